This is an optimization exercise on Yosys and OpenROAD, whose aim is small area, a short achievable clock period and few clock cycles, not a production implementation.
RTL that was checked went through simulation tests only; none was proved equivalent to the original.
The runs stand in the order in which they began. Some may have run side by side, so a run need not build on the results above it, and the first need not be the original design.
Some runs may be left out. An edit can pass the tests and still lose a function that they never use.
Function not checked in run 3: the RTL went through the layout flow alone.
Power figures rest on the tool's default switching activity, not on a simulated workload.

### flow/design.v
module lab9(input clk,
            input reset,
            input give_valid,
            input [13:0]Intake,
            output reg [13:0]UpPrime,
            output reg [13:0]LowPrime,
            output reg out_valid);
reg [13:0]upper_temp_value;
reg [2:0]find_upper;
reg [2:0]combine_upper;
reg [13:0]ix;
reg [13:0]lower_temp_value;
reg [2:0]find_lower;
reg [2:0]combine_lower;
reg [13:0]iy;
reg [3:0]work_state;
wire[7:0]lower_root;
wire[7:0]upper_root;
always@(posedge clk or posedge reset)
begin
    if(reset)
    begin
        upper_temp_value <= 0;
		  find_upper <= 0;
		  combine_upper <= 1;
		  ix <= 2;
		  lower_temp_value <= 0;
		  find_lower <= 0;
		  combine_lower <= 1;
		  iy <= 2;
		  work_state <= 1;
		  out_valid <= 0;
		  UpPrime <= 0;
		  LowPrime <= 0;
    end
    else if(work_state == 0)
    begin
		  upper_temp_value <= 0;
		  find_upper <= 0;
		  combine_upper <= 1;
		  ix <= 2;
		  lower_temp_value <= 0;
		  find_lower <= 0;
		  combine_lower <= 1;
		  iy <= 2;
		  work_state <= 1;
		  out_valid <= 0;
		  UpPrime <= 0;
		  LowPrime <= 0;
    end
	 else if(work_state == 1)
	 begin
			if(give_valid)
			begin
				upper_temp_value <= Intake;
				lower_temp_value <= Intake;
				work_state <= 2;
			end
	 end
	 else if(work_state == 2)
	 begin
			if(find_upper == 1 && find_lower == 1)
				work_state <= 3;
			else
			begin
				if(find_upper != 1)
				begin
					if(combine_upper == 1)
					begin
						upper_temp_value <= upper_temp_value + 1;
						combine_upper <= 0;
					end
					else
					begin
						if(ix > upper_root)
							find_upper <= 1;
						else
						begin
							if(upper_temp_value % ix == 0)
							begin
								combine_upper <= 1;
								ix <= 2;
							end
							else
							begin
								ix <= ix + 1;
							end
						end
					end
				end
				if(find_lower != 1)
				begin
					if(combine_lower == 1)
					begin
						lower_temp_value <= lower_temp_value - 1;
						combine_lower <= 0;
					end
					else
					begin
						if(iy > lower_root)
							find_lower <= 1;
						else
						begin
							if(lower_temp_value % iy == 0)
							begin
								combine_lower <= 1;
								iy <= 2;
							end
							else
							begin
								iy <= iy + 1;
							end
						end
					end	
				end
			end
	 end
	 else if(work_state == 3)
	 begin
			work_state <= 0;
			out_valid <= 1;
			UpPrime <= upper_temp_value;
			LowPrime <= lower_temp_value;
	 end
end
sqrt x0(.in(upper_temp_value), .out(upper_root) );
sqrt x1(.in(lower_temp_value), .out(lower_root) );
endmodule
module sqrt(
input [13:0]in,
output reg [7:0]out);
always@(*)
begin
	if ( in >= 9409 ) out <=  97 ;
    else if ( in >= 7921 ) out <=  89 ;
    else if ( in >= 6889 ) out <=  83 ;
    else if ( in >= 6241 ) out <=  79 ;
    else if ( in >= 5329 ) out <=  73 ;
    else if ( in >= 5041 ) out <=  71 ;
    else if ( in >= 4489 ) out <=  67 ;
    else if ( in >= 3721 ) out <=  61 ;
    else if ( in >= 3481 ) out <=  59 ;
    else if ( in >= 2809 ) out <=  53 ;
    else if ( in >= 2209 ) out <=  47 ;
    else if ( in >= 1849 ) out <=  43 ;
    else if ( in >= 1681 ) out <=  41 ;
    else if ( in >= 1369 ) out <=  37 ;
    else if ( in >= 961 ) out <=  31 ;
    else if ( in >= 841 ) out <=  29 ;
    else if ( in >= 529 ) out <=  23 ;
    else if ( in >= 361 ) out <=  19 ;
    else if ( in >= 289 ) out <=  17 ;
    else if ( in >= 169 ) out <=  13 ;
    else if ( in >= 121 ) out <=  11 ;
    else if ( in >= 49 ) out <=  7 ;
    else if ( in >= 25 ) out <=  5 ;
    else if ( in >= 9 ) out <=  3 ;
    else if ( in >= 4 ) out <=  2 ;
    else out <=  1 ;
end
endmodule 
### flow/run.sh
#!/bin/bash
# synth_recipe.tcl (not shown) runs the flow's synth.tcl, then flattens the netlist and writes it again
# the make line also repeats each setting of config.mk as NAME=value (left out here)
make -C /OpenROAD-flow-scripts/flow DESIGN_CONFIG=/design/flow/config.mk WORK_HOME=/design/flow/orfs CLKGATE_MAP_FILE= SYNTH_SCRIPT=/design/flow/synth_recipe.tcl finish
### flow/config.mk
export PLATFORM = sky130hd
export DESIGN_NAME = lab9
export DESIGN_NICKNAME = lab9
export VERILOG_FILES = /design/flow/design.v
export SDC_FILE = /design/flow/constraint.sdc
export NUM_CORES = 4
export LEC_CHECK = 0
export CAP_MARGIN = 20
export CORE_MARGIN = 2
export CORE_UTILIZATION = 40
export SLEW_MARGIN = 20
### flow/constraint.sdc
create_clock -name core_clock -period 85.0 [get_ports {clk}]
set_input_delay 17.0000 -clock core_clock [delete_from_list [all_inputs] [get_ports {clk}]]
set_output_delay 17.0000 -clock core_clock [all_outputs]
set_load 0.01 [all_outputs]
==> results of run 1 <==
[cells in the final DEF, fill, tap and decap left out, drive strengths merged, types with 24 or more instances in the layout]
cell type	count
ha	744
nor2	704
nand2	663
buf	570
a21oi	540
nor3	501
o21ai	419
o21a	388
o31ai	212
xnor2	206
a21o	206
nand3	190
inv	156
or2	155
xor2	147
mux2	136
nand4	102
or3	95
and2	92
nand2b	87
dfrtp	86
nor2b	77
a31oi	76
o211ai	75
a211oi	70
and3	69
nor4	68
mux2i	60
clkdlybuf4s50	45
conb	34
a211o	34
o31a	32
a22o	31
a31o	29
o21bai	29
a21boi	28
or4	26
o211a	24
[logic make-up (layout without fill, tap and decap cells)]
| kind of cell | after synthesis | count (layout) | share of synthesized area, % |
|---|---|---|---|
| XOR/XNOR | 353 | 353 | 6.22 |
| AND/OR/NAND/NOR | 2932 | 2936 | 29.1 |
| multiplexers | 196 | 196 | 4.29 |
| other | 1 | 34 | 0.00746 |
| buffers and inverters | 402 | 793 | 3.13 |
| AO/OA/AOI/OAI | 2485 | 2487 | 34.1 |
| flip-flops | 91 | 91 | 4.54 |
| adder cells (fa/ha/maj) | 750 | 750 | 18.7 |
[state kept, by name, summed over array words and instances (netlist names), 2 cells and up]
signal / count
upper_temp_value: 14
LowPrime: 14
ix: 14
UpPrime: 14
iy: 14
work_state: 2
lower_temp_value: 14
[layout make-up]
cell class | count | area (sq um)
Inverter | 161 | 614
Tap cell | 1650 | 2060
Sequential cell | 91 | 2290
Timing Repair Buffer | 616 | 4880
Clock buffer | 11 | 253
Multi-Input combinational cell | 6756 | 49100
Clock inverter | 5 | 82.6
Fill cell | 12500 | 65800
[through the flow]
step	cells	util (%)	setup TNS, ns
floorplan	7243	-	0
global placement	9082	44.1	-0.0103
detailed placement	9082	44.1	-22.00
CTS	9102	44.6	0
global route	9290	47.4	-10.46
finish	9290	47.4	0
[worst paths after layout]
kind                                          endpoint  slack, ns  cells past startpoint
worst max-delay path                 ix[5]$_DFFE_PP0P_       3.92                    410
worst min-delay path            UpPrime[0]$_DFFE_PP0P_       0.49                      2
worst max register to register       ix[5]$_DFFE_PP0P_       3.92                    410
worst min register to register  UpPrime[0]$_DFFE_PP0P_       0.49                      2
max in group asynchronous            ix[4]$_DFFE_PP0P_      66.79                      3
min in group asynchronous           ix[13]$_DFFE_PP0P_      17.06                      2
[routing by layer]
metal  global-route usage, %  vias up  share of wire [%]
met5                       0        -             0.0069
met4                    4.35        2                1.7
li1                        -    28400                  -
met3                    3.04      229                6.3
met2                    40.3     1651                 44
met1                    35.9    27000                 48
[critical path, delay by kind of cell (launching register included)]
kind	cells	cell delay [ns]
AO/OA/AOI/OAI	236	45.09
adder cells (fa/ha/maj)	31	9.14
buffers and inverters	19	2.90
flip-flops	1	0.44
multiplexers	12	3.68
AND/OR/NAND/NOR	112	19.58
[timing repair]
item,in CTS,in global routing
gates resized for setup,46,456
setup buffers,4,179
endpoints found under the setup margin,18,18
gates cloned,0,9
pin swaps,1,167
==> impl_metrics.json, run 1 <==
{
  "status": "complete, no violations",
  "reg2reg_from": "ix[13]$_DFFE_PP0P_",
  "viasPerCell": 6.17,
  "yosysMostFrequentCell": "ha_1",
  "place.gp.congestion": 0.927,
  "place_area_sq_um": 55200,
  "dieArea_sq_um": 129000,
  "end_kind": "register",
  "n_antenna_cell": 0,
  "worstPathArrival_ns": 81.34,
  "critical_path_class": "register to register",
  "synthFlopType": "dfrtp_1",
  "area_growth_syn_to_layout_pct": 18.0,
  "yosys_register_bits": 91,
  "grt_max_degree": 58,
  "syn_area_per_cell_sq_um": 6.97,
  "finClkSkew_ns": 0.00802,
  "cts_buffers": 9,
  "fmax_mhz": 12.3,
  "async_flop_share_pct": 100,
  "layout-drive-gt1-share_pct": 18.3,
  "finalWorstSetupSlack_ns": 3.92,
  "placementRows": 130,
  "drt_wl_total_mm": 174,
  "critPathLaunch": "ix[13]$_DFFE_PP0P_",
  "tightestPinTransition_ns": 1.19,
  "ys_warn_count": 2,
  "max_slew_margin_pct": 20.4,
  "antenna_found_initial": 4,
  "drv_slew": 0,
  "grt_overflow": 0,
  "num_vias": 57300,
  "setup_viol": 0,
  "die_h_um": 358,
  "clk_latency_ns": 0.37,
  "cpPeakStageDelay_ns": 0.75,
  "synth_top_area_share_pct": 18.5,
  "hold_path.class": "register to register",
  "drcViolationCount": 0,
  "cts_root_buf": "clkbuf_16",
  "dp_hpwl_mm": 134,
  "nets": 8398,
  "min_from": "UpPrime[0]$_DFFE_PP0P_",
  "synth_edf_count": 0,
  "dr.pass1.iters": 8,
  "grt_pass1_wl_mm": 269,
  "htree_levels": 3,
  "first_global_vias": 52000,
  "netlist_area_sq_um": 50300,
  "pre_cts_slack_ns": -2.10,
  "clk_pin_slew_ns": 0.07,
  "core_sq_um": 125000,
  "track_usage_pct": 25.0,
  "clockBufferDepth": 2,
  "die_w_um": 358,
  "worst_path_max_delay_cell": "o31ai_1",
  "cp_common_cell": "o21a_1",
  "startpoint_type": "register",
  "drv_cap": 0,
  "hold_ws_ns": 0.490,
  "synth_cells": 7210,
  "detail-route-antenna-nets": 0,
  "ys_seq_area_share_pct": 4.54,
  "cts_num_sinks": 91,
  "cp.required_ns": 85.26,
  "io_pins": 46,
  "holdBufCountCts": 0,
  "synth_cell_types": 138,
  "hold_viol": 0,
  "initial_core_util_pct": 40.2,
  "wl_per_cell_um": 18.8,
  "yosys-top-cells-area": "ha_1, o21a_1, a21oi_1, nor2_1, nor3_1",
  "cts_tree": "done",
  "synth_common_cells": "ha_1, nor2_1, nand2_1",
  "cp_max_fo": 21,
  "first_iter_violations": 4647,
  "synth_area_leader_cell": "ha_1",
  "port-buffer-count": 45,
  "fin_crit_ns": 81.08,
  "fin_area_sq_um": 59300,
  "post-route-period-util_pct": 95.4
}
Testbench counts, summed over its fixed seeds: cycles 1,027,620.
Power of run 1 is not shown: default switching activity piles up to over one toggle a cycle in this logic, so the estimate is an artifact.
==> run 2, diff against run 1 <==
==> flow/design.v (replaced) <==
module lab9(input clk,
            input reset,
            input give_valid,
            input [13:0] Intake,
            output [13:0] UpPrime,
            output [13:0] LowPrime,
            output reg out_valid);
reg [12:0] up_q;      
reg [13:0] low_q;
reg pend_up, pend_low;
wire busy = pend_up | pend_low;
assign UpPrime  = {up_q, 1'b1};
assign LowPrime = low_q;
wire [8:0] blk = !busy ? Intake[13:5] : pend_up ? up_q[12:4] : low_q[13:5];
wire [4:0] off = Intake[4:0];
reg [15:0] word;
always @* begin
  case (blk)
      9'd0: word = 16'hcb6f;
      9'd1: word = 16'h64b4;
      9'd2: word = 16'h129a;
      9'd3: word = 16'h816d;
      9'd4: word = 16'h4c32;
      9'd5: word = 16'h864a;
      9'd6: word = 16'h820d;
      9'd7: word = 16'h2196;
      9'd8: word = 16'h34c9;
      9'd9: word = 16'h5a04;
      9'd10: word = 16'h6120;
      9'd11: word = 16'ha489;
      9'd12: word = 16'h1144;
      9'd13: word = 16'h2986;
      9'd14: word = 16'h82d1;
      9'd15: word = 16'h4a28;
      9'd16: word = 16'h4030;
      9'd17: word = 16'h3242;
      9'd18: word = 16'h9921;
      9'd19: word = 16'h0834;
      9'd20: word = 16'h064b;
      9'd21: word = 16'h4225;
      9'd22: word = 16'h4884;
      9'd23: word = 16'h148a;
      9'd24: word = 16'h4205;
      9'd25: word = 16'h6c30;
      9'd26: word = 16'hb408;
      9'd27: word = 16'h0b40;
      9'd28: word = 16'h08a0;
      9'd29: word = 16'h1251;
      9'd30: word = 16'h8928;
      9'd31: word = 16'h6504;
      9'd32: word = 16'h3098;
      9'd33: word = 16'h804c;
      9'd34: word = 16'h4496;
      9'd35: word = 16'h8012;
      9'd36: word = 16'h4221;
      9'd37: word = 16'h4112;
      9'd38: word = 16'h04c9;
      9'd39: word = 16'hc021;
      9'd40: word = 16'h2d32;
      9'd41: word = 16'h0098;
      9'd42: word = 16'h4900;
      9'd43: word = 16'h0804;
      9'd44: word = 16'h9681;
      9'd45: word = 16'h8268;
      9'd46: word = 16'h25b0;
      9'd47: word = 16'h2208;
      9'd48: word = 16'h8948;
      9'd49: word = 16'h40a2;
      9'd50: word = 16'h2659;
      9'd51: word = 16'h9004;
      9'd52: word = 16'h4006;
      9'd53: word = 16'h3043;
      9'd54: word = 16'h9244;
      9'd55: word = 16'h6900;
      9'd56: word = 16'h8210;
      9'd57: word = 16'h0808;
      9'd58: word = 16'h0da4;
      9'd59: word = 16'h1241;
      9'd60: word = 16'hc060;
      9'd61: word = 16'h2400;
      9'd62: word = 16'h22d2;
      9'd63: word = 16'h0861;
      9'd64: word = 16'h0484;
      9'd65: word = 16'h821b;
      9'd66: word = 16'hd301;
      9'd67: word = 16'h0110;
      9'd68: word = 16'ha002;
      9'd69: word = 16'hc044;
      9'd70: word = 16'h6022;
      9'd71: word = 16'h1491;
      9'd72: word = 16'h400c;
      9'd73: word = 16'h04a6;
      9'd74: word = 16'h94d2;
      9'd75: word = 16'h0920;
      9'd76: word = 16'h2094;
      9'd77: word = 16'h0052;
      9'd78: word = 16'h1008;
      9'd79: word = 16'h4ca2;
      9'd80: word = 16'h8200;
      9'd81: word = 16'h5101;
      9'd82: word = 16'h0810;
      9'd83: word = 16'ha48b;
      9'd84: word = 16'h9a25;
      9'd85: word = 16'h4430;
      9'd86: word = 16'h1081;
      9'd87: word = 16'h034c;
      9'd88: word = 16'h2502;
      9'd89: word = 16'h8052;
      9'd90: word = 16'h4908;
      9'd91: word = 16'h2084;
      9'd92: word = 16'h3250;
      9'd93: word = 16'h1800;
      9'd94: word = 16'h40a2;
      9'd95: word = 16'h2411;
      9'd96: word = 16'h0128;
      9'd97: word = 16'h0184;
      9'd98: word = 16'ha001;
      9'd99: word = 16'h0a41;
      9'd100: word = 16'h4512;
      9'd101: word = 16'h3600;
      9'd102: word = 16'h0008;
      9'd103: word = 16'h2926;
      9'd104: word = 16'h8283;
      9'd105: word = 16'hc061;
      9'd106: word = 16'h0480;
      9'd107: word = 16'h1010;
      9'd108: word = 16'h006d;
      9'd109: word = 16'h4822;
      9'd110: word = 16'h2658;
      9'd111: word = 16'hc20c;
      9'd112: word = 16'h4810;
      9'd113: word = 16'h2489;
      9'd114: word = 16'h5820;
      9'd115: word = 16'h4520;
      9'd116: word = 16'h2488;
      9'd117: word = 16'h1900;
      9'd118: word = 16'h2502;
      9'd119: word = 16'h10c0;
      9'd120: word = 16'h0868;
      9'd121: word = 16'h0114;
      9'd122: word = 16'h32ca;
      9'd123: word = 16'h8028;
      9'd124: word = 16'h0400;
      9'd125: word = 16'h264b;
      9'd126: word = 16'h1300;
      9'd127: word = 16'h6090;
      9'd128: word = 16'h8082;
      9'd129: word = 16'hd025;
      9'd130: word = 16'h0100;
      9'd131: word = 16'h3210;
      9'd132: word = 16'h430c;
      9'd133: word = 16'h2186;
      9'd134: word = 16'h0011;
      9'd135: word = 16'h4308;
      9'd136: word = 16'h0424;
      9'd137: word = 16'h1048;
      9'd138: word = 16'h900c;
      9'd139: word = 16'h0092;
      9'd140: word = 16'h2043;
      9'd141: word = 16'h002d;
      9'd142: word = 16'h0906;
      9'd143: word = 16'h2488;
      9'd144: word = 16'hc040;
      9'd145: word = 16'h0932;
      9'd146: word = 16'h8209;
      9'd147: word = 16'h5300;
      9'd148: word = 16'h0880;
      9'd149: word = 16'h9680;
      9'd150: word = 16'h8141;
      9'd151: word = 16'h4000;
      9'd152: word = 16'h1048;
      9'd153: word = 16'h0848;
      9'd154: word = 16'h4896;
      9'd155: word = 16'h2058;
      9'd156: word = 16'hc329;
      9'd157: word = 16'h2080;
      9'd158: word = 16'h9402;
      9'd159: word = 16'h9260;
      9'd160: word = 16'h2000;
      9'd161: word = 16'h2281;
      9'd162: word = 16'h1044;
      9'd163: word = 16'h05a0;
      9'd164: word = 16'h9040;
      9'd165: word = 16'h4901;
      9'd166: word = 16'h0420;
      9'd167: word = 16'h000a;
      9'd168: word = 16'h8924;
      9'd169: word = 16'h4834;
      9'd170: word = 16'h8013;
      9'd171: word = 16'hc02c;
      9'd172: word = 16'h2982;
      9'd173: word = 16'h2400;
      9'd174: word = 16'h0845;
      9'd175: word = 16'h0800;
      9'd176: word = 16'h3698;
      9'd177: word = 16'h5204;
      9'd178: word = 16'h0484;
      9'd179: word = 16'h04d0;
      9'd180: word = 16'h8a00;
      9'd181: word = 16'h4490;
      9'd182: word = 16'h3282;
      9'd183: word = 16'h1865;
      9'd184: word = 16'h0090;
      9'd185: word = 16'h020a;
      9'd186: word = 16'h4001;
      9'd187: word = 16'h2802;
      9'd188: word = 16'ha440;
      9'd189: word = 16'h9204;
      9'd190: word = 16'h0430;
      9'd191: word = 16'h8611;
      9'd192: word = 16'h4208;
      9'd193: word = 16'h2c00;
      9'd194: word = 16'h0452;
      9'd195: word = 16'hc908;
      9'd196: word = 16'h6084;
      9'd197: word = 16'h1248;
      9'd198: word = 16'h9909;
      9'd199: word = 16'h4424;
      9'd200: word = 16'h2400;
      9'd201: word = 16'h0300;
      9'd202: word = 16'h2114;
      9'd203: word = 16'h1000;
      9'd204: word = 16'h1a01;
      9'd205: word = 16'h0532;
      9'd206: word = 16'h2088;
      9'd207: word = 16'h4040;
      9'd208: word = 16'h0906;
      9'd209: word = 16'h84c3;
      9'd210: word = 16'h0140;
      9'd211: word = 16'h6030;
      9'd212: word = 16'h0218;
      9'd213: word = 16'h1168;
      9'd214: word = 16'h0c90;
      9'd215: word = 16'ha202;
      9'd216: word = 16'h0004;
      9'd217: word = 16'h2986;
      9'd218: word = 16'h1489;
      9'd219: word = 16'h8224;
      9'd220: word = 16'h4102;
      9'd221: word = 16'h8008;
      9'd222: word = 16'h1904;
      9'd223: word = 16'h0880;
      9'd224: word = 16'h1210;
      9'd225: word = 16'h4268;
      9'd226: word = 16'h04a4;
      9'd227: word = 16'h0200;
      9'd228: word = 16'h1061;
      9'd229: word = 16'h0c06;
      9'd230: word = 16'h0010;
      9'd231: word = 16'h1201;
      9'd232: word = 16'h2010;
      9'd233: word = 16'h9403;
      9'd234: word = 16'h4221;
      9'd235: word = 16'h6512;
      9'd236: word = 16'h9418;
      9'd237: word = 16'h0a0c;
      9'd238: word = 16'h2804;
      9'd239: word = 16'h1401;
      9'd240: word = 16'h0a29;
      9'd241: word = 16'h40a4;
      9'd242: word = 16'h00d0;
      9'd243: word = 16'h0140;
      9'd244: word = 16'h0490;
      9'd245: word = 16'h2041;
      9'd246: word = 16'h402d;
      9'd247: word = 16'h4882;
      9'd248: word = 16'h20c1;
      9'd249: word = 16'h1000;
      9'd250: word = 16'h0130;
      9'd251: word = 16'h2408;
      9'd252: word = 16'h5904;
      9'd253: word = 16'h2484;
      9'd254: word = 16'h0200;
      9'd255: word = 16'h8229;
      9'd256: word = 16'h6100;
      9'd257: word = 16'h0258;
      9'd258: word = 16'h8148;
      9'd259: word = 16'h4816;
      9'd260: word = 16'h0010;
      9'd261: word = 16'h1121;
      9'd262: word = 16'h0006;
      9'd263: word = 16'ha0ca;
      9'd264: word = 16'h0240;
      9'd265: word = 16'h0400;
      9'd266: word = 16'hb091;
      9'd267: word = 16'h4200;
      9'd268: word = 16'h0c04;
      9'd269: word = 16'h0681;
      9'd270: word = 16'h4809;
      9'd271: word = 16'h2514;
      9'd272: word = 16'h2092;
      9'd273: word = 16'h1125;
      9'd274: word = 16'h00a0;
      9'd275: word = 16'h860a;
      9'd276: word = 16'hc10c;
      9'd277: word = 16'h4802;
      9'd278: word = 16'h2000;
      9'd279: word = 16'h0845;
      9'd280: word = 16'h0032;
      9'd281: word = 16'h0698;
      9'd282: word = 16'h1304;
      9'd283: word = 16'h0022;
      9'd284: word = 16'h0482;
      9'd285: word = 16'h8148;
      9'd286: word = 16'h4414;
      9'd287: word = 16'h1282;
      9'd288: word = 16'h1824;
      9'd289: word = 16'h4010;
      9'd290: word = 16'h8043;
      9'd291: word = 16'hd028;
      9'd292: word = 16'h2004;
      9'd293: word = 16'h2481;
      9'd294: word = 16'hd864;
      9'd295: word = 16'h2c00;
      9'd296: word = 16'h1209;
      9'd297: word = 16'h4108;
      9'd298: word = 16'h00a2;
      9'd299: word = 16'h0200;
      9'd300: word = 16'hca41;
      9'd301: word = 16'h4120;
      9'd302: word = 16'h10c0;
      9'd303: word = 16'h1801;
      9'd304: word = 16'h04a4;
      9'd305: word = 16'ha418;
      9'd306: word = 16'h1220;
      9'd307: word = 16'h2094;
      9'd308: word = 16'ha083;
      9'd309: word = 16'h0240;
      9'd310: word = 16'h4432;
      9'd311: word = 16'h0480;
      default: word = 16'h0000;
  endcase
end
reg [15:0] mu, ml;
integer i;
always @* begin
  for (i = 0; i < 16; i = i + 1) begin
    mu[i] = busy | (2*i+1 > off);
    ml[i] = busy | (2*i+1 < off);
  end
end
wire [15:0] cu = word & mu;
wire [15:0] cl = word & ml;
reg [3:0] iu, il;
always @* begin
  iu = 4'd0;
  for (i = 15; i >= 0; i = i - 1) if (cu[i]) iu = i;
  il = 4'd0;
  for (i = 0; i < 16; i = i + 1) if (cl[i]) il = i;
end
wire fu = |cu;
wire fl = |cl;
wire n_is3 = Intake[13:2] == 12'd0;    
always @(posedge clk or posedge reset) begin
  if (reset) begin
    pend_up <= 1'b0;
    pend_low <= 1'b0;
    out_valid <= 1'b0;
  end else if (!busy) begin
    pend_up <= give_valid & ~fu;
    pend_low <= give_valid & ~fl;
    out_valid <= give_valid & fu & fl;
  end else if (pend_up) begin
    pend_up <= ~fu;
    out_valid <= fu & ~pend_low;
  end else begin
    pend_low <= ~fl;
    out_valid <= fl;
  end
end
always @(posedge clk) begin
  if (!busy) begin
    up_q <= fu ? {blk, iu} : {blk + 9'd1, 4'd0};
    low_q <= fl ? (n_is3 ? 14'd2 : {blk, il, 1'b1}) : {blk - 9'd1, 5'd0};
  end else if (pend_up) begin
    if (!fu) up_q <= {blk + 9'd1, 4'd0};
    else up_q <= {blk, iu};
  end else begin
    if (!fl) low_q <= {blk - 9'd1, 5'd0};
    else low_q <= {blk, il, 1'b1};
  end
end
endmodule
==> impl_metrics.json, run 2 <==
{
  "status": "did not finish",
  "haltStage": "synthesis (1_2_yosys)",
  "stop_error": "ERROR: TCL interpreter returned an error: Source files actually used in the design:",
  "ys_warn_count": 1
}
Testbench counts for the RTL of run 2, summed over its fixed seeds: cycles 19,418.
==> run 3, diff against run 2 <==
==> flow/design.v (replaced) <==
module lab9(input clk,
            input reset,
            input give_valid,
            input [13:0] Intake,
            output [13:0] UpPrime,
            output [13:0] LowPrime,
            output reg out_valid);
reg [12:0] up_q;      
reg [13:0] low_q;
reg pend_up, pend_low;
wire busy = pend_up | pend_low;
assign UpPrime  = {up_q, 1'b1};
assign LowPrime = low_q;
wire [7:0] blk = !busy ? Intake[13:6] : pend_up ? up_q[12:5] : low_q[13:6];
wire [5:0] off = Intake[5:0];
wire [31:0] word;
wire [15:0] row = 16'b1 << blk[7:4];
wire [15:0] t0_0 = 16'h1699;
wire [15:0] t0_1 = 16'h24c;
wire [15:0] t0_2 = 16'hc02;
wire [15:0] t0_3 = 16'h52;
wire [15:0] t0_4 = 16'h4a48;
wire [15:0] t0_5 = 16'h20a0;
wire [15:0] t0_6 = 16'h2048;
wire [15:0] t0_7 = 16'h1924;
wire [15:0] t0_8 = 16'ha0;
wire [15:0] t0_9 = 16'h452;
assign word[0] = (row[0] & t0_0[blk[3:0]]) | (row[1] & t0_1[blk[3:0]]) | (row[2] & t0_2[blk[3:0]]) | (row[3] & t0_3[blk[3:0]]) | (row[4] & t0_4[blk[3:0]]) | (row[5] & t0_5[blk[3:0]]) | (row[6] & t0_6[blk[3:0]]) | (row[7] & t0_7[blk[3:0]]) | (row[8] & t0_8[blk[3:0]]) | (row[9] & t0_9[blk[3:0]]);
wire [15:0] t1_0 = 16'h407;
wire [15:0] t1_1 = 16'h8412;
wire [15:0] t1_2 = 16'h902c;
wire [15:0] t1_3 = 16'h2814;
wire [15:0] t1_4 = 16'ha0c1;
wire [15:0] t1_5 = 16'h860;
wire [15:0] t1_6 = 16'h4102;
wire [15:0] t1_8 = 16'h5108;
wire [15:0] t1_9 = 16'hc22;
assign word[1] = (row[0] & t1_0[blk[3:0]]) | (row[1] & t1_1[blk[3:0]]) | (row[2] & t1_2[blk[3:0]]) | (row[3] & t1_3[blk[3:0]]) | (row[4] & t1_4[blk[3:0]]) | (row[5] & t1_5[blk[3:0]]) | (row[6] & t1_6[blk[3:0]]) | (row[8] & t1_8[blk[3:0]]) | (row[9] & t1_9[blk[3:0]]);
wire [15:0] t2_0 = 16'h1849;
wire [15:0] t2_1 = 16'h2c02;
wire [15:0] t2_2 = 16'h451;
wire [15:0] t2_3 = 16'h40;
wire [15:0] t2_4 = 16'h20b4;
wire [15:0] t2_5 = 16'h292;
wire [15:0] t2_6 = 16'h9124;
wire [15:0] t2_7 = 16'h4882;
wire [15:0] t2_8 = 16'ha448;
wire [15:0] t2_9 = 16'h10d;
assign word[2] = (row[0] & t2_0[blk[3:0]]) | (row[1] & t2_1[blk[3:0]]) | (row[2] & t2_2[blk[3:0]]) | (row[3] & t2_3[blk[3:0]]) | (row[4] & t2_4[blk[3:0]]) | (row[5] & t2_5[blk[3:0]]) | (row[6] & t2_6[blk[3:0]]) | (row[7] & t2_7[blk[3:0]]) | (row[8] & t2_8[blk[3:0]]) | (row[9] & t2_9[blk[3:0]]);
wire [15:0] t3_0 = 16'ha41b;
wire [15:0] t3_1 = 16'h309;
wire [15:0] t3_2 = 16'h2090;
wire [15:0] t3_3 = 16'h34c9;
wire [15:0] t3_4 = 16'h5224;
wire [15:0] t3_5 = 16'h100;
wire [15:0] t3_6 = 16'h2489;
wire [15:0] t3_7 = 16'h940;
wire [15:0] t3_8 = 16'h482;
wire [15:0] t3_9 = 16'h10;
assign word[3] = (row[0] & t3_0[blk[3:0]]) | (row[1] & t3_1[blk[3:0]]) | (row[2] & t3_2[blk[3:0]]) | (row[3] & t3_3[blk[3:0]]) | (row[4] & t3_4[blk[3:0]]) | (row[5] & t3_5[blk[3:0]]) | (row[6] & t3_6[blk[3:0]]) | (row[7] & t3_7[blk[3:0]]) | (row[8] & t3_8[blk[3:0]]) | (row[9] & t3_9[blk[3:0]]);
wire [15:0] t4_0 = 16'h186;
wire [15:0] t4_1 = 16'h9293;
wire [15:0] t4_2 = 16'h4260;
wire [15:0] t4_3 = 16'h184;
wire [15:0] t4_4 = 16'h2008;
wire [15:0] t4_5 = 16'h9120;
wire [15:0] t4_6 = 16'hc22;
wire [15:0] t4_7 = 16'h2659;
wire [15:0] t4_8 = 16'h9124;
wire [15:0] t4_9 = 16'h800;
assign word[4] = (row[0] & t4_0[blk[3:0]]) | (row[1] & t4_1[blk[3:0]]) | (row[2] & t4_2[blk[3:0]]) | (row[3] & t4_3[blk[3:0]]) | (row[4] & t4_4[blk[3:0]]) | (row[5] & t4_5[blk[3:0]]) | (row[6] & t4_6[blk[3:0]]) | (row[7] & t4_7[blk[3:0]]) | (row[8] & t4_8[blk[3:0]]) | (row[9] & t4_9[blk[3:0]]);
wire [15:0] t5_0 = 16'hc325;
wire [15:0] t5_1 = 16'h6094;
wire [15:0] t5_2 = 16'h8408;
wire [15:0] t5_3 = 16'h1241;
wire [15:0] t5_4 = 16'h4010;
wire [15:0] t5_5 = 16'h8018;
wire [15:0] t5_7 = 16'h2926;
wire [15:0] t5_8 = 16'h1200;
wire [15:0] t5_9 = 16'hb29;
assign word[5] = (row[0] & t5_0[blk[3:0]]) | (row[1] & t5_1[blk[3:0]]) | (row[2] & t5_2[blk[3:0]]) | (row[3] & t5_3[blk[3:0]]) | (row[4] & t5_4[blk[3:0]]) | (row[5] & t5_5[blk[3:0]]) | (row[7] & t5_7[blk[3:0]]) | (row[8] & t5_8[blk[3:0]]) | (row[9] & t5_9[blk[3:0]]);
wire [15:0] t6_0 = 16'h4d1;
wire [15:0] t6_1 = 16'hcb08;
wire [15:0] t6_2 = 16'h4020;
wire [15:0] t6_3 = 16'h30c0;
wire [15:0] t6_4 = 16'h1940;
wire [15:0] t6_5 = 16'h4086;
wire [15:0] t6_6 = 16'h202;
wire [15:0] t6_7 = 16'h1204;
wire [15:0] t6_8 = 16'h12;
wire [15:0] t6_9 = 16'hca;
assign word[6] = (row[0] & t6_0[blk[3:0]]) | (row[1] & t6_1[blk[3:0]]) | (row[2] & t6_2[blk[3:0]]) | (row[3] & t6_3[blk[3:0]]) | (row[4] & t6_4[blk[3:0]]) | (row[5] & t6_5[blk[3:0]]) | (row[6] & t6_6[blk[3:0]]) | (row[7] & t6_7[blk[3:0]]) | (row[8] & t6_8[blk[3:0]]) | (row[9] & t6_9[blk[3:0]]);
wire [15:0] t7_0 = 16'h4892;
wire [15:0] t7_1 = 16'ha0cb;
wire [15:0] t7_2 = 16'h8861;
wire [15:0] t7_3 = 16'h2430;
wire [15:0] t7_4 = 16'h2401;
wire [15:0] t7_5 = 16'h1b40;
wire [15:0] t7_6 = 16'h2884;
wire [15:0] t7_7 = 16'h1602;
wire [15:0] t7_8 = 16'h4320;
wire [15:0] t7_9 = 16'h5a0;
assign word[7] = (row[0] & t7_0[blk[3:0]]) | (row[1] & t7_1[blk[3:0]]) | (row[2] & t7_2[blk[3:0]]) | (row[3] & t7_3[blk[3:0]]) | (row[4] & t7_4[blk[3:0]]) | (row[5] & t7_5[blk[3:0]]) | (row[6] & t7_6[blk[3:0]]) | (row[7] & t7_7[blk[3:0]]) | (row[8] & t7_8[blk[3:0]]) | (row[9] & t7_9[blk[3:0]]);
wire [15:0] t8_0 = 16'h8261;
wire [15:0] t8_1 = 16'h21b0;
wire [15:0] t8_2 = 16'h3002;
wire [15:0] t8_3 = 16'h8805;
wire [15:0] t8_4 = 16'h4886;
wire [15:0] t8_5 = 16'h50;
wire [15:0] t8_6 = 16'hc328;
wire [15:0] t8_7 = 16'h6000;
wire [15:0] t8_8 = 16'h2403;
assign word[8] = (row[0] & t8_0[blk[3:0]]) | (row[1] & t8_1[blk[3:0]]) | (row[2] & t8_2[blk[3:0]]) | (row[3] & t8_3[blk[3:0]]) | (row[4] & t8_4[blk[3:0]]) | (row[5] & t8_5[blk[3:0]]) | (row[6] & t8_6[blk[3:0]]) | (row[7] & t8_7[blk[3:0]]) | (row[8] & t8_8[blk[3:0]]);
wire [15:0] t9_0 = 16'h148b;
wire [15:0] t9_1 = 16'h9a44;
wire [15:0] t9_2 = 16'h4502;
wire [15:0] t9_3 = 16'ha090;
wire [15:0] t9_4 = 16'h4204;
wire [15:0] t9_5 = 16'hd00;
wire [15:0] t9_6 = 16'h441;
wire [15:0] t9_7 = 16'h8121;
wire [15:0] t9_8 = 16'h2010;
wire [15:0] t9_9 = 16'h250;
assign word[9] = (row[0] & t9_0[blk[3:0]]) | (row[1] & t9_1[blk[3:0]]) | (row[2] & t9_2[blk[3:0]]) | (row[3] & t9_3[blk[3:0]]) | (row[4] & t9_4[blk[3:0]]) | (row[5] & t9_5[blk[3:0]]) | (row[6] & t9_6[blk[3:0]]) | (row[7] & t9_7[blk[3:0]]) | (row[8] & t9_8[blk[3:0]]) | (row[9] & t9_9[blk[3:0]]);
wire [15:0] t10_0 = 16'h2414;
wire [15:0] t10_1 = 16'h22da;
wire [15:0] t10_2 = 16'h1021;
wire [15:0] t10_3 = 16'h4ca4;
wire [15:0] t10_4 = 16'h8010;
wire [15:0] t10_5 = 16'hc308;
wire [15:0] t10_6 = 16'h2812;
wire [15:0] t10_7 = 16'h442;
wire [15:0] t10_8 = 16'hc040;
wire [15:0] t10_9 = 16'h900;
assign word[10] = (row[0] & t10_0[blk[3:0]]) | (row[1] & t10_1[blk[3:0]]) | (row[2] & t10_2[blk[3:0]]) | (row[3] & t10_3[blk[3:0]]) | (row[4] & t10_4[blk[3:0]]) | (row[5] & t10_5[blk[3:0]]) | (row[6] & t10_6[blk[3:0]]) | (row[7] & t10_7[blk[3:0]]) | (row[8] & t10_8[blk[3:0]]) | (row[9] & t10_9[blk[3:0]]);
wire [15:0] t11_0 = 16'hca05;
wire [15:0] t11_1 = 16'h2130;
wire [15:0] t11_2 = 16'h2600;
wire [15:0] t11_3 = 16'h1300;
wire [15:0] t11_4 = 16'h2480;
wire [15:0] t11_5 = 16'h4d0;
wire [15:0] t11_6 = 16'h8948;
wire [15:0] t11_7 = 16'h4180;
wire [15:0] t11_8 = 16'hc0;
wire [15:0] t11_9 = 16'h49;
assign word[11] = (row[0] & t11_0[blk[3:0]]) | (row[1] & t11_1[blk[3:0]]) | (row[2] & t11_2[blk[3:0]]) | (row[3] & t11_3[blk[3:0]]) | (row[4] & t11_4[blk[3:0]]) | (row[5] & t11_5[blk[3:0]]) | (row[6] & t11_6[blk[3:0]]) | (row[7] & t11_7[blk[3:0]]) | (row[8] & t11_8[blk[3:0]]) | (row[9] & t11_9[blk[3:0]]);
wire [15:0] t12_0 = 16'h2252;
wire [15:0] t12_1 = 16'h841;
wire [15:0] t12_2 = 16'h4ca2;
wire [15:0] t12_3 = 16'ha200;
wire [15:0] t12_4 = 16'h9020;
wire [15:0] t12_5 = 16'h906;
wire [15:0] t12_6 = 16'ha048;
wire [15:0] t12_7 = 16'h4045;
wire [15:0] t12_8 = 16'h2020;
wire [15:0] t12_9 = 16'h299;
assign word[12] = (row[0] & t12_0[blk[3:0]]) | (row[1] & t12_1[blk[3:0]]) | (row[2] & t12_2[blk[3:0]]) | (row[3] & t12_3[blk[3:0]]) | (row[4] & t12_4[blk[3:0]]) | (row[5] & t12_5[blk[3:0]]) | (row[6] & t12_6[blk[3:0]]) | (row[7] & t12_7[blk[3:0]]) | (row[8] & t12_8[blk[3:0]]) | (row[9] & t12_9[blk[3:0]]);
wire [15:0] t13_0 = 16'h2030;
wire [15:0] t13_1 = 16'h8291;
wire [15:0] t13_2 = 16'h504c;
wire [15:0] t13_3 = 16'h2c82;
wire [15:0] t13_4 = 16'h40;
wire [15:0] t13_5 = 16'h4941;
wire [15:0] t13_6 = 16'hb4;
wire [15:0] t13_7 = 16'h1090;
wire [15:0] t13_8 = 16'h921;
wire [15:0] t13_9 = 16'h404;
assign word[13] = (row[0] & t13_0[blk[3:0]]) | (row[1] & t13_1[blk[3:0]]) | (row[2] & t13_2[blk[3:0]]) | (row[3] & t13_3[blk[3:0]]) | (row[4] & t13_4[blk[3:0]]) | (row[5] & t13_5[blk[3:0]]) | (row[6] & t13_6[blk[3:0]]) | (row[7] & t13_7[blk[3:0]]) | (row[8] & t13_8[blk[3:0]]) | (row[9] & t13_9[blk[3:0]]);
wire [15:0] t14_0 = 16'h1925;
wire [15:0] t14_1 = 16'h4426;
wire [15:0] t14_2 = 16'ha01a;
wire [15:0] t14_3 = 16'h304;
wire [15:0] t14_4 = 16'h6104;
wire [15:0] t14_5 = 16'h2000;
wire [15:0] t14_6 = 16'h4005;
wire [15:0] t14_7 = 16'h4820;
wire [15:0] t14_8 = 16'h8481;
wire [15:0] t14_9 = 16'h848;
assign word[14] = (row[0] & t14_0[blk[3:0]]) | (row[1] & t14_1[blk[3:0]]) | (row[2] & t14_2[blk[3:0]]) | (row[3] & t14_3[blk[3:0]]) | (row[4] & t14_4[blk[3:0]]) | (row[5] & t14_5[blk[3:0]]) | (row[6] & t14_6[blk[3:0]]) | (row[7] & t14_7[blk[3:0]]) | (row[8] & t14_8[blk[3:0]]) | (row[9] & t14_9[blk[3:0]]);
wire [15:0] t15_0 = 16'ha289;
wire [15:0] t15_1 = 16'h5940;
wire [15:0] t15_2 = 16'h526;
wire [15:0] t15_3 = 16'h12;
wire [15:0] t15_4 = 16'hcb21;
wire [15:0] t15_5 = 16'h4434;
wire [15:0] t15_6 = 16'h8;
wire [15:0] t15_7 = 16'h40;
wire [15:0] t15_8 = 16'h422;
wire [15:0] t15_9 = 16'h44a;
assign word[15] = (row[0] & t15_0[blk[3:0]]) | (row[1] & t15_1[blk[3:0]]) | (row[2] & t15_2[blk[3:0]]) | (row[3] & t15_3[blk[3:0]]) | (row[4] & t15_4[blk[3:0]]) | (row[5] & t15_5[blk[3:0]]) | (row[6] & t15_6[blk[3:0]]) | (row[7] & t15_7[blk[3:0]]) | (row[8] & t15_8[blk[3:0]]) | (row[9] & t15_9[blk[3:0]]);
wire [15:0] t16_0 = 16'h4422;
wire [15:0] t16_1 = 16'ha408;
wire [15:0] t16_2 = 16'h8309;
wire [15:0] t16_3 = 16'h4112;
wire [15:0] t16_4 = 16'h41;
wire [15:0] t16_5 = 16'h8805;
wire [15:0] t16_6 = 16'h100;
wire [15:0] t16_7 = 16'h8498;
wire [15:0] t16_8 = 16'h944;
wire [15:0] t16_9 = 16'h84;
assign word[16] = (row[0] & t16_0[blk[3:0]]) | (row[1] & t16_1[blk[3:0]]) | (row[2] & t16_2[blk[3:0]]) | (row[3] & t16_3[blk[3:0]]) | (row[4] & t16_4[blk[3:0]]) | (row[5] & t16_5[blk[3:0]]) | (row[6] & t16_6[blk[3:0]]) | (row[7] & t16_7[blk[3:0]]) | (row[8] & t16_8[blk[3:0]]) | (row[9] & t16_9[blk[3:0]]);
wire [15:0] t17_0 = 16'h94c;
wire [15:0] t17_1 = 16'h506;
wire [15:0] t17_2 = 16'h12d1;
wire [15:0] t17_3 = 16'h4048;
wire [15:0] t17_4 = 16'h124;
wire [15:0] t17_5 = 16'h3008;
wire [15:0] t17_6 = 16'h1940;
wire [15:0] t17_7 = 16'h834;
wire [15:0] t17_8 = 16'ha60a;
assign word[17] = (row[0] & t17_0[blk[3:0]]) | (row[1] & t17_1[blk[3:0]]) | (row[2] & t17_2[blk[3:0]]) | (row[3] & t17_3[blk[3:0]]) | (row[4] & t17_4[blk[3:0]]) | (row[5] & t17_5[blk[3:0]]) | (row[6] & t17_6[blk[3:0]]) | (row[7] & t17_7[blk[3:0]]) | (row[8] & t17_8[blk[3:0]]);
wire [15:0] t18_0 = 16'h865b;
wire [15:0] t18_1 = 16'h221;
wire [15:0] t18_2 = 16'h2814;
wire [15:0] t18_3 = 16'h1089;
wire [15:0] t18_4 = 16'h45;
wire [15:0] t18_5 = 16'h4930;
wire [15:0] t18_6 = 16'h3008;
wire [15:0] t18_7 = 16'h4144;
wire [15:0] t18_8 = 16'h982;
wire [15:0] t18_9 = 16'h200;
assign word[18] = (row[0] & t18_0[blk[3:0]]) | (row[1] & t18_1[blk[3:0]]) | (row[2] & t18_2[blk[3:0]]) | (row[3] & t18_3[blk[3:0]]) | (row[4] & t18_4[blk[3:0]]) | (row[5] & t18_5[blk[3:0]]) | (row[6] & t18_6[blk[3:0]]) | (row[7] & t18_7[blk[3:0]]) | (row[8] & t18_8[blk[3:0]]) | (row[9] & t18_9[blk[3:0]]);
wire [15:0] t19_0 = 16'h8a6;
wire [15:0] t19_1 = 16'h10d1;
wire [15:0] t19_2 = 16'ha01;
wire [15:0] t19_3 = 16'h6180;
wire [15:0] t19_4 = 16'h30d8;
wire [15:0] t19_5 = 16'h1028;
wire [15:0] t19_6 = 16'h4406;
wire [15:0] t19_7 = 16'ha041;
wire [15:0] t19_8 = 16'h5209;
wire [15:0] t19_9 = 16'h112;
assign word[19] = (row[0] & t19_0[blk[3:0]]) | (row[1] & t19_1[blk[3:0]]) | (row[2] & t19_2[blk[3:0]]) | (row[3] & t19_3[blk[3:0]]) | (row[4] & t19_4[blk[3:0]]) | (row[5] & t19_5[blk[3:0]]) | (row[6] & t19_6[blk[3:0]]) | (row[7] & t19_7[blk[3:0]]) | (row[8] & t19_8[blk[3:0]]) | (row[9] & t19_9[blk[3:0]]);
wire [15:0] t20_0 = 16'h5209;
wire [15:0] t20_1 = 16'h16;
wire [15:0] t20_2 = 16'h944b;
wire [15:0] t20_3 = 16'h9020;
wire [15:0] t20_4 = 16'h2122;
wire [15:0] t20_5 = 16'h8610;
wire [15:0] t20_6 = 16'h240;
wire [15:0] t20_7 = 16'h20;
wire [15:0] t20_8 = 16'h1083;
wire [15:0] t20_9 = 16'h301;
assign word[20] = (row[0] & t20_0[blk[3:0]]) | (row[1] & t20_1[blk[3:0]]) | (row[2] & t20_2[blk[3:0]]) | (row[3] & t20_3[blk[3:0]]) | (row[4] & t20_4[blk[3:0]]) | (row[5] & t20_5[blk[3:0]]) | (row[6] & t20_6[blk[3:0]]) | (row[7] & t20_7[blk[3:0]]) | (row[8] & t20_8[blk[3:0]]) | (row[9] & t20_9[blk[3:0]]);
wire [15:0] t21_0 = 16'h1683;
wire [15:0] t21_1 = 16'h8148;
wire [15:0] t21_2 = 16'h4b0;
wire [15:0] t21_3 = 16'h2258;
wire [15:0] t21_4 = 16'h8141;
wire [15:0] t21_5 = 16'h832;
wire [15:0] t21_6 = 16'h2648;
wire [15:0] t21_7 = 16'h8101;
wire [15:0] t21_8 = 16'h2104;
wire [15:0] t21_9 = 16'h42;
assign word[21] = (row[0] & t21_0[blk[3:0]]) | (row[1] & t21_1[blk[3:0]]) | (row[2] & t21_2[blk[3:0]]) | (row[3] & t21_3[blk[3:0]]) | (row[4] & t21_4[blk[3:0]]) | (row[5] & t21_5[blk[3:0]]) | (row[6] & t21_6[blk[3:0]]) | (row[7] & t21_7[blk[3:0]]) | (row[8] & t21_8[blk[3:0]]) | (row[9] & t21_9[blk[3:0]]);
wire [15:0] t22_0 = 16'h6106;
wire [15:0] t22_1 = 16'ha441;
wire [15:0] t22_2 = 16'h1844;
wire [15:0] t22_3 = 16'h4812;
wire [15:0] t22_4 = 16'hb010;
wire [15:0] t22_5 = 16'ha00;
wire [15:0] t22_6 = 16'h584;
wire [15:0] t22_7 = 16'h601;
wire [15:0] t22_8 = 16'h4809;
wire [15:0] t22_9 = 16'h400;
assign word[22] = (row[0] & t22_0[blk[3:0]]) | (row[1] & t22_1[blk[3:0]]) | (row[2] & t22_2[blk[3:0]]) | (row[3] & t22_3[blk[3:0]]) | (row[4] & t22_4[blk[3:0]]) | (row[5] & t22_5[blk[3:0]]) | (row[6] & t22_6[blk[3:0]]) | (row[7] & t22_7[blk[3:0]]) | (row[8] & t22_8[blk[3:0]]) | (row[9] & t22_9[blk[3:0]]);
wire [15:0] t23_0 = 16'h869;
wire [15:0] t23_1 = 16'h110;
wire [15:0] t23_2 = 16'h2298;
wire [15:0] t23_3 = 16'h8901;
wire [15:0] t23_4 = 16'h44a4;
wire [15:0] t23_5 = 16'h603;
wire [15:0] t23_6 = 16'h9100;
wire [15:0] t23_7 = 16'h4900;
wire [15:0] t23_8 = 16'h9048;
wire [15:0] t23_9 = 16'ha04;
assign word[23] = (row[0] & t23_0[blk[3:0]]) | (row[1] & t23_1[blk[3:0]]) | (row[2] & t23_2[blk[3:0]]) | (row[3] & t23_3[blk[3:0]]) | (row[4] & t23_4[blk[3:0]]) | (row[5] & t23_5[blk[3:0]]) | (row[6] & t23_6[blk[3:0]]) | (row[7] & t23_7[blk[3:0]]) | (row[8] & t23_8[blk[3:0]]) | (row[9] & t23_9[blk[3:0]]);
wire [15:0] t24_0 = 16'ha04a;
wire [15:0] t24_1 = 16'h804;
wire [15:0] t24_2 = 16'h922;
wire [15:0] t24_3 = 16'h1609;
wire [15:0] t24_4 = 16'h30c;
wire [15:0] t24_5 = 16'h6;
wire [15:0] t24_6 = 16'h1452;
wire [15:0] t24_7 = 16'h220;
wire [15:0] t24_8 = 16'h4184;
wire [15:0] t24_9 = 16'h50;
assign word[24] = (row[0] & t24_0[blk[3:0]]) | (row[1] & t24_1[blk[3:0]]) | (row[2] & t24_2[blk[3:0]]) | (row[3] & t24_3[blk[3:0]]) | (row[4] & t24_4[blk[3:0]]) | (row[5] & t24_5[blk[3:0]]) | (row[6] & t24_6[blk[3:0]]) | (row[7] & t24_7[blk[3:0]]) | (row[8] & t24_8[blk[3:0]]) | (row[9] & t24_9[blk[3:0]]);
wire [15:0] t25_0 = 16'h6594;
wire [15:0] t25_1 = 16'h20c0;
wire [15:0] t25_2 = 16'h801;
wire [15:0] t25_3 = 16'h4086;
wire [15:0] t25_4 = 16'h860a;
wire [15:0] t25_5 = 16'hd101;
wire [15:0] t25_6 = 16'h2814;
wire [15:0] t25_7 = 16'h804b;
wire [15:0] t25_8 = 16'h9261;
wire [15:0] t25_9 = 16'h420;
assign word[25] = (row[0] & t25_0[blk[3:0]]) | (row[1] & t25_1[blk[3:0]]) | (row[2] & t25_2[blk[3:0]]) | (row[3] & t25_3[blk[3:0]]) | (row[4] & t25_4[blk[3:0]]) | (row[5] & t25_5[blk[3:0]]) | (row[6] & t25_6[blk[3:0]]) | (row[7] & t25_7[blk[3:0]]) | (row[8] & t25_8[blk[3:0]]) | (row[9] & t25_9[blk[3:0]]);
wire [15:0] t26_0 = 16'h9825;
wire [15:0] t26_1 = 16'h4000;
wire [15:0] t26_2 = 16'h8698;
wire [15:0] t26_3 = 16'h4304;
wire [15:0] t26_4 = 16'h480;
wire [15:0] t26_5 = 16'h8642;
wire [15:0] t26_6 = 16'h149;
wire [15:0] t26_7 = 16'h60b4;
wire [15:0] t26_8 = 16'h12d0;
wire [15:0] t26_9 = 16'h90c;
assign word[26] = (row[0] & t26_0[blk[3:0]]) | (row[1] & t26_1[blk[3:0]]) | (row[2] & t26_2[blk[3:0]]) | (row[3] & t26_3[blk[3:0]]) | (row[4] & t26_4[blk[3:0]]) | (row[5] & t26_5[blk[3:0]]) | (row[6] & t26_6[blk[3:0]]) | (row[7] & t26_7[blk[3:0]]) | (row[8] & t26_8[blk[3:0]]) | (row[9] & t26_9[blk[3:0]]);
wire [15:0] t27_0 = 16'h32d0;
wire [15:0] t27_1 = 16'h9820;
wire [15:0] t27_2 = 16'h40a0;
wire [15:0] t27_3 = 16'h44a;
wire [15:0] t27_4 = 16'h1100;
wire [15:0] t27_5 = 16'h2894;
wire [15:0] t27_6 = 16'h9003;
wire [15:0] t27_7 = 16'h844;
wire [15:0] t27_8 = 16'hc02;
wire [15:0] t27_9 = 16'h88;
assign word[27] = (row[0] & t27_0[blk[3:0]]) | (row[1] & t27_1[blk[3:0]]) | (row[2] & t27_2[blk[3:0]]) | (row[3] & t27_3[blk[3:0]]) | (row[4] & t27_4[blk[3:0]]) | (row[5] & t27_5[blk[3:0]]) | (row[6] & t27_6[blk[3:0]]) | (row[7] & t27_7[blk[3:0]]) | (row[8] & t27_8[blk[3:0]]) | (row[9] & t27_9[blk[3:0]]);
wire [15:0] t28_0 = 16'h4910;
wire [15:0] t28_1 = 16'h2600;
wire [15:0] t28_2 = 16'h4108;
wire [15:0] t28_3 = 16'hc24;
wire [15:0] t28_4 = 16'h8613;
wire [15:0] t28_5 = 16'h4900;
wire [15:0] t28_6 = 16'h424;
wire [15:0] t28_7 = 16'h1098;
wire [15:0] t28_8 = 16'h8104;
wire [15:0] t28_9 = 16'h82;
assign word[28] = (row[0] & t28_0[blk[3:0]]) | (row[1] & t28_1[blk[3:0]]) | (row[2] & t28_2[blk[3:0]]) | (row[3] & t28_3[blk[3:0]]) | (row[4] & t28_4[blk[3:0]]) | (row[5] & t28_5[blk[3:0]]) | (row[6] & t28_6[blk[3:0]]) | (row[7] & t28_7[blk[3:0]]) | (row[8] & t28_8[blk[3:0]]) | (row[9] & t28_9[blk[3:0]]);
wire [15:0] t29_0 = 16'h9169;
wire [15:0] t29_1 = 16'h4c80;
wire [15:0] t29_2 = 16'ha200;
wire [15:0] t29_3 = 16'hc10c;
wire [15:0] t29_4 = 16'h6086;
wire [15:0] t29_5 = 16'h2041;
wire [15:0] t29_6 = 16'h1a01;
wire [15:0] t29_7 = 16'h6420;
wire [15:0] t29_8 = 16'h88;
wire [15:0] t29_9 = 16'h30c;
assign word[29] = (row[0] & t29_0[blk[3:0]]) | (row[1] & t29_1[blk[3:0]]) | (row[2] & t29_2[blk[3:0]]) | (row[3] & t29_3[blk[3:0]]) | (row[4] & t29_4[blk[3:0]]) | (row[5] & t29_5[blk[3:0]]) | (row[6] & t29_6[blk[3:0]]) | (row[7] & t29_7[blk[3:0]]) | (row[8] & t29_8[blk[3:0]]) | (row[9] & t29_9[blk[3:0]]);
wire [15:0] t30_0 = 16'h9491;
wire [15:0] t30_1 = 16'h90c;
wire [15:0] t30_2 = 16'h584;
wire [15:0] t30_3 = 16'h82d0;
wire [15:0] t30_4 = 16'ha09;
wire [15:0] t30_5 = 16'h534;
wire [15:0] t30_6 = 16'h28a;
wire [15:0] t30_7 = 16'h921;
wire [15:0] t30_8 = 16'h422;
wire [15:0] t30_9 = 16'h53;
assign word[30] = (row[0] & t30_0[blk[3:0]]) | (row[1] & t30_1[blk[3:0]]) | (row[2] & t30_2[blk[3:0]]) | (row[3] & t30_3[blk[3:0]]) | (row[4] & t30_4[blk[3:0]]) | (row[5] & t30_5[blk[3:0]]) | (row[6] & t30_6[blk[3:0]]) | (row[7] & t30_7[blk[3:0]]) | (row[8] & t30_8[blk[3:0]]) | (row[9] & t30_9[blk[3:0]]);
wire [15:0] t31_0 = 16'h26;
wire [15:0] t31_1 = 16'h24b;
wire [15:0] t31_2 = 16'h1205;
wire [15:0] t31_3 = 16'h2090;
wire [15:0] t31_4 = 16'h8401;
wire [15:0] t31_5 = 16'hc020;
wire [15:0] t31_6 = 16'h6902;
wire [15:0] t31_7 = 16'h8010;
wire [15:0] t31_8 = 16'h4208;
wire [15:0] t31_9 = 16'h102;
assign word[31] = (row[0] & t31_0[blk[3:0]]) | (row[1] & t31_1[blk[3:0]]) | (row[2] & t31_2[blk[3:0]]) | (row[3] & t31_3[blk[3:0]]) | (row[4] & t31_4[blk[3:0]]) | (row[5] & t31_5[blk[3:0]]) | (row[6] & t31_6[blk[3:0]]) | (row[7] & t31_7[blk[3:0]]) | (row[8] & t31_8[blk[3:0]]) | (row[9] & t31_9[blk[3:0]]);
reg [31:0] mu, ml;
integer i;
always @* begin
  for (i = 0; i < 32; i = i + 1) begin
    mu[i] = busy | (2*i+1 > off);
    ml[i] = busy | (2*i+1 < off);
  end
end
wire [31:0] cu = word & mu;
wire [31:0] cl = word & ml;
reg [4:0] iu, il;
always @* begin
  iu = 5'd0;
  for (i = 31; i >= 0; i = i - 1) if (cu[i]) iu = i;
  il = 5'd0;
  for (i = 0; i < 32; i = i + 1) if (cl[i]) il = i;
end
wire fu = |cu;
wire fl = |cl;
wire n_is3 = Intake[13:2] == 12'd0;    
always @(posedge clk or posedge reset) begin
  if (reset) begin
    pend_up <= 1'b0;
    pend_low <= 1'b0;
    out_valid <= 1'b0;
  end else if (!busy) begin
    pend_up <= give_valid & ~fu;
    pend_low <= give_valid & ~fl;
    out_valid <= give_valid & fu & fl;
  end else if (pend_up) begin
    pend_up <= ~fu;
    out_valid <= fu & ~pend_low;
  end else begin
    pend_low <= ~fl;
    out_valid <= fl;
  end
end
always @(posedge clk) begin
  if (!busy) begin
    up_q <= fu ? {blk, iu} : {blk + 8'd1, 5'd0};
    low_q <= fl ? (n_is3 ? 14'd2 : {blk, il, 1'b1}) : {blk - 8'd1, 6'd0};
  end else if (pend_up) begin
    if (!fu) up_q <= {blk + 8'd1, 5'd0};
    else up_q <= {blk, iu};
  end else begin
    if (!fl) low_q <= {blk - 8'd1, 6'd0};
    else low_q <= {blk, il, 1'b1};
  end
end
endmodule
==> flow/flow/run.sh (new file) <==
#!/bin/bash
# Standard ORFS layout, except that synthesis maps logic with ABC's area-oriented
# mapper (map -a) instead of the delay-oriented one. The synthesis script is
# synth_recipe.tcl with only the abc command's -script argument replaced, so the
# registers are the standard synthesis's.
# Ports are buffered with the smallest buffer, sky130_fd_sc_hd__buf_1.
set -euo pipefail
here=$(pwd)
export MY_ABC_SCRIPT=$here/flow/abc_area.script
{
  cat <<'TCL'
proc abc {args} {
  set i [lsearch -exact $args -script]
  if {$i >= 0} { lset args [expr {$i + 1}] $::env(MY_ABC_SCRIPT) }
  yosys abc {*}$args
}
TCL
  cat synth_recipe.tcl
} > my_synth.tcl
bash standard.sh SYNTH_SCRIPT=$here/my_synth.tcl "BUFFER_PORTS_ARGS=-buffer_cell sky130_fd_sc_hd__buf_1" finish > $here/flow_make.log 2>&1
==> flow/flow/abc_area.script (new file) <==
strash
dch
map -a
==> flow/standard.sh (new file) <==
#!/bin/bash
# synth_recipe.tcl (not shown) runs the flow's synth.tcl, then flattens the netlist and writes it again
# the make line also repeats each setting of config.mk as NAME=value (left out here)
make -C /OpenROAD-flow-scripts/flow DESIGN_CONFIG=/design/flow/config.mk WORK_HOME=/design/flow/orfs CLKGATE_MAP_FILE= SYNTH_SCRIPT=/design/flow/synth_recipe.tcl "${@:-finish}"
--- a/flow/config.mk
+++ b/flow/config.mk
@@ -7,5 +7,5 @@
 export LEC_CHECK = 0
 export CAP_MARGIN = 20
 export CORE_MARGIN = 2
-export CORE_UTILIZATION = 40
+export CORE_UTILIZATION = 60
 export SLEW_MARGIN = 20
removed: flow/run.sh
==> impl_metrics.json, run 3 <==
{
  "haltStage": "global routing (5_1_grt)",
  "cts_num_sinks": 30,
  "die_h_um": 108,
  "stop_error": "[ERROR GRT-0116] Global routing finished with congestion. Check the congestion regions in the DRC Viewer.",
  "synth_cells": 1160,
  "initial_core_util_pct": 62.1,
  "port-buffer-count": 44,
  "die_w_um": 108,
  "yosysMostFrequentCell": "nor2_1",
  "synth_common_cells": "nor2_1, clkinv_1, nand2_1",
  "holdBufCountCts": 0,
  "synth_area_leader_cell": "nor2_1",
  "first_global_vias": 10300,
  "syn_area_per_cell_sq_um": 5.58,
  "netlist_area_sq_um": 6470,
  "synthFlopType": "edfxtp_1",
  "htree_levels": 2,
  "synth_top_area_share_pct": 13.1,
  "synth_cell_types": 42,
  "place.gp.congestion": 1.60,
  "grt_overflow": 5,
  "placementRows": 37,
  "dp_hpwl_mm": 25.6,
  "status": "did not finish",
  "yosys_register_bits": 30,
  "clockBufferDepth": 2,
  "synth_edf_count": 27,
  "ys_warn_count": 1,
  "cts_buffers": 5,
  "grt_max_degree": 62,
  "async_flop_share_pct": 10.0,
  "ys_seq_area_share_pct": 13.7,
  "cts_root_buf": "clkbuf_8",
  "yosys-top-cells-area": "nor2_1, edfxtp_1, clkinv_1, nand3_1, nand2_1",
  "io_pins": 46,
  "track_usage_pct": 71.4,
  "ctsResizeCount": 0,
  "grt_pass1_wl_mm": 62.2,
  "postCtsSetupBuffers": 0
}
## run 3: metal layers
layer / global-route usage [%] / overflow
met5: 28.6 / 0
met4: 62.3 / 2
met3: 59.2 / 1
met2: 85.4 / 1
met1: 74.4 / 1
## run 3: worst max path at each step
| stage | endpoint | slack (ns) | cells after the start |
|---|---|---|---|
| detailed placement | up_q[12]$_DFFE_PP_ | 61.81 | 21 |
| global placement | low_q[1]$_DFFE_PP_ | 61.66 | 31 |
| CTS | up_q[12]$_DFFE_PP_ | 62.12 | 21 |
| floorplan | low_q[1]$_DFFE_PP_ | 60.77 | 29 |
## run 3: cell families after synthesis
kind of cell	share of synthesized area, %
compound gates	30.9
xor+xnor	0.812
fa+ha+maj	2.90
buf+inv	10.9
flops	13.7
other cells	0.0580
simple gates	40.8
## run 3: per-stage QoR
step	area (sq um)	std cells	hold WS (ns)	utilization (%)	setup slack [ns]
after floorplan	6470	1160	0.507	-	60.77
after global placement	6940	1356	0.550	66.6	61.66
after detailed placement	6940	1356	0.562	66.6	61.81
after CTS	7050	1364	0.578	67.7	62.12
==> run 4, diff against run 3 <==
--- a/flow/design.v
+++ b/flow/design.v
@@ -5,13 +5,15 @@
             output [13:0] UpPrime,
             output [13:0] LowPrime,
             output reg out_valid);
-reg [12:0] up_q;      
-reg [13:0] low_q;
+reg [7:0] up_blk, low_blk;
+reg [4:0] up_idx, low_idx;
+reg low_lsb;
 reg pend_up, pend_low;
 wire busy = pend_up | pend_low;
-assign UpPrime  = {up_q, 1'b1};
-assign LowPrime = low_q;
-wire [7:0] blk = !busy ? Intake[13:6] : pend_up ? up_q[12:5] : low_q[13:6];
+assign UpPrime  = {up_blk, up_idx, 1'b1};
+assign LowPrime = {low_blk, low_idx, low_lsb};
+wire [7:0] nxt = (pend_up ? up_blk : low_blk) + (pend_up ? 8'd1 : {8{1'b1}});
+wire [7:0] blk = busy ? nxt : Intake[13:6];
 wire [5:0] off = Intake[5:0];
 wire [31:0] word;
 wire [15:0] row = 16'b1 << blk[7:4];
@@ -373,16 +375,135 @@
 end
 wire [31:0] cu = word & mu;
 wire [31:0] cl = word & ml;
-reg [4:0] iu, il;
-always @* begin
-  iu = 5'd0;
-  for (i = 31; i >= 0; i = i - 1) if (cu[i]) iu = i;
-  il = 5'd0;
-  for (i = 0; i < 32; i = i + 1) if (cl[i]) il = i;
-end
-wire fu = |cu;
-wire fl = |cl;
-wire n_is3 = Intake[13:2] == 12'd0;    
+wire eu_f0_0 = cu[0] | cu[1];
+wire eu_i0_0 = ~cu[0];
+wire eu_f0_1 = cu[2] | cu[3];
+wire eu_i0_1 = ~cu[2];
+wire eu_f0_2 = cu[4] | cu[5];
+wire eu_i0_2 = ~cu[4];
+wire eu_f0_3 = cu[6] | cu[7];
+wire eu_i0_3 = ~cu[6];
+wire eu_f0_4 = cu[8] | cu[9];
+wire eu_i0_4 = ~cu[8];
+wire eu_f0_5 = cu[10] | cu[11];
+wire eu_i0_5 = ~cu[10];
+wire eu_f0_6 = cu[12] | cu[13];
+wire eu_i0_6 = ~cu[12];
+wire eu_f0_7 = cu[14] | cu[15];
+wire eu_i0_7 = ~cu[14];
+wire eu_f0_8 = cu[16] | cu[17];
+wire eu_i0_8 = ~cu[16];
+wire eu_f0_9 = cu[18] | cu[19];
+wire eu_i0_9 = ~cu[18];
+wire eu_f0_10 = cu[20] | cu[21];
+wire eu_i0_10 = ~cu[20];
+wire eu_f0_11 = cu[22] | cu[23];
+wire eu_i0_11 = ~cu[22];
+wire eu_f0_12 = cu[24] | cu[25];
+wire eu_i0_12 = ~cu[24];
+wire eu_f0_13 = cu[26] | cu[27];
+wire eu_i0_13 = ~cu[26];
+wire eu_f0_14 = cu[28] | cu[29];
+wire eu_i0_14 = ~cu[28];
+wire eu_f0_15 = cu[30] | cu[31];
+wire eu_i0_15 = ~cu[30];
+wire eu_f1_0 = eu_f0_0 | eu_f0_1;
+wire [1:0] eu_i1_0 = ~eu_f0_0 ? {1'b1, eu_i0_1} : {1'b0, eu_i0_0};
+wire eu_f1_1 = eu_f0_2 | eu_f0_3;
+wire [1:0] eu_i1_1 = ~eu_f0_2 ? {1'b1, eu_i0_3} : {1'b0, eu_i0_2};
+wire eu_f1_2 = eu_f0_4 | eu_f0_5;
+wire [1:0] eu_i1_2 = ~eu_f0_4 ? {1'b1, eu_i0_5} : {1'b0, eu_i0_4};
+wire eu_f1_3 = eu_f0_6 | eu_f0_7;
+wire [1:0] eu_i1_3 = ~eu_f0_6 ? {1'b1, eu_i0_7} : {1'b0, eu_i0_6};
+wire eu_f1_4 = eu_f0_8 | eu_f0_9;
+wire [1:0] eu_i1_4 = ~eu_f0_8 ? {1'b1, eu_i0_9} : {1'b0, eu_i0_8};
+wire eu_f1_5 = eu_f0_10 | eu_f0_11;
+wire [1:0] eu_i1_5 = ~eu_f0_10 ? {1'b1, eu_i0_11} : {1'b0, eu_i0_10};
+wire eu_f1_6 = eu_f0_12 | eu_f0_13;
+wire [1:0] eu_i1_6 = ~eu_f0_12 ? {1'b1, eu_i0_13} : {1'b0, eu_i0_12};
+wire eu_f1_7 = eu_f0_14 | eu_f0_15;
+wire [1:0] eu_i1_7 = ~eu_f0_14 ? {1'b1, eu_i0_15} : {1'b0, eu_i0_14};
+wire eu_f2_0 = eu_f1_0 | eu_f1_1;
+wire [2:0] eu_i2_0 = ~eu_f1_0 ? {1'b1, eu_i1_1} : {1'b0, eu_i1_0};
+wire eu_f2_1 = eu_f1_2 | eu_f1_3;
+wire [2:0] eu_i2_1 = ~eu_f1_2 ? {1'b1, eu_i1_3} : {1'b0, eu_i1_2};
+wire eu_f2_2 = eu_f1_4 | eu_f1_5;
+wire [2:0] eu_i2_2 = ~eu_f1_4 ? {1'b1, eu_i1_5} : {1'b0, eu_i1_4};
+wire eu_f2_3 = eu_f1_6 | eu_f1_7;
+wire [2:0] eu_i2_3 = ~eu_f1_6 ? {1'b1, eu_i1_7} : {1'b0, eu_i1_6};
+wire eu_f3_0 = eu_f2_0 | eu_f2_1;
+wire [3:0] eu_i3_0 = ~eu_f2_0 ? {1'b1, eu_i2_1} : {1'b0, eu_i2_0};
+wire eu_f3_1 = eu_f2_2 | eu_f2_3;
+wire [3:0] eu_i3_1 = ~eu_f2_2 ? {1'b1, eu_i2_3} : {1'b0, eu_i2_2};
+wire eu_f4_0 = eu_f3_0 | eu_f3_1;
+wire [4:0] eu_i4_0 = ~eu_f3_0 ? {1'b1, eu_i3_1} : {1'b0, eu_i3_0};
+wire el_f0_0 = cl[0] | cl[1];
+wire el_i0_0 = cl[1];
+wire el_f0_1 = cl[2] | cl[3];
+wire el_i0_1 = cl[3];
+wire el_f0_2 = cl[4] | cl[5];
+wire el_i0_2 = cl[5];
+wire el_f0_3 = cl[6] | cl[7];
+wire el_i0_3 = cl[7];
+wire el_f0_4 = cl[8] | cl[9];
+wire el_i0_4 = cl[9];
+wire el_f0_5 = cl[10] | cl[11];
+wire el_i0_5 = cl[11];
+wire el_f0_6 = cl[12] | cl[13];
+wire el_i0_6 = cl[13];
+wire el_f0_7 = cl[14] | cl[15];
+wire el_i0_7 = cl[15];
+wire el_f0_8 = cl[16] | cl[17];
+wire el_i0_8 = cl[17];
+wire el_f0_9 = cl[18] | cl[19];
+wire el_i0_9 = cl[19];
+wire el_f0_10 = cl[20] | cl[21];
+wire el_i0_10 = cl[21];
+wire el_f0_11 = cl[22] | cl[23];
+wire el_i0_11 = cl[23];
+wire el_f0_12 = cl[24] | cl[25];
+wire el_i0_12 = cl[25];
+wire el_f0_13 = cl[26] | cl[27];
+wire el_i0_13 = cl[27];
+wire el_f0_14 = cl[28] | cl[29];
+wire el_i0_14 = cl[29];
+wire el_f0_15 = cl[30] | cl[31];
+wire el_i0_15 = cl[31];
+wire el_f1_0 = el_f0_0 | el_f0_1;
+wire [1:0] el_i1_0 = el_f0_1 ? {1'b1, el_i0_1} : {1'b0, el_i0_0};
+wire el_f1_1 = el_f0_2 | el_f0_3;
+wire [1:0] el_i1_1 = el_f0_3 ? {1'b1, el_i0_3} : {1'b0, el_i0_2};
+wire el_f1_2 = el_f0_4 | el_f0_5;
+wire [1:0] el_i1_2 = el_f0_5 ? {1'b1, el_i0_5} : {1'b0, el_i0_4};
+wire el_f1_3 = el_f0_6 | el_f0_7;
+wire [1:0] el_i1_3 = el_f0_7 ? {1'b1, el_i0_7} : {1'b0, el_i0_6};
+wire el_f1_4 = el_f0_8 | el_f0_9;
+wire [1:0] el_i1_4 = el_f0_9 ? {1'b1, el_i0_9} : {1'b0, el_i0_8};
+wire el_f1_5 = el_f0_10 | el_f0_11;
+wire [1:0] el_i1_5 = el_f0_11 ? {1'b1, el_i0_11} : {1'b0, el_i0_10};
+wire el_f1_6 = el_f0_12 | el_f0_13;
+wire [1:0] el_i1_6 = el_f0_13 ? {1'b1, el_i0_13} : {1'b0, el_i0_12};
+wire el_f1_7 = el_f0_14 | el_f0_15;
+wire [1:0] el_i1_7 = el_f0_15 ? {1'b1, el_i0_15} : {1'b0, el_i0_14};
+wire el_f2_0 = el_f1_0 | el_f1_1;
+wire [2:0] el_i2_0 = el_f1_1 ? {1'b1, el_i1_1} : {1'b0, el_i1_0};
+wire el_f2_1 = el_f1_2 | el_f1_3;
+wire [2:0] el_i2_1 = el_f1_3 ? {1'b1, el_i1_3} : {1'b0, el_i1_2};
+wire el_f2_2 = el_f1_4 | el_f1_5;
+wire [2:0] el_i2_2 = el_f1_5 ? {1'b1, el_i1_5} : {1'b0, el_i1_4};
+wire el_f2_3 = el_f1_6 | el_f1_7;
+wire [2:0] el_i2_3 = el_f1_7 ? {1'b1, el_i1_7} : {1'b0, el_i1_6};
+wire el_f3_0 = el_f2_0 | el_f2_1;
+wire [3:0] el_i3_0 = el_f2_1 ? {1'b1, el_i2_1} : {1'b0, el_i2_0};
+wire el_f3_1 = el_f2_2 | el_f2_3;
+wire [3:0] el_i3_1 = el_f2_3 ? {1'b1, el_i2_3} : {1'b0, el_i2_2};
+wire el_f4_0 = el_f3_0 | el_f3_1;
+wire [4:0] el_i4_0 = el_f3_1 ? {1'b1, el_i3_1} : {1'b0, el_i3_0};
+wire [4:0] iu = eu_i4_0;
+wire fu = eu_f4_0;
+wire [4:0] il = el_i4_0;
+wire fl = el_f4_0;
+wire n_is3 = ~busy & (Intake[13:2] == 12'd0);    
 always @(posedge clk or posedge reset) begin
   if (reset) begin
     pend_up <= 1'b0;
@@ -401,15 +522,14 @@
   end
 end
 always @(posedge clk) begin
-  if (!busy) begin
-    up_q <= fu ? {blk, iu} : {blk + 8'd1, 5'd0};
-    low_q <= fl ? (n_is3 ? 14'd2 : {blk, il, 1'b1}) : {blk - 8'd1, 6'd0};
-  end else if (pend_up) begin
-    if (!fu) up_q <= {blk + 8'd1, 5'd0};
-    else up_q <= {blk, iu};
-  end else begin
-    if (!fl) low_q <= {blk - 8'd1, 6'd0};
-    else low_q <= {blk, il, 1'b1};
+  if (!busy || pend_up) begin
+    up_blk <= blk;
+    up_idx <= iu;
+  end
+  if (!busy || !pend_up) begin
+    low_blk <= blk;
+    low_idx <= n_is3 ? 5'd1 : il;
+    low_lsb <= ~n_is3;
   end
 end
 endmodule
==> flow/run.sh (new file) <==
#!/bin/bash
# synth_recipe.tcl (not shown) runs the flow's synth.tcl, then flattens the netlist and writes it again
# the make line also repeats each setting of config.mk as NAME=value (left out here)
make -C /OpenROAD-flow-scripts/flow DESIGN_CONFIG=/design/flow/config.mk WORK_HOME=/design/flow/orfs CLKGATE_MAP_FILE= SYNTH_SCRIPT=/design/flow/synth_recipe.tcl finish
--- a/flow/config.mk
+++ b/flow/config.mk
@@ -7,5 +7,5 @@
 export LEC_CHECK = 0
 export CAP_MARGIN = 20
 export CORE_MARGIN = 2
-export CORE_UTILIZATION = 60
+export CORE_UTILIZATION = 40
 export SLEW_MARGIN = 20
removed: flow/flow/run.sh
removed: flow/flow/abc_area.script
removed: flow/standard.sh
==> impl_metrics.json, run 4 <==
{
  "status": "complete, no violations",
  "viasPerCell": 8.30,
  "synth_common_cells": "nand2_1, a21oi_1, nor2_1",
  "first_iter_violations": 3177,
  "drv_cap": 0,
  "nets": 1376,
  "layout-drive-gt1-share_pct": 8.91,
  "grt_max_degree": 66,
  "ys_warn_count": 1,
  "synth_area_leader_cell": "edfxtp_1",
  "irDropWorstVdd_mv": 0.0152,
  "cts_root_buf": "clkbuf_16",
  "tns_ns": 0,
  "dr.pass1.iters": 13,
  "core_sq_um": 21200,
  "synth_cells": 1370,
  "hold_path.class": "register to register",
  "htree_levels": 2,
  "yosys_register_bits": 30,
  "clk_pin_slew_ns": 0.05,
  "cp_max_fo": 14,
  "clockBufferDepth": 2,
  "cts_buffers": 5,
  "holdBufCountCts": 0,
  "met1_usage_pct": 64.7,
  "async_flop_share_pct": 10.0,
  "drv_slew": 0,
  "critical_path_class": "primary input to register",
  "leakagePower_nw": 3.17,
  "hold_viol": 0,
  "syn_area_per_cell_sq_um": 6.33,
  "antenna_found_initial": 8,
  "max_slew_margin_pct": 13.0,
  "crit_buf_inv": 3,
  "initial_core_util_pct": 41.0,
  "yosysMostFrequentCell": "nand2_1",
  "cts_num_sinks": 30,
  "num_vias": 13500,
  "grt.busiest_layer": "met2",
  "met3_usage_pct": 28.7,
  "dp_hpwl_mm": 44.9,
  "drt_wl_total_mm": 63.3,
  "drcViolationCount": 0,
  "mostFrequentLayoutCells": "nand2_1, nor2_1, a21oi_1, o21ai_0, nand3_1",
  "finClkSkew_ns": 0.00737,
  "synth_cell_types": 96,
  "ys_seq_area_share_pct": 10.2,
  "crit_chain": "clkdlybuf4s50_1 -> nor2b_1 -> o31a_1 -> inv_1 -> ha_1 -> inv_1 -> a21oi_1 -> nor2_1 -> nand2_1 -> o211ai_1 -> a21oi_1 -> nor4_2 -> o21ai_0 -> a21o_1 -> or2_1 -> or2_1 -> o22a_1",
  "worst_path_max_delay_cell": "nor4_2",
  "total_power_uw": 308,
  "end_kind": "register",
  "cp.required_ns": 85.03,
  "dieArea_sq_um": 22900,
  "grt_pass1_wl_mm": 88.8,
  "die_w_um": 151,
  "synth_edf_count": 27,
  "setup_viol": 0,
  "cp_top_family": "simple AND/OR/NAND/NOR gates",
  "die_h_um": 151,
  "cpPeakStageDelay_ns": 1.09,
  "wl_per_cell_um": 38.9,
  "reg_top3": "low_blk x8, up_blk x8",
  "synthFlopType": "edfxtp_1",
  "power_density_nw_per_um2": 32.6,
  "tightestPinTransition_ns": 1.31,
  "final_common_cell": "nand2_1",
  "netlist_area_sq_um": 8670,
  "ctsResizeCount": 0,
  "place.gp.congestion": 1.15,
  "port-buffer-count": 44,
  "placementRows": 53,
  "synth_top_area_share_pct": 9.36,
  "clk_latency_ns": 0.28,
  "yosys-top-cells-area": "edfxtp_1, a21oi_1, o21ai_0, nand2_1, nor2_1",
  "use_met2_pct": 73.3,
  "rsz0062_at_grt": "no",
  "fin_crit_ns": 23.31,
  "worstPathArrival_ns": 23.34,
  "grt_overflow": 0,
  "cts_tree": "done",
  "first_global_vias": 12300,
  "post-route-period-util_pct": 27.4,
  "detail-route-antenna-nets": 0,
  "track_usage_pct": 54.5,
  "fmax_mhz": 42.9,
  "io_pins": 46,
  "area_growth_syn_to_layout_pct": 9.11,
  "startpoint_type": "primary input",
  "postCtsSetupBuffers": 0
}
[run 4: changes by cell type after synthesis, moves of 21 or more]
cell,delta
clkbuf_1,+66
o22ai_1,+26
buf_2,+43
clkinv_1,-184
nand3_1,-70
o21ai_0,+38
a21oi_1,+61
nor2_1,-84
inv_1,+21
[run 4: cell families after synthesis]
logic type	Yosys count	synth area share, %
mux	10	1.20
simple gates	542	30.0
buf+inv	157	8.43
flops	30	10.2
fa+ha+maj	13	1.88
xor+xnor	6	0.606
compound gates	611	47.6
other cells	1	0.0433
[run 4: path summary, 6_finish.rpt]
kind | start | end | slack [ns] | depth (start not counted)
max in group asynchronous | reset | pend_low$_DFFE_PP0P_ | 67.98 | 2
worst max register to register | pend_low$_DFFE_PP0P_ | low_idx[1]$_SDFFCE_PP0P_ | 77.82 | 16
worst min register to register | pend_low$_DFFE_PP0P_ | pend_low$_DFFE_PP0P_ | 0.94 | 2
worst min-delay path | pend_low$_DFFE_PP0P_ | pend_low$_DFFE_PP0P_ | 0.94 | 2
min in group asynchronous | reset | pend_up$_DFF_PP0_ | 16.88 | 2
worst max-delay path | Intake[6] | low_idx[1]$_SDFFCE_PP0P_ | 61.69 | 17
[run 4: power by group]
part           internal (mW)  switching (mW)
clock network         0.0107         0.00633
registers             0.0261         0.00907
logic                 0.0759           0.180
total                  0.113           0.195
[run 4: routing by layer]
layer,part of all wire (%),vias to the layer above
li1,-,5269
met1,35,6176
met2,37,1594
met3,18,459
met4,10,8
met5,0.30,-
[run 4: worst register-to-register path, cell delays in order (launching register included)]
cell	delay, ns
dfrtp_1	0.75
nor2b_1	0.58
o21ai_1	0.22
and3_4	0.35
clkinv_2	0.10
buf_4	0.64
buf_4	0.72
nor2_1	0.43
o21bai_1	0.26
a32oi_1	0.19
o22ai_1	0.15
nor4_2	1.03
o21ai_0	0.39
a21o_1	0.30
or2_1	0.30
or2_1	0.30
o22a_1	0.23
[run 4: area by class of cell]
cell class	instances	area, sq um
Fill cell	2229	11700
Multi-Input combinational cell	1183	7110
Sequential cell	30	886
Timing Repair Buffer	102	876
Tap cell	275	344
Clock buffer	6	129
Inverter	24	92.6
Antenna cell	5	12.5
Clock inverter	2	10.0
[run 4: through the flow]
stage | util [%] | instance area [sq um] | instances | setup slack (ns) | hold slack (ns)
after floorplan | - | 8670 | 1370 | 63.78 | 0.731
after global placement | 43.9 | 9290 | 1613 | 61.80 | 0.856
after detailed placement | 44.0 | 9300 | 1614 | 61.96 | 0.890
after CTS | 44.6 | 9440 | 1622 | 62.25 | 0.896
after global routing | 44.7 | 9450 | 1625 | 61.67 | 0.941
final | 44.7 | 9460 | 1627 | 61.69 | 0.942
Testbench counts for the RTL of run 4, summed over its fixed seeds: cycles 17,618.
==> run 5, diff against run 4 <==
==> flow/flow/run.sh (new file) <==
#!/bin/bash
# Standard ORFS layout, except that synthesis maps logic with ABC's area-oriented
# mapper (amap, repeated) instead of the delay-oriented one. The synthesis script is
# synth_recipe.tcl with only the abc command's -script argument replaced, so the
# registers are the standard synthesis's.
# Ports are buffered with the smallest buffer, sky130_fd_sc_hd__buf_1.
# Timing repair aims for 63 ns of setup slack, so that the critical paths are sped up
# (the constraints themselves are unchanged).
set -euo pipefail
here=$(pwd)
export MY_ABC_SCRIPT=$here/flow/abc_area.script
{
  cat <<'TCL'
proc abc {args} {
  set i [lsearch -exact $args -script]
  if {$i >= 0} { lset args [expr {$i + 1}] $::env(MY_ABC_SCRIPT) }
  yosys abc {*}$args
}
TCL
  cat synth_recipe.tcl
} > my_synth.tcl
bash standard.sh SYNTH_SCRIPT=$here/my_synth.tcl "BUFFER_PORTS_ARGS=-buffer_cell sky130_fd_sc_hd__buf_1" SETUP_SLACK_MARGIN=63 finish > $here/flow_make.log 2>&1
==> flow/flow/abc_area.script (new file) <==
strash
dch
amap
strash
dch
amap
strash
dch
amap
strash
dch
amap
strash
dch
amap
==> flow/standard.sh (new file) <==
#!/bin/bash
# synth_recipe.tcl (not shown) runs the flow's synth.tcl, then flattens the netlist and writes it again
# the make line also repeats each setting of config.mk as NAME=value (left out here)
make -C /OpenROAD-flow-scripts/flow DESIGN_CONFIG=/design/flow/config.mk WORK_HOME=/design/flow/orfs CLKGATE_MAP_FILE= SYNTH_SCRIPT=/design/flow/synth_recipe.tcl "${@:-finish}"
--- a/flow/config.mk
+++ b/flow/config.mk
@@ -7,5 +7,5 @@
 export LEC_CHECK = 0
 export CAP_MARGIN = 20
 export CORE_MARGIN = 2
-export CORE_UTILIZATION = 40
+export CORE_UTILIZATION = 30
 export SLEW_MARGIN = 20
removed: flow/run.sh
==> impl_metrics.json, run 5 <==
{
  "reg_top3": "low_blk x8, up_blk x8",
  "drcViolationCount": 0,
  "core_sq_um": 19300,
  "yosys-top-cells-area": "nor2_1, nor3_1, edfxtp_1, clkinv_1, o21ai_0",
  "fin_crit_ns": 22.03,
  "r2r_slack_ns": 77.14,
  "wl_per_cell_um": 33.9,
  "drv_slew": 0,
  "initial_core_util_pct": 30.4,
  "io_pins": 46,
  "die_h_um": 144,
  "synth_cell_types": 47,
  "synth_area_leader_cell": "nor2_1",
  "async_flop_share_pct": 10.0,
  "viasPerCell": 7.21,
  "final_common_cell": "nor2_1",
  "htree_levels": 2,
  "mostFrequentLayoutCells": "nor2_1, nor3_1, clkinv_1, buf_4, o21ai_0",
  "nets": 1142,
  "die_w_um": 144,
  "tightestPinTransition_ns": 1.12,
  "ys_warn_count": 1,
  "ff2ff_path_depth": 24,
  "detail-route-antenna-nets": 0,
  "crit_chain": "buf_1 -> o22ai_4 -> buf_4 -> clkinv_8 -> nor2_1 -> buf_4 -> clkinvlp_4 -> nor2_4 -> nor3_1 -> a2111oi_1 -> o2111ai_1 -> o311a_1 -> nor2_1 -> o311ai_0 -> nor3_2 -> nand2_1 -> nor4b_4 -> o21a_1 -> o32ai_1",
  "hold_path.class": "register to register",
  "clk_pin_slew_ns": 0.05,
  "area_growth_syn_to_layout_pct": 25.7,
  "dp_hpwl_mm": 34.4,
  "startpoint_type": "primary input",
  "setup_viol": 0,
  "cts_buffers": 5,
  "rsz0062_at_grt": "no",
  "finClkSkew_ns": 0.00642,
  "clk_latency_ns": 0.27,
  "cp_max_fo": 50,
  "worstPathArrival_ns": 22.16,
  "grt_overflow": 0,
  "post-route-period-util_pct": 25.9,
  "cts_root_buf": "clkbuf_16",
  "antenna_found_initial": 0,
  "min_from": "pend_low$_DFFE_PP0P_",
  "synth_cells": 1000,
  "port-buffer-count": 44,
  "rr_endpoint": "out_valid$_DFF_PP0_",
  "drt_wl_total_mm": 46.7,
  "dr.pass1.iters": 9,
  "first_global_vias": 8896,
  "cts_tree": "done",
  "synthFlopType": "edfxtp_1",
  "netlist_area_sq_um": 5850,
  "syn_area_per_cell_sq_um": 5.85,
  "tns_ns": 0,
  "grt_max_degree": 51,
  "track_usage_pct": 44.1,
  "place.gp.congestion": 1.18,
  "synth_edf_count": 27,
  "status": "complete, no violations",
  "first_iter_violations": 1912,
  "nFillCells": 2236,
  "fmax_mhz": 45.4,
  "end_kind": "register",
  "whs_path_depth": 1,
  "synth_common_cells": "nor2_1, nor3_1, clkinv_1",
  "synth_top_area_share_pct": 19.2,
  "ys_seq_area_share_pct": 15.1,
  "grt_pass1_wl_mm": 64.4,
  "yosysMostFrequentCell": "nor2_1",
  "drv_cap": 0,
  "cts_num_sinks": 30,
  "yosys_register_bits": 30,
  "placementRows": 51,
  "cpPeakStageDelay_ns": 0.67,
  "num_vias": 9947,
  "clockBufferDepth": 2,
  "layout-drive-gt1-share_pct": 12.3,
  "max_slew_margin_pct": 25.0,
  "worst_path_max_delay_cell": "a2111oi_1",
  "dieArea_sq_um": 20600,
  "hold_viol": 0,
  "cp.required_ns": 85.13,
  "reg2reg_from": "pend_up$_DFF_PP0_",
  "holdPathEnd": "pend_low$_DFFE_PP0P_",
  "critical_path_class": "primary input to register"
}
-- run 5: cell count changes in the layout (fill, tap and decap cells not counted), sizes merged, moves of 25 or more --
cell / change
a21oi: -89
a31oi: -25
buf: +50
clkdlybuf4s50: -44
clkinv: +85
nand2: -112
nand3: -51
nor2: +157
nor3: +115
o21ai: -67
-- run 5: worst max-delay path by stage --
| stage | start | endpoint | cells past startpoint |
|---|---|---|---|
| global placement | Intake[7] | out_valid$_DFF_PP0_ | 22 |
| CTS | Intake[7] | out_valid$_DFF_PP0_ | 22 |
| detailed placement | Intake[7] | out_valid$_DFF_PP0_ | 24 |
| global route | Intake[7] | out_valid$_DFF_PP0_ | 25 |
| finish | Intake[9] | out_valid$_DFF_PP0_ | 19 |
| floorplan | Intake[9] | out_valid$_DFF_PP0_ | 19 |
-- run 5: logic make-up after synthesis --
logic type	count (synthesis)	share of synthesized area (%)
compound gates	284	32.3
flops	30	15.1
other cells	1	0.0641
fa+ha+maj	13	2.78
simple gates	576	43.4
buf+inv	96	6.29
-- run 5: repair_timing --
| item | CTS | global route |
|---|---|---|
| setup buffers | 1 | 10 |
| pin swaps | 1 | 4 |
| hold buffers | 0 | 0 |
| resized for setup | 58 | 33 |
| setup endpoints to repair | 13 | 11 |
-- run 5: area by class of cell --
class / count / area [sq um] / area share, %
tap: 265 / 332 / 4.51
antenna: 1 / 2.50 / 0.0340
sequential: 30 / 886 / 12.0
multi-input combinational: 874 / 4970 / 67.6
clock inverter: 2 / 10.0 / 0.136
timing repair buffer: 108 / 646 / 8.78
clock buffer: 6 / 129 / 1.75
inverter: 93 / 377 / 5.12
-- run 5: routing by layer --
layer,routed length [um],vias to the layer above,track usage [%]
met5,0,-,0
met4,4240,0,26.1
met3,8250,316,22.2
met2,17300,1098,59.6
met1,16900,4559,55.4
li1,-,3974,-
-- run 5: worst max-delay path: cells and delay by family --
| family | cells | cell delay [ns] |
|---|---|---|
| AOI/OAI and AO/OA | 7 | 2.09 |
| and+or+nand+nor | 7 | 1.59 |
| buffers and inverters | 5 | 1.42 |
-- run 5: through the flow --
| stage | worst slack (ns) | area (sq um) | utilization, % | cells | hold slack (ns) |
|---|---|---|---|---|---|
| floorplan | 63.18 | 5870 | - | 1000 | 0.508 |
| global placement | 61.45 | 6760 | 35.1 | 1359 | 0.538 |
| detailed placement | 61.42 | 6760 | 35.1 | 1359 | 0.545 |
| CTS | 63.03 | 7140 | 37.1 | 1368 | 0.558 |
| global route | 62.98 | 7350 | 38.1 | 1378 | 0.595 |
| finish | 62.97 | 7350 | 38.2 | 1379 | 0.554 |
Power of run 5 is not shown: the default activity estimate is doubtful for this run.
==> run 6, diff against run 5 <==
--- a/flow/flow/run.sh
+++ b/flow/flow/run.sh
@@ -4,7 +4,7 @@
 # synth_recipe.tcl with only the abc command's -script argument replaced, so the
 # registers are the standard synthesis's.
 # Ports are buffered with the smallest buffer, sky130_fd_sc_hd__buf_1.
-# Timing repair aims for 63 ns of setup slack, so that the critical paths are sped up
+# Timing repair aims for 62.5 ns of setup slack, so that the critical paths are sped up
 # (the constraints themselves are unchanged).
 set -euo pipefail
 here=$(pwd)
@@ -19,4 +19,4 @@
 TCL
   cat synth_recipe.tcl
 } > my_synth.tcl
-bash standard.sh SYNTH_SCRIPT=$here/my_synth.tcl "BUFFER_PORTS_ARGS=-buffer_cell sky130_fd_sc_hd__buf_1" SETUP_SLACK_MARGIN=63 finish > $here/flow_make.log 2>&1
+bash standard.sh SYNTH_SCRIPT=$here/my_synth.tcl "BUFFER_PORTS_ARGS=-buffer_cell sky130_fd_sc_hd__buf_1" SETUP_SLACK_MARGIN=62.5 finish > $here/flow_make.log 2>&1
==> impl_metrics.json, run 6 <==
{
  "fmax_mhz": 44.4,
  "core_sq_um": 19300,
  "die_w_um": 144,
  "ys_warn_count": 1,
  "drcViolationCount": 0,
  "first_global_vias": 8926,
  "antenna_found_initial": 1,
  "cp.required_ns": 85.13,
  "yosysMostFrequentCell": "nor2_1",
  "drv_cap": 0,
  "clk_pin_slew_ns": 0.05,
  "startpoint_type": "primary input",
  "rsz0062_at_grt": "no",
  "detail-route-antenna-nets": 0,
  "path_depth": 21,
  "grt_max_degree": 50,
  "ff2ff_path_depth": 26,
  "crit_buf_inv": 6,
  "synth_top_area_share_pct": 19.2,
  "max_slew_margin_pct": 22.7,
  "synth_edf_count": 27,
  "cp_common_cell": "nor2_1",
  "io_pins": 46,
  "cts_num_sinks": 30,
  "wl_per_cell_um": 33.5,
  "dieArea_sq_um": 20600,
  "ys_seq_area_share_pct": 15.1,
  "reg_top3": "low_blk x8, up_blk x8",
  "clockBufferDepth": 2,
  "setup_viol": 0,
  "yosys_register_bits": 30,
  "htree_levels": 2,
  "dp_hpwl_mm": 34.3,
  "synth_common_cells": "nor2_1, nor3_1, clkinv_1",
  "synth_cells": 1000,
  "syn_area_per_cell_sq_um": 5.85,
  "crit_chain": "buf_1 -> o22ai_4 -> buf_6 -> clkinv_2 -> buf_4 -> nor2_1 -> clkinv_1 -> nor2_1 -> nor3_1 -> nor4_1 -> o21ai_0 -> a311oi_1 -> a211oi_1 -> nor2_1 -> o311ai_0 -> buf_4 -> nor3_2 -> nand2_1 -> nor4b_2 -> o21a_1 -> o32ai_1",
  "yosys-top-cells-area": "nor2_1, nor3_1, edfxtp_1, clkinv_1, o21ai_0",
  "synth_cell_types": 47,
  "place.gp.congestion": 1.18,
  "dr.pass1.iters": 9,
  "tns_ns": 0,
  "end_kind": "register",
  "critical_path_class": "primary input to register",
  "post-route-period-util_pct": 26.5,
  "whs_path_depth": 1,
  "cpPeakStageDelay_ns": 0.64,
  "initial_core_util_pct": 30.4,
  "layout-drive-gt1-share_pct": 8.30,
  "viasPerCell": 7.15,
  "status": "complete, no violations",
  "num_vias": 9753,
  "port-buffer-count": 44,
  "final_common_cell": "nor2_1",
  "drt_wl_total_mm": 45.7,
  "cts_buffers": 5,
  "nets": 1125,
  "synthFlopType": "edfxtp_1",
  "drv_slew": 0,
  "async_flop_share_pct": 10.0,
  "synth_area_leader_cell": "nor2_1",
  "track_usage_pct": 42.9,
  "clk_latency_ns": 0.27,
  "mostFrequentLayoutCells": "nor2_1, nor3_1, clkinv_1, o21ai_0, a21oi_1",
  "hold_path.class": "register to register",
  "netlist_area_sq_um": 5850,
  "cts_root_buf": "clkbuf_16",
  "worstPathArrival_ns": 22.63,
  "hold_viol": 0,
  "grt_overflow": 0,
  "cts_tree": "done",
  "cp_top_family": "simple AND/OR/NAND/NOR gates",
  "first_iter_violations": 1961,
  "finClkSkew_ns": 0.00886,
  "worst_path_max_delay_cell": "a311oi_1",
  "fin_crit_ns": 22.50,
  "placementRows": 51,
  "area_growth_syn_to_layout_pct": 19.9,
  "tightestPinTransition_ns": 1.16,
  "die_h_um": 144,
  "grt_pass1_wl_mm": 63.1,
  "cp_max_fo": 49
}
## run 6: per-layer routing
metal | GRT usage, % | up-vias | routed length (um) | part of all wire (%)
li1 | - | 3947 | - | -
met1 | 54.5 | 4517 | 17000 | 37
met2 | 59.0 | 985 | 17100 | 37
met3 | 18.4 | 304 | 7440 | 16
met4 | 26.8 | 0 | 4080 | 8.9
met5 | 0 | - | 0 | 0
## run 6: cell families after synthesis
kind of cell	share of synthesized area [%]
fa+ha+maj	2.78
simple gates	43.4
compound gates	32.3
buf+inv	6.29
flops	15.1
other cells	0.0641
## run 6: path summary, 6_finish.rpt
kind,start,endpoint,slack [ns]
worst min-delay path,pend_low$_DFFE_PP0P_,pend_low$_DFFE_PP0P_,0.56
max in group asynchronous,reset,pend_up$_DFF_PP0_,68.35
worst min register to register,pend_low$_DFFE_PP0P_,pend_low$_DFFE_PP0P_,0.56
worst max register to register,pend_up$_DFF_PP0_,out_valid$_DFF_PP0_,77.38
worst max-delay path,Intake[9],out_valid$_DFF_PP0_,62.50
min in group asynchronous,reset,out_valid$_DFF_PP0_,16.54
## run 6: layout make-up
type                            count  area, sq um
Antenna cell                        3         7.51
Clock buffer                        6          139
Clock inverter                      2         12.5
Fill cell                        2178        12300
Inverter                           93          368
Multi-Input combinational cell    874         4750
Sequential cell                    30          886
Tap cell                          265          332
Timing Repair Buffer               91          522
## run 6: stage by stage
step	std cells	setup slack, ns	instance area [sq um]	util [%]	hold WS (ns)
finish	1364	62.50	7010	36.4	0.563
global placement	1351	60.43	6690	34.7	0.541
detailed placement	1351	60.27	6690	34.7	0.556
global route	1361	62.52	7000	36.3	0.612
floorplan	1000	62.91	5860	-	0.508
CTS	1359	62.50	6930	36.0	0.568
## run 6: timing repair
item | 4_1_cts | 5_1_grt
hold buffers | 0 | 0
setup buffers | 0 | 2
endpoints found under the setup margin | 13 | 8
resized for setup | 21 | 19
pin swaps | 0 | 2
## run 6: worst reg2reg max path, cell delays in order (launching register included)
cell and delay (ns):
dfrtp_1 0.53, clkinv_1 0.25, nand2_1 0.16, o21ai_0 0.15
o311ai_0 0.60, nand2_1 0.18, o21a_1 0.17, o22ai_4 0.10
buf_6 0.43, clkinv_2 0.18, buf_4 0.36, nor2_1 0.39
clkinv_1 0.28, nor2_1 0.49, nor3_1 0.12, nor4_1 0.36
o21ai_0 0.14, a311oi_1 0.64, a211oi_1 0.16, nor2_1 0.21
o311ai_0 0.16, buf_4 0.20, nor3_2 0.38, nand2_1 0.14
nor4b_2 0.44, o21a_1 0.17, o32ai_1 0.07
Power of run 6 is not shown: the default activity estimate is doubtful for this run.

-- what the ideal ports hide --
In the flow no input, the clock included, has a driving cell. The finished layouts below were timed again as built, in two steps.
Step 1 (the two cells are an assumption about what drives the block):
set clk [get_ports {clk}]
set_driving_cell -lib_cell sky130_fd_sc_hd__clkbuf_16 $clk
set_driving_cell -lib_cell sky130_fd_sc_hd__buf_2 [delete_from_list [all_inputs] $clk]
Step 2, shift: input delay + t, output delay - t, t = (earliest + latest rising clock arrival at the registers) / 2. This alone moves slack from input paths to output paths.
Three values: no drivers, after step 1, after step 2; two values: the first two.
run	t, ns	setup slack, ns	worst hold slack (ns)
run 1	0.438	3.916 / 3.916 / 3.916	0.490 / 0.490 / 0.490
run 4	0.318	61.692 / 61.694 / 61.376	0.942 / 0.942 / 0.942
run 5	0.296	62.971 / 62.981 / 62.684	0.554 / 0.554 / 0.554
run 6	0.299	62.500 / 62.499 / 62.200	0.563 / 0.563 / 0.563
After both steps setup and hold are still met in every run listed. For run 4, which loses most, drivers alone change the setup slack by +0.002 ns; drivers and shift together by -0.316 ns.
